From an optimization exercise on the open Yosys and OpenROAD flow, aimed at small area and a short achievable clock period; shortcuts taken in it are not production practice.
RTL that was checked went through simulation tests only; none was proved equivalent to the original.
Runs are listed by start time; runs that overlapped did not see each other's results, and the first one shown may already differ from the original design.
Not every run is shown, and edits may drop behaviour that the tests do not exercise.
Only the layout flow was run in run 1; the RTL was not checked for function there.
Power and IR drop assume default switching activity.

[flow/constraint.sdc]
create_clock -name core_clock -period 12.0 [get_ports {clk}]
set_input_delay 2.4000 -clock core_clock [delete_from_list [all_inputs] [get_ports {clk}]]
set_output_delay 2.4000 -clock core_clock [all_outputs]
set_load 0.01 [all_outputs]
[flow/config.mk]
export PLATFORM = sky130hd
export DESIGN_NAME = processor
export DESIGN_NICKNAME = processor
export VERILOG_FILES = /design/flow/design.v
export SDC_FILE = /design/flow/constraint.sdc
export NUM_CORES = 4
export LEC_CHECK = 0
export CAP_MARGIN = 30
export CORE_MARGIN = 2
export CORE_UTILIZATION = 30
export PLACE_DENSITY = 0.34
export SETUP_SLACK_MARGIN = 0.3
export SLEW_MARGIN = 45
[flow/run.sh]
#!/bin/bash
# synth_recipe.tcl (not shown) runs the flow's synth.tcl, then flattens the netlist and writes it again
# the make line also repeats each setting of config.mk as NAME=value (left out here)
make -C /OpenROAD-flow-scripts/flow DESIGN_CONFIG=/design/flow/config.mk WORK_HOME=/design/flow/orfs CLKGATE_MAP_FILE= SYNTH_SCRIPT=/design/flow/synth_recipe.tcl finish
[flow/design.v]
`timescale 1ns / 1ps
module processor(
    input clk, reset,
    input [31:0] Instr,
    output [7:0] PC,
    output [31:0] Result
    );
    wire [6:0] Funct7, Opcode;
    wire [2:0] Funct3;
    wire [3:0] Operation;
    wire ALUSrc, MemtoReg, RegWrite, MemRead, MemWrite;
    wire [1:0] ALUOp;
    Controller controller(.Opcode(Opcode), .ALUSrc(ALUSrc), .MemtoReg(MemtoReg), .RegWrite(RegWrite), .MemRead(MemRead), .MemWrite(MemWrite), .ALUOp(ALUOp));
    ALUController alu_controller(.ALUOp(ALUOp), .Funct7(Funct7), .Funct3(Funct3), .Operation(Operation));
    data_path datapath(.clk(clk), .reset(reset), .reg_write(RegWrite), .mem2reg(MemtoReg), .alu_src(ALUSrc), .mem_write(MemWrite), .mem_read(MemRead), .alu_cc(Operation), .opcode(Opcode), .funct7(Funct7), .funct3(Funct3), .instr(Instr), .pc(PC), .alu_result(Result));
endmodule   
`timescale 1 ns / 1 ps
module data_path #(
    parameter PC_W = 8,                 
    parameter INS_W = 32,               
    parameter RF_ADDRESS = 5,           
    parameter DATA_W = 32,              
    parameter DM_ADDRESS = 9,           
    parameter ALU_CC_W = 4              
)(                                      
    input                  clk,         
    input                  reset,       
    input                  reg_write,   
    input                  mem2reg,     
    input                  alu_src,     
    input                  mem_write,   
    input                  mem_read,    
    input  [ALU_CC_W-1:0]  alu_cc,      
    output          [6:0]  opcode,      
    output          [6:0]  funct7,      
    output          [2:0]  funct3,      
    input    [INS_W-1:0]  instr,       
    output          [7:0]  pc,          
    output   [DATA_W-1:0]  alu_result   
);
    wire [7:0] PC;
    wire carry_out, zero, overflow;
    wire [31:0] instruct, Reg1, Reg2, SrcB, ExtImm, WriteBack_Data, ALU_Result, DataMem_Read;
    ALU_32 ALU_instant(.A_in(Reg1), .B_in(SrcB), .ALU_ctrl(alu_cc), .ALU_out(ALU_Result), .carry_out(carry_out), .zero(zero), .overflow(overflow));
    FlipFlop FF_instant(.clk(clk), .reset(reset), .d(PC + 4), .q(PC));
    ImmGen IG_instant(.InstCode(instruct[31:0]), .ImmOut(ExtImm));
    mux21 MUX0_instant(.S(alu_src), .D1(Reg2), .D2(ExtImm), .Y(SrcB));
    mux21 MUX1_instant(.S(mem2reg), .D1(ALU_Result), .D2(DataMem_Read), .Y(WriteBack_Data));
    DataMem DM_instant(.clk(clk), .MemRead(mem_read), .MemWrite(mem_write), .addr(ALU_Result[8:0]), .write_data(Reg2), .read_data(DataMem_Read));
    RegFile RF_instant(.clk(clk), .reset(reset), .rg_wrt_en(reg_write), .rg_wrt_addr(instruct[11:7]), .rg_rd_addr1(instruct[19:15]), .rg_rd_addr2(instruct[24:20]), .rg_wrt_data(WriteBack_Data), .rg_rd_data1(Reg1), .rg_rd_data2(Reg2));
    assign instruct = instr;
    assign pc = PC;
    assign opcode = instruct[6:0];
    assign funct7 = instruct[31:25];
    assign funct3 = instruct[14:12];
    assign alu_result = ALU_Result;
endmodule   
`timescale 1ns / 1ps
module Controller(
    Opcode,
    ALUSrc,
    MemtoReg,
    RegWrite,
    MemRead,
    MemWrite,
    ALUOp
    );
    input [6:0] Opcode;
    output reg ALUSrc, MemtoReg, RegWrite, MemRead, MemWrite;
    output reg [1:0] ALUOp;
    always @(*)
    begin
        MemtoReg = 1'b0;
        MemWrite = 1'b0;
        MemRead = 1'b0;
        ALUSrc = 1'b0;
        RegWrite = 1'b0;
        ALUOp = 2'b00;
        case(Opcode)
            7'b0100011: begin
                MemtoReg = 1'b0;
                MemWrite = 1'b1;
                MemRead = 1'b0;
                ALUSrc = 1'b1;
                RegWrite = 1'b0;
                ALUOp = 2'b01;
            end
            7'b0000011: begin
                MemtoReg = 1'b1;
                MemWrite = 1'b0;
                MemRead = 1'b1;
                ALUSrc = 1'b1;
                RegWrite = 1'b1;
                ALUOp = 2'b01;
            end
            7'b0010011: begin
                MemtoReg = 1'b0;
                MemWrite = 1'b0;
                MemRead = 1'b0;
                ALUSrc = 1'b1;
                RegWrite = 1'b1;
                ALUOp = 2'b00;
            end
            7'b0110011: begin
                MemtoReg = 1'b0;
                MemWrite = 1'b0;
                MemRead = 1'b0;
                ALUSrc = 1'b0;
                RegWrite = 1'b1;
                ALUOp = 2'b10;
            end
        endcase
    end
endmodule   
`timescale 1ns / 1ps
module ALUController (
    ALUOp, Funct7, Funct3, Operation
    );
    input [1:0] ALUOp;
    input [6:0] Funct7;
    input [2:0] Funct3;
    output [3:0] Operation;
    assign Operation[0]=
        ((Funct3[1] == 1)&&
         (Funct3 != 3'b111)&&
         (ALUOp[0] == 0))
         ? 1'b1 : 1'b0;
    assign Operation[1] = (Funct3[2] == 1) ? 1'b0 : 1'b1;
    assign Operation[2]=
        ((Funct3 == 3'b100)||
         (Funct7[5] == 1 && Funct3 == 3'b000 && ALUOp == 2'b10)||
         (Funct3 == 3'b010 && ALUOp[0] != 1))
         ? 1'b1 : 1'b0;
    assign Operation[3] = (Funct3 == 3'b100) ? 1'b1 : 1'b0;
endmodule  
`timescale 1ns / 1ps
module ALU_32(A_in, B_in, ALU_ctrl, ALU_out, carry_out, zero, overflow);
    input [31:0] A_in, B_in;
    input [3:0] ALU_ctrl;
    output [31:0] ALU_out;
    output overflow, zero, carry_out;
    reg [31:0] ALU_reg;
    reg [32:0] tmp;
    assign ALU_out = ALU_reg;
    assign carry_out = tmp[32];
    always @(*)
    begin
        tmp = 33'b0;
        case(ALU_ctrl)
            4'b0000: ALU_reg = A_in & B_in;
            4'b0001: ALU_reg = A_in | B_in;
            4'b0010: {tmp, ALU_reg} = $signed(A_in) + $signed(B_in);
            4'b0110: {tmp, ALU_reg} = $signed(A_in) - $signed(B_in);
            4'b0111: ALU_reg = $signed(A_in) < $signed(B_in);
            4'b1100: ALU_reg = ~(A_in | B_in);
            4'b1111: ALU_reg = A_in == B_in;
            default: {tmp, ALU_reg} = $signed(A_in) + $signed(B_in);  
        endcase
    end
    assign overflow = (A_in[31] == B_in[31]) & (A_in[31] != ALU_out[31]);
    assign zero = (ALU_out == 32'b0);
endmodule  
`timescale 1ns / 1ps
module RegFile(
    clk, reset, rg_wrt_en,
    rg_wrt_addr,
    rg_rd_addr1,
    rg_rd_addr2,
    rg_wrt_data,
    rg_rd_data1,
    rg_rd_data2
    );
    input clk, reset, rg_wrt_en;
    input [4:0] rg_wrt_addr, rg_rd_addr1, rg_rd_addr2;
    input [31:0] rg_wrt_data;
    output reg [31:0] rg_rd_data1, rg_rd_data2;
    reg [31:0] register_file [31:0];
    integer i;
    always @(posedge clk or posedge reset) begin
        if (reset) begin
            for(i = 0; i < 32; i = i + 1) begin
                register_file[i] <= 32'h00000000;
            end
        end else begin
            if (rg_wrt_en && rg_wrt_addr != 5'b0) begin  
                register_file[rg_wrt_addr] <= rg_wrt_data;
            end
        end
    end
    always @(*) begin
        rg_rd_data1 = register_file[rg_rd_addr1];
        rg_rd_data2 = register_file[rg_rd_addr2];
    end
endmodule  
`timescale 1 ns / 1 ps
module DataMem(clk, MemRead, MemWrite, addr, write_data, read_data);
    input clk, MemRead, MemWrite;
    input [8:0] addr;
    input [31:0] write_data;
    output reg [31:0] read_data;
    reg [31:0] data_mem [127:0];   
    wire [6:0] mem_addr = addr[8:2];   
    assign read_data = (MemRead) ? data_mem[mem_addr] : 32'b0;
    always @(posedge clk) begin
        if (MemWrite) begin
            data_mem[mem_addr] <= write_data;   
        end
    end
endmodule   
`timescale 1ns / 1ps
module FlipFlop(clk, reset, d, q);
    input clk, reset;  
    input [7:0] d;  
    output reg [7:0] q;
    always @(posedge clk)
        begin
            if (reset == 1'b1)
                q <= 8'b00000000;
            else
                q <= d;
        end
endmodule  
`timescale 1ns / 1ps
module mux21(
    input S,
    input [31:0] D1,
    input [31:0] D2,
    output [31:0] Y);
    assign Y = S ? D2 : D1;
endmodule
`timescale 1ns / 1ps
module ImmGen(InstCode, ImmOut);
    input [31:0] InstCode;
    output reg [31:0] ImmOut;
    always @(InstCode) begin
        case (InstCode [6:0])
            7'b0000011:
                ImmOut = {InstCode [31]? {20{1'b1}}:20'b0, InstCode [31:20]};
            7'b0010011:
                ImmOut = {InstCode [31]? {20{1'b1}}:20'b0, InstCode [31:20]};
            7'b0100011:
                ImmOut = {InstCode [31]? {20{1'b1}}:20'b0, InstCode [31:25], InstCode [11:7]};
            7'b0010111:
                ImmOut = {InstCode [31:12], 12'b0};
            default:
                ImmOut = {32'b0};
        endcase
    end
endmodule
==> key figures, run 1 <==
Clock tree
  • Longest Clk Path Bufs: 4
  • Root Buffer: clkbuf_16
  • Worst-Skew Late Latency: 1.15 ns
  • CTS clk-pin slew, worst paths: 0.05 ns
  • Clock sinks: 5126
  • CTS Hold Bufs: 0
  • Htree depth: 6
  • TritonCTS Buffers: 621
  • CTS tree: yes

Die
  • Core Rows: 313
  • DIE AREA: ~0.73 mm2
  • Die X: 856 um
  • Die H: ~860 um
  • I/O pin total: 74
  • Core area: 0.725 mm2
  • Starting density of the core: between 30% and 40%

Hold path
  • Hold path depth: 0
  • Hold Crit Class: reg2reg
  • Hold Path Sink: datapath.RF_instant.register_file[0][13]
  • Hold path start: datapath.RF_instant.register_file[0][13]

Yosys
  • Top FF cell, synth: edfxtp_1
  • Syn Std Cell Area: 0.218 mm2
  • Seq/Total Area, Yosys: 68.3%
  • Share of the synthesized area in the top cell type: a little under three fifths
  • Syn Area/Cell: around 12 um2
  • Post-synth EDFFs: 4096
  • Top area cells in the synthesized netlist: edfxtp_1 56%, dfrtp_1 12%, nand2_1 7.5%, nand3_1 3.5%, mux2i_1 2.3%
  • Syn Inst Count: 18051
  • Register bit total from synthesis: 5126
  • Cell taking the most area after synthesis: edfxtp_1
  • Yosys cell types: 111
  • Synth Warn #: 9
  • Ys async rst share: 20.0%

Cells and area
  • Largest Register: datapath.DM_instant.data_mem
  • Commonest non-fill, non-tap cells in the layout: 4325 x nand2_1, 4096 x edfxtp_1, 1497 x nand3_1
  • Layout cell share with drive strength beyond 1: 15.2%
  • Largest registers: datapath.DM_instant.data_mem: 4096 flops, datapath.RF_instant.register_file: 1024 flops, datapath.FF_instant.q: 6 flops
  • Nets: ~19000
  • Max FFs per register: 4096
  • FF+latch area: 0.149 mm2
  • Layout area overhead: 20.2%
  • Filler cell count: 71090
  • Area occupied by multi-input gates: 0.0660 mm2
  • Commonest non-fill, non-tap cell in the layout: nand2_1

Setup path
  • Worst r2r dst: datapath.RF_instant.register_file[31][24]
  • CP Class: in2out
  • CP Launch Type: input port
  • Worst-path maximum fanout: 22
  • Required time of the critical path: 9.60 ns
  • Data arrival, critical path: 9.03 ns
  • Crit. End Element: primary output
  • Reg2Reg Launch Point: datapath.RF_instant.register_file[24][0]
  • Worst-case reg-to-reg path depth: 27
  • Worst reg2reg setup slack: 3.71 ns

STA
  • RSZ-0062 raised after global routing: no
  • Hold Vio Cnt, Final: 0
  • Max Fclk: 0.0875 GHz
  • Setup Skew: roughly 0.096 ns
  • Final setup fails: 0
  • Final Cycle Share: 95.2%
  • WHS: roughly 0.40 ns
  • Setup TNS: 0 ns
  • Relative slew slack: 41.1%
  • Max-slew violations: 0
  • Final worst path period need: 11.43 ns
  • Worst-margin pin slew: 0.880 ns

Global routing
  • M3 GR Usage: under 10%
  • Gr busiest metal: met2
  • Met1 usage: between 40 and 50%
  • Initial antenna violation count: 128
  • Vias in the first global route: 153975
  • Routing usage on met2: 48.3%
  • Gr usage total: 31.1%
  • GRT overflow: 0
  • Largest net degree at the start of global routing: 118
  • First-pass GRT wire length: 1550000 um

Pwr
  • P_leak: 95.0 nW
  • Power Density: about 160 mW/mm2
  • Maximum VDD drop: 0.158 mV
  • Power Total: 0.0419 W

Detailed routing
  • Pre-antenna DRT Iters: 6
  • Vias/cell: 5.65
  • 1st-iter DRT viols: 21672
  • DRC Markers: 0
  • Final wirelength: 1180000 um
  • Post-DRT Antenna Nets: 0
  • DR vias: 163344
  • WL/cell: 40.8 um

Place
  • Hpwl dp: 772000 um
  • # port buffers: 71
  • Placer Congestion: 0.918

Flow run
  • Max_cap viols: 0

Outcome
  • Status: complete, no violations
==> kinds of logic after synthesis <==
logic type	after synthesis	synth area share, %
AND/OR/NAND/NOR	7000	13.8
flip-flops	5126	68.3
AO/OA/AOI/OAI	3652	11.3
buffers and inverters	1545	3.14
multiplexers	625	2.95
adder cells (fa/ha/maj)	90	0.524
XOR/XNOR	12	0.0482
other	1	0.00172
==> power breakdown <==
part / total [W] / internal (W) / switching, W
registers: 0.0192 / 0.0191 / 0.0000637
clock network: 0.0182 / 0.0103 / 0.00794
logic: 0.00448 / 0.00113 / 0.00334
==> through the flow <==
stage	cell area (um2)	util, %	instances	setup WS [ns]
4_1_cts	261000	36.0	28800	0.235
3_5_place_dp	242000	33.4	27685	-0.473
6_report	262000	36.1	28913	0.571
5_1_grt	262000	36.1	28859	0.389
3_3_place_gp	241000	33.2	27638	-0.887
2_1_floorplan	218000	-	18052	-4.51
==> metal layers <==
layer  up-vias  wire, um
met1     86447    530000
li1      68571         -
met3      1490     77300
met4        10     45900
met2      6826    526000
met5         -        60
==> worst max-delay path, stage by stage <==
cell,delay (ns)
dlymetal6s2s_1,0.25
buf_4,0.28
nor2_1,0.28
inv_1,0.16
nor3_2,0.43
buf_4,0.52
buf_4,0.42
a22oi_1,0.13
nand2_1,0.08
nor4_1,0.05
nand2_1,0.07
o21a_1,0.47
ha_1,0.41
o21ai_0,0.14
nand2b_1,0.12
and3_1,0.20
a211oi_2,0.40
buf_4,0.23
o31ai_1,0.10
a311oi_1,0.47
mux2i_1,0.33
nand3_2,0.28
buf_4,0.27
clkdlybuf4s50_1,0.49
==> how the worst max path moves through the flow <==
stage / endpoint / slack, ns / start / depth (start not counted)
after global routing: Result[30] / 0.39 / Instr[19] / 29
after CTS: Result[20] / 0.24 / Instr[21] / 30
after global placement: datapath.RF_instant.register_file[21][2] / -0.89 / Instr[20] / 31
after floorplan: datapath.RF_instant.register_file[0][0] / -4.51 / reset / 1
after detailed placement: Result[20] / -0.47 / Instr[22] / 28
final: Result[20] / 0.57 / Instr[19] / 24
==> layout make-up <==
type | count | share of cell area (%)
tap | 9607 | 4.59
clock buffer | 848 | 6.47
timing repair buffer | 1456 | 5.86
antenna | 105 | 0.100
multi-input combinational | 11381 | 25.2
inverter | 126 | 0.200
clock inverter | 264 | 0.788
sequential | 5126 | 56.8
==> synth_stat cells, types with 81 or more instances <==
cell and count:
a21oi_1 571, a22oi_1 569, a32oi_1 139, a22o_1 157, buf_2 457, clkbuf_1 670
mux2i_1 500, nand4_1 138, dfrtp_1 1024, mux2_2 124, buf_1 172, nand2_1 4361
a221oi_1 199, buf_4 98, a31oi_1 172, ha_1 88, o21ai_1 81, edfxtp_1 4096
nor2_1 440, a211oi_1 136, o21ai_0 956, nand3_1 1509, inv_1 117, and3_1 184
==> repair_timing <==
action	4_1_cts	5_1_grt
pin swaps	2	1
setup endpoints to repair	18	17
buffers inserted	3	3
gates resized for setup	21	23
==> inputs of run 2 (changes only) <==
==> flow/design.v (replaced) <==
`timescale 1ns / 1ps
module processor(
    input clk, reset,
    input [31:0] Instr,
    output [7:0] PC,
    output [31:0] Result
    );
    wire [6:0] opcode = Instr[6:0];
    wire [4:0] rd     = Instr[11:7];
    wire [2:0] funct3 = Instr[14:12];
    wire [4:0] rs1    = Instr[19:15];
    wire [4:0] rs2    = Instr[24:20];
    wire is_op, is_imm, is_load, is_store, reg_write;
    wire [31:0] A, R2, B, ALU_Result, MemData;
    Controller controller(.Opcode(opcode), .IsOp(is_op), .IsImm(is_imm),
                          .IsLoad(is_load), .IsStore(is_store), .RegWrite(reg_write));
    ImmGen imm_gen(.InstCode(Instr), .R2(R2), .B(B));
    RegFile rf(.clk(clk), .reset(reset), .we(reg_write), .wa(rd),
               .wd(is_load ? MemData : ALU_Result),
               .ra1(rs1), .ra2(rs2), .rd1(A), .rd2(R2));
    ALU_32 alu(.A(A), .B(B), .Funct3(funct3), .B30(Instr[30]), .Instr5(Instr[5]),
               .Instr4(Instr[4]), .Y(ALU_Result));
    DataMem dm(.clk(clk), .we(is_store), .addr(ALU_Result[8:2]), .wd(R2), .rd(MemData));
    FlipFlop pc_reg(.clk(clk), .reset(reset), .q(PC));
    assign Result = ALU_Result;
endmodule
`timescale 1ns / 1ps
module Controller(
    input [6:0] Opcode,
    output IsOp, IsImm, IsLoad, IsStore, RegWrite
    );
    assign IsOp    = (Opcode == 7'b0110011);
    assign IsImm   = (Opcode == 7'b0010011);
    assign IsLoad  = (Opcode == 7'b0000011);
    assign IsStore = (Opcode == 7'b0100011);
    assign RegWrite = IsOp | IsImm | IsLoad;
endmodule
`timescale 1ns / 1ps
module ALU_32(
    input [31:0] A, B,
    input [2:0] Funct3,
    input B30, Instr5, Instr4,
    output reg [31:0] Y
    );
    wire ls  = ~Instr4;
    wire slt = (Funct3 == 3'b010) & ~ls;
    wire sub = ((Funct3 == 3'b000) & B30 & Instr5 & Instr4) | slt;
    wire [31:0] sum = A + (sub ? ~B : B) + {31'b0, sub};
    wire lt = (A[31] ^ B[31]) ? A[31] : sum[31];
    always @(*) begin
        case (Funct3)
            3'b010:  Y = ls ? sum : {31'b0, lt};
            3'b100:  Y = ~(A | B);
            3'b101:  Y = A & B;
            3'b110:  Y = ls ? (A & B) : (A | B);
            3'b111:  Y = A & B;
            default: Y = sum;
        endcase
    end
endmodule
`timescale 1ns / 1ps
module RegFile(
    input clk, reset, we,
    input [4:0] wa, ra1, ra2,
    input [31:0] wd,
    output reg [31:0] rd1, rd2
    );
    wire [32*32-1:0] q;
    wire [31:0] v;
    assign q[31:0] = 32'b0;
    assign v[0] = 1'b0;
    genvar i;
    generate
        for (i = 1; i < 32; i = i + 1) begin : r
            reg [31:0] data;
            reg valid;
            wire wen = we & (wa == i);
            always @(posedge clk)
                if (wen) data <= wd;
            always @(posedge clk or posedge reset)
                if (reset) valid <= 1'b0;
                else if (wen) valid <= 1'b1;
            assign q[i*32 +: 32] = data;
            assign v[i] = valid;
        end
    endgenerate
    integer k;
    always @(*) begin
        rd1 = 32'b0;
        rd2 = 32'b0;
        for (k = 1; k < 32; k = k + 1) begin
            rd1 = rd1 | ({32{v[k] & (ra1 == k)}} & q[k*32 +: 32]);
            rd2 = rd2 | ({32{v[k] & (ra2 == k)}} & q[k*32 +: 32]);
        end
    end
endmodule
`timescale 1 ns / 1 ps
module DataMem(
    input clk, we,
    input [6:0] addr,
    input [31:0] wd,
    output reg [31:0] rd
    );
    wire [128*32-1:0] q;
    genvar w;
    generate
        for (w = 0; w < 128; w = w + 1) begin : m
            reg [31:0] data;
            always @(posedge clk)
                if (we && addr == w) data <= wd;
            assign q[w*32 +: 32] = data;
        end
    endgenerate
    integer k;
    always @(*) begin
        rd = 32'b0;
        for (k = 0; k < 128; k = k + 1)
            rd = rd | ({32{addr == k}} & q[k*32 +: 32]);
    end
endmodule
`timescale 1ns / 1ps
module FlipFlop(
    input clk, reset,
    output [7:0] q
    );
    reg [5:0] pc;
    always @(posedge clk)
        if (reset) pc <= 6'b0;
        else pc <= pc + 6'd1;
    assign q = {pc, 2'b00};
endmodule
`timescale 1ns / 1ps
module ImmGen(
    input [31:0] InstCode,
    input [31:0] R2,
    output [31:0] B
    );
    wire use_reg = InstCode[5] & InstCode[4];
    wire s_type  = InstCode[5] & ~InstCode[4];
    wire [31:0] imm = {{21{InstCode[31]}}, InstCode[30:25],
                       s_type ? InstCode[11:7] : InstCode[24:20]};
    assign B = use_reg ? R2 : imm;
endmodule
==> run 2 against run 1 <==
Critical path type unchanged. Final cell count is 19% lower. Critical path depth is 4 higher. Flip-flop and latch count is 1 lower. Still clean on timing, DRC and antenna. Power is 3.6% lower. Register-to-register slack worse by 1.4 ns. Cell area is 3.3% lower. Synthesized cell count is 35% lower. First-iteration DRC count is 59% higher. Die area is 9.5% lower. Fmax is 2.5% lower.
==> key figures, run 2 <==
Outcome
  • Status: complete, no violations

Pwr
  • P_leak: 87.2 nW
  • NetSw: 0.0100 W
  • Clock power frac: 44.4%
  • Sequential power share: 48.8%
  • Sw Ratio: 24.9%
  • Power Internal: 0.0303 W
  • Power share of the combinational group: 6.8%
  • Maximum VDD drop: 0.142 mV
  • Power Density: 159 mW/mm2

Detailed routing
  • DRC Markers: 0
  • DR vias: approximately 160k
  • Final wirelength: 1450000 um
  • Vias/cell: 6.67
  • Pre-antenna DRT Iters: 10
  • 1st-iter DRT viols: between 30000 and 40000
  • Post-DRT Antenna Nets: 0
  • WL/cell: 62.2 um

Cells and area
  • Layout cell share with drive strength beyond 1: 26.6%
  • Final Core Density: 38.7%
  • Post-route insts no fill: ~23000
  • Max FFs per register: 4096
  • Largest registers: dm.m.data: 4096 flops, rf.r.data: 992 flops, rf.r.valid: 31 flops
  • Largest Register: dm.m.data
  • Layout area overhead: 28.5%
  • Filler cell count: 60524
  • Commonest non-fill, non-tap cells in the layout: 5088 x edfxtp_1, 1778 x buf_4, 1630 x a22oi_1
  • Commonest non-fill, non-tap cell in the layout: edfxtp_1
  • Fin area: ~0.25 mm2
  • FF+latch area: 0.154 mm2
  • Area occupied by multi-input gates: 0.0432 mm2
  • Nets: 14165

STA
  • Worst-margin pin slew: 1.00 ns
  • Max Fclk: around 0.085 GHz
  • Hold Vio Cnt, Final: 0
  • Relative slew slack: 33.2%
  • Final setup fails: 0
  • Max-slew violations: 0
  • RSZ-0062 raised after global routing: yes
  • Final Cycle Share: 97.7%
  • Setup TNS: 0 ns
  • Setup Skew: ~0.094 ns
  • Final worst path period need: 11.72 ns

Flow run
  • Max_cap viols: 0

Global routing
  • Met1 usage: 56.4%
  • Largest net degree at the start of global routing: between 100 and 150
  • Routing usage on met2: a little over three fifths
  • M3 GR Usage: 11.3%
  • Vias in the first global route: 140744
  • First-pass GRT wire length: 1780000 um
  • GRT overflow: 0
  • Initial antenna violation count: 268
  • Gr usage total: 42.3%
  • Gr busiest metal: met2

Setup path
  • CP bufs+invs: 10
  • Data arrival, critical path: 9.32 ns
  • Worst-path maximum fanout: 11
  • CP Class: in2out
  • Most used cell, CP: buf_4
  • Crit. End Element: primary output
  • CP Launch Type: input port
  • Worst path slowest cell: a2111oi_1
  • Peak per-stage delay on the critical path: 0.71 ns
  • Critical path's top delay family: buffers and inverters
  • Required time of the critical path: roughly 9.6 ns

Yosys
  • Share of the synthesized area in the top cell type: slightly below 80%
  • Yosys cell types: 106
  • Synth Warn #: 4
  • Top area cells in the synthesized netlist: edfxtp_1 78%, a22oi_1 6.2%, nand4_1 1.5%, and3_1 1.2%, a22o_1 1.2%
  • Syn Inst Count: 11822
  • Syn Area/Cell: 16.7 um2
  • Syn Std Cell Area: 0.197 mm2
  • Count leader, synth: edfxtp_1
  • Ys async rst share: 0.605%
  • Post-synth EDFFs: between 5000 and 6000
  • Cell taking the most area after synthesis: edfxtp_1
  • Post-synth top cells: 5088 x edfxtp_1, 1633 x a22oi_1, 615 x nand2_1, 602 x clkbuf_1, 485 x nand4_1
  • Top FF cell, synth: edfxtp_1
  • Seq/Total Area, Yosys: 78.0%
  • Register bit total from synthesis: between 5000 and 6000

Clock tree
  • CTS Hold Bufs: 0
  • Root Buffer: clkbuf_16
  • Worst-Skew Late Latency: 1.16 ns
  • Htree depth: 6
  • CTS clk-pin slew, worst paths: around 0.060 ns
  • TritonCTS Buffers: around 600
  • Clock sinks: slightly above 5000
  • CTS tree: yes
  • Longest Clk Path Bufs: 4

Die
  • DIE AREA: 0.663 mm2
  • Core Rows: 297
  • I/O pin total: 74
  • Die H: ~810 um
  • Die X: 815 um
  • Starting density of the core: 30.1%
  • Core area: between 0.6 and 0.7 mm2

Hold path
  • Hold Crit Class: reg2reg

Place
  • Placer Congestion: 0.975
  • # port buffers: 71
  • Cell Area, Placed: about 0.23 mm2
  • Cells after DPL: ~22000
  • Hpwl dp: 1000000 um
[run 2: changes by cell type in the layout (fill, tap and decap cells not counted), sizes merged, moves of 349 or more]
cell | before | now
nand2 | 4363 | 615
buf | 1390 | 2446
a21oi | 571 | 92
edfxtp | 4096 | 5088
dfrtp | 1024 | 31
mux2i | 500 | 14
a22oi | 569 | 1633
nand3 | 1511 | 292
o21ai | 1066 | 60
nand4 | 138 | 487
[run 2: logic make-up (layout without fill, tap and decap cells)]
group | after synthesis | count (layout) | share of synthesized area (%)
other cells | 1 | 137 | 0.00190
buf+inv | 883 | 3625 | 1.82
flops | 5125 | 5125 | 78.0
compound gates | 2986 | 2986 | 12.1
xor+xnor | 55 | 55 | 0.244
fa+ha+maj | 38 | 38 | 0.240
mux | 22 | 22 | 0.119
simple gates | 2712 | 2712 | 7.51
[run 2: metal layers]
| layer | part of all wire, % | vias to the layer above |
|---|---|---|
| met2 | 43 | 13657 |
| met1 | 39 | 84661 |
| met4 | 6.7 | 68 |
| met3 | 11 | 2870 |
| met5 | 0.029 | - |
| li1 | - | 54738 |
[run 2: power by group through the flow]
stage                     clock network [W]  registers (W)  logic (W)
after floorplan                           0         0.0201   0.000710
after global routing                 0.0186         0.0197    0.00270
final                                0.0179         0.0197    0.00275
after CTS                            0.0179         0.0197    0.00264
after detailed placement                  0         0.0201    0.00263
after global placement                    0         0.0201    0.00260
[run 2: final cells by class]
type,count,area share (%)
Clock buffer,771,6.28
Sequential cell,5125,60.7
Inverter,46,0.0741
Timing Repair Buffer,2508,10.4
Multi-Input combinational cell,5815,17.1
Antenna cell,135,0.133
Tap cell,8671,4.28
Clock inverter,300,1.03
[run 2: path summary, 6_finish.rpt]
path / slack, ns / start / depth (start not counted) / to
setup reg to reg: 2.36 / rf.r[20].valid / 35 / rf.r[22].data[6]
hold / removal: 0.48 / pc_reg.pc[0] / 1 / pc_reg.pc[0]
setup / recovery: 0.28 / Instr[20] / 28 / Result[0]
hold reg to reg: 0.48 / pc_reg.pc[0] / 1 / pc_reg.pc[0]
max in group asynchronous: 9.44 / reset / 3 / rf.r[11].valid
min in group asynchronous: 1.94 / reset / 3 / rf.r[4].valid
[run 2: what timing repair did]
item / CTS / global route
pin swaps: 14 / 22
setup endpoints to repair: 10 / 12
resized for setup: 40 / 15
buffers inserted: 7 / 7
[run 2: worst reg2reg max path: cells and delay by family (launching register included)]
kind,cells,cell delay [ns]
DFF,1,0.90
and+or+nand+nor,10,2.50
xor gates and xnor gates,1,0.16
adders and majority gates,1,0.27
AOI/OAI and AO/OA,10,2.41
buffers and inverters,13,2.95
[run 2: through the flow]
step | hold slack [ns] | total power, W | worst slack (ns)
6_report | 0.476 | 0.0403 | 0.278
2_1_floorplan | 0.469 | 0.0208 | -0.457
3_5_place_dp | 0.460 | 0.0227 | -0.455
4_1_cts | 0.478 | 0.0403 | 0.320
5_1_grt | 0.518 | 0.0410 | 0.266
3_3_place_gp | 0.446 | 0.0227 | -1.19
==> inputs of run 3 (changes only) <==
==> flow/design.v (replaced) <==
`timescale 1ns / 1ps
module processor(
    input clk, reset,
    input [31:0] Instr,
    output [7:0] PC,
    output [31:0] Result
    );
    wire [6:0] opcode = Instr[6:0];
    wire [4:0] rd     = Instr[11:7];
    wire [2:0] funct3 = Instr[14:12];
    wire [4:0] rs1    = Instr[19:15];
    wire [4:0] rs2    = Instr[24:20];
    wire is_op, is_imm, is_load, is_store, reg_write;
    wire [31:0] A, B, R2, Y, WB, MemData, Imm;
    Controller controller(.Opcode(opcode), .IsOp(is_op), .IsImm(is_imm),
                          .IsLoad(is_load), .IsStore(is_store), .RegWrite(reg_write));
    wire s_type = Instr[5] & ~Instr[4];
    assign Imm = {{21{Instr[31]}}, Instr[30:25], s_type ? Instr[11:7] : Instr[24:20]};
    wire use_reg = Instr[5] & Instr[4];
    RegFile rf(.clk(clk), .reset(reset), .we(reg_write), .wa(rd), .wd(WB),
               .ra1(rs1), .ra2(rs2), .use_reg(use_reg), .imm(Imm),
               .rd1(A), .rdb(B), .rd2(R2));
    ALU_32 alu(.A(A), .B(B), .Funct3(funct3), .B30(Instr[30]), .Instr5(Instr[5]),
               .Instr4(Instr[4]), .MemData(MemData), .Y(Y), .WB(WB));
    DataMem dm(.clk(clk), .we(is_store), .addr(Y[8:2]), .wd(R2), .rd(MemData));
    FlipFlop pc_reg(.clk(clk), .reset(reset), .q(PC));
    assign Result = Y;
endmodule
`timescale 1ns / 1ps
module Controller(
    input [6:0] Opcode,
    output IsOp, IsImm, IsLoad, IsStore, RegWrite
    );
    assign IsOp    = (Opcode == 7'b0110011);
    assign IsImm   = (Opcode == 7'b0010011);
    assign IsLoad  = (Opcode == 7'b0000011);
    assign IsStore = (Opcode == 7'b0100011);
    assign RegWrite = IsOp | IsImm | IsLoad;
endmodule
`timescale 1ns / 1ps
module ALU_32(
    input [31:0] A, B,
    input [2:0] Funct3,
    input B30, Instr5, Instr4,
    input [31:0] MemData,
    output [31:0] Y, WB
    );
    wire ls    = ~Instr4;
    wire s_slt = (Funct3 == 3'b010) & ~ls;
    wire s_sub = (Funct3 == 3'b000) & B30 & Instr5 & Instr4;
    wire s_add = ~Funct3[2] & ~s_slt & ~s_sub;
    wire s_and = (Funct3 == 3'b101) | (Funct3 == 3'b111) | ((Funct3 == 3'b110) & ls);
    wire s_or  = (Funct3 == 3'b110) & ~ls;
    wire s_nor = (Funct3 == 3'b100);
    wire [31:0] x, gna, tna, gns, tns, ca, cs;
    genvar i;
    generate
        for (i = 0; i < 32; i = i + 1) begin : pg
            g_xor2   ux(.a(A[i]), .b(B[i]), .y(x[i]));
            g_pg_add ua(.a(A[i]), .b(B[i]), .gn(gna[i]), .tn(tna[i]));
            g_pg_sub us(.a(A[i]), .b(B[i]), .gn(gns[i]), .tn(tns[i]));
        end
    endgenerate
    KSCarry add_c(.gn0(gna), .tn0(tna), .c(ca));
    KSCarry sub_c(.gn0({gns[31:1], tns[0]}), .tn0(tns), .c(cs));
    wire [31:0] a_and = A & B;
    wire [31:0] a_or  = A | B;
    wire [31:0] lv = ({32{s_and}} & a_and) | ({32{s_or}} & a_or) | ({32{s_nor}} & ~a_or);
    wire e0 = lv[0] | ((s_add | s_sub) & x[0]);
    g_res0 r0(.e(e0), .s_slt(s_slt), .x31(x[31]), .a31(A[31]), .cs31(cs[31]), .y(Y[0]));
    generate
        for (i = 1; i < 32; i = i + 1) begin : res
            g_res u(.x(x[i]), .ca(ca[i-1]), .cs(cs[i-1]), .s_add(s_add), .s_sub(s_sub),
                    .l(lv[i]), .y(Y[i]));
        end
    endgenerate
    wire ld = ~Instr5 & ~Instr4;
    assign WB = ld ? MemData : Y;
endmodule
`timescale 1ns / 1ps
module RegDec(
    input [4:0] ra,
    input [31:1] v,
    input en,
    output [31:1] sel
    );
    genvar k;
    generate
        for (k = 1; k < 32; k = k + 1) begin : d
            assign sel[k] = en & v[k] & (ra == k);
        end
    endgenerate
endmodule
module ReadPort(
    input [31:0] s,
    input [32*32-1:0] q,
    output [31:0] y
    );
    genvar j, k;
    generate
        for (j = 0; j < 32; j = j + 1) begin : b
            wire [31:0] d;
            for (k = 0; k < 32; k = k + 1) begin : w
                assign d[k] = q[k*32 + j];
            end
            g_aomux32 m(.s(s), .d(d), .y(y[j]));
        end
    endgenerate
endmodule
module RegFile(
    input clk, reset, we,
    input [4:0] wa, ra1, ra2,
    input [31:0] wd,
    input use_reg,
    input [31:0] imm,
    output [31:0] rd1, rdb, rd2
    );
    wire [32*32-1:0] q;
    wire [31:1] v;
    genvar i;
    generate
        for (i = 1; i < 32; i = i + 1) begin : r
            reg [31:0] data;
            reg valid;
            wire wen = we & (wa == i);
            always @(posedge clk)
                if (wen) data <= wd;
            always @(posedge clk or posedge reset)
                if (reset) valid <= 1'b0;
                else if (wen) valid <= 1'b1;
            assign q[i*32 +: 32] = data;
            assign v[i] = valid;
        end
    endgenerate
    wire [31:1] s1, sb, s2;
    RegDec d1(.ra(ra1), .v(v), .en(1'b1),    .sel(s1));
    RegDec db(.ra(ra2), .v(v), .en(use_reg), .sel(sb));
    RegDec d2(.ra(ra2), .v(v), .en(1'b1),    .sel(s2));
    ReadPort p1(.s({s1, 1'b0}),     .q({q[32*32-1:32], 32'b0}), .y(rd1));
    ReadPort pb(.s({sb, ~use_reg}), .q({q[32*32-1:32], imm}),   .y(rdb));
    ReadPort p2(.s({s2, 1'b0}),     .q({q[32*32-1:32], 32'b0}), .y(rd2));
endmodule
`timescale 1 ns / 1 ps
module g_aomux32a(input [31:0] s, input [31:0] d, output y);
    wire [15:0] a;
    wire [3:0] n;
    genvar i;
    generate
        for (i = 0; i < 16; i = i + 1) begin : l1
            assign a[i] = ~((s[2*i] & d[2*i]) | (s[2*i+1] & d[2*i+1]));
        end
        for (i = 0; i < 4; i = i + 1) begin : l2
            assign n[i] = ~(a[4*i] & a[4*i+1] & a[4*i+2] & a[4*i+3]);
        end
    endgenerate
    assign y = |n;
endmodule
module DataMem(
    input clk, we,
    input [6:0] addr,
    input [31:0] wd,
    output [31:0] rd
    );
    wire [128*32-1:0] q;
    wire [127:0] sel;
    genvar w, j, c;
    generate
        for (w = 0; w < 128; w = w + 1) begin : m
            reg [31:0] data;
            assign sel[w] = (addr == w);
            always @(posedge clk)
                if (we && sel[w]) data <= wd;
            assign q[w*32 +: 32] = data;
        end
        for (j = 0; j < 32; j = j + 1) begin : b
            wire [3:0] part;
            for (c = 0; c < 4; c = c + 1) begin : c4
                wire [31:0] d;
                for (w = 0; w < 32; w = w + 1) begin : x
                    assign d[w] = q[(c*32 + w)*32 + j];
                end
                g_aomux32a u(.s(sel[c*32 +: 32]), .d(d), .y(part[c]));
            end
            assign rd[j] = |part;
        end
    endgenerate
endmodule
`timescale 1ns / 1ps
module FlipFlop(
    input clk, reset,
    output [7:0] q
    );
    reg [5:0] pc;
    always @(posedge clk)
        if (reset) pc <= 6'b0;
        else pc <= pc + 6'd1;
    assign q = {pc, 2'b00};
endmodule
`timescale 1ns / 1ps
module g_aoi22(input a1, a2, b1, b2, output y);
    assign y = ~((a1 & a2) | (b1 & b2));
endmodule
module g_nand4(input a, b, c, d, output y);
    assign y = ~(a & b & c & d);
endmodule
module g_nor2(input a, b, output y);
    assign y = ~(a | b);
endmodule
module g_nand2(input a, b, output y);
    assign y = ~(a & b);
endmodule
module g_inv(input a, output y);
    assign y = ~a;
endmodule
module g_pre_n(input gn_hi, tn_hi, gn_lo, tn_lo, output g, t);
    assign g = ~(gn_hi & (tn_hi | gn_lo));
    assign t = ~(tn_hi | tn_lo);
endmodule
module g_pre_p(input g_hi, t_hi, g_lo, t_lo, output gn, tn);
    assign gn = ~(g_hi | (t_hi & g_lo));
    assign tn = ~(t_hi & t_lo);
endmodule
module g_aomux32(input [31:0] s, input [31:0] d, output y);
    wire [15:0] a;
    wire [3:0] n;
    wire [1:0] o;
    genvar i;
    generate
        for (i = 0; i < 16; i = i + 1) begin : l1
            assign a[i] = ~((s[2*i] & d[2*i]) | (s[2*i+1] & d[2*i+1]));
        end
        for (i = 0; i < 4; i = i + 1) begin : l2
            assign n[i] = ~(a[4*i] & a[4*i+1] & a[4*i+2] & a[4*i+3]);
        end
    endgenerate
    g_nor2  u0(.a(n[0]), .b(n[1]), .y(o[0]));
    g_nor2  u1(.a(n[2]), .b(n[3]), .y(o[1]));
    g_nand2 u2(.a(o[0]), .b(o[1]), .y(y));
endmodule
module g_pg_add(input a, b, output gn, tn);
    assign gn = ~(a & b);
    assign tn = ~(a | b);
endmodule
module g_pg_sub(input a, b, output gn, tn);
    assign gn = ~(a & ~b);
    assign tn = ~(a | ~b);
endmodule
module g_xor2(input a, b, output y);
    assign y = a ^ b;
endmodule
module KSCarry(input [31:0] gn0, tn0, output [31:0] c);
    wire [32*5-1:0] g, t;
    assign g[31:0] = gn0;
    assign t[31:0] = tn0;
    genvar l, i;
    generate
        for (l = 0; l < 5; l = l + 1) begin : lev
            for (i = 0; i < 32; i = i + 1) begin : b
                if (i >= (1 << l) && l == 4) begin : last
                    assign c[i] = ~(g[l*32+i] & (t[l*32+i] | g[l*32+i-(1<<l)]));
                end else if (i >= (1 << l)) begin : cl
                    if (l % 2 == 0) begin : n
                        g_pre_n u(.gn_hi(g[l*32+i]), .tn_hi(t[l*32+i]),
                                  .gn_lo(g[l*32+i-(1<<l)]), .tn_lo(t[l*32+i-(1<<l)]),
                                  .g(g[(l+1)*32+i]), .t(t[(l+1)*32+i]));
                    end else begin : p
                        g_pre_p u(.g_hi(g[l*32+i]), .t_hi(t[l*32+i]),
                                  .g_lo(g[l*32+i-(1<<l)]), .t_lo(t[l*32+i-(1<<l)]),
                                  .gn(g[(l+1)*32+i]), .tn(t[(l+1)*32+i]));
                    end
                end else if (l == 4) begin : wl
                    assign c[i] = ~g[l*32+i];
                end else begin : w
                    g_inv u(.a(g[l*32+i]), .y(g[(l+1)*32+i]));
                    assign t[(l+1)*32+i] = 1'b0;
                end
            end
        end
    endgenerate
endmodule
module g_res(input x, ca, cs, s_add, s_sub, l, output y);
    assign y = l | (s_add & (x ^ ca)) | (s_sub & ~(x ^ cs));
endmodule
module g_res0(input e, s_slt, x31, a31, cs31, output y);
    assign y = e | (s_slt & (x31 ? a31 : ~cs31));
endmodule
--- a/flow/config.mk
+++ b/flow/config.mk
@@ -8,6 +8,10 @@
 export CAP_MARGIN = 30
 export CORE_MARGIN = 2
-export CORE_UTILIZATION = 30
-export PLACE_DENSITY = 0.34
-export SETUP_SLACK_MARGIN = 0.3
+export CORE_UTILIZATION = 55
+export CTS_CLUSTER_DIAMETER = 100
+export CTS_CLUSTER_SIZE = 20
+export PLACE_DENSITY = 0.62
+export SETUP_SLACK_MARGIN = 4.0
 export SLEW_MARGIN = 45
+export SYNTH_HIERARCHICAL = 1
+export TNS_END_PERCENT = 5
==> run 3 against run 2 <==
Now fails the layout checks on antenna violations. Fmax grew 29%. Largest power group unchanged. Clock power shrank 42%. Critical path depth fell by 3. Critical endpoint is now Result[23]. Clock skew fell by 0.014 ns. Largest cell class unchanged. Register-to-register slack better by 1.8 ns. Combinational power increased by 93%.
==> key figures, run 3 <==
Pwr
  • P_leak: around 70 nW
  • NetSw: 0.00960 W
  • Power Total: around 0.036 W
  • Maximum VDD drop: ~0.13 mV
  • Power share of the combinational group: 14.9%
  • Sw Ratio: 26.8%
  • Power Internal: 0.0262 W
  • Sequential power share: 56.0%
  • Power Density: 150 mW/mm2
  • Clock power frac: 29.1%

STA
  • Worst-margin pin slew: a little under 0.9 ns
  • Max Fclk: 0.110 GHz
  • Setup Skew: 0.0795 ns
  • RSZ-0062 raised after global routing: yes
  • Final setup fails: 0
  • Max-slew violations: 0
  • Hold Vio Cnt, Final: 0
  • Final worst path period need: 9.12 ns
  • Final Cycle Share: approximately 76%
  • Worst path setup slack after routing: 2.88 ns
  • Relative slew slack: roughly 40%

Setup path
  • Peak per-stage delay on the critical path: between 0.5 and 0.6 ns
  • Worst path slowest cell: nor2_4
  • Crit. End Element: primary output
  • Most used cell, CP: buf_6
  • Required time of the critical path: 9.60 ns
  • CP Class: in2out
  • Data arrival, critical path: 6.72 ns
  • CP Launch Type: input port
  • Worst-path maximum fanout: 7

Detailed routing
  • Pre-antenna DRT Iters: 11
  • DR vias: 138541
  • Final wirelength: 792000 um
  • WL/cell: around 43 um
  • Vias/cell: 7.46
  • DRC Markers: 0
  • Post-DRT Antenna Nets: 1
  • 1st-iter DRT viols: 26146

Outcome
  • Status: complete, but fails checks
  • Fail Reasons: antenna violations

Clock tree
  • TritonCTS Buffers: 297
  • CTS clk-pin slew, worst paths: 0.08 ns
  • CTS tree: yes
  • Worst-Skew Late Latency: 0.99 ns
  • Root Buffer: clkbuf_16
  • Clock sinks: 5125
  • Longest Clk Path Bufs: 4
  • Htree depth: 5
  • CTS Hold Bufs: 0

Global routing
  • Largest net degree at the start of global routing: 96
  • First-pass GRT wire length: 1060000 um
  • Gr usage total: 42.1%
  • Vias in the first global route: 127764
  • Initial antenna violation count: approximately 100
  • GRT overflow: 0

Die
  • Die H: approximately 600 um
  • Core area: 0.362 mm2
  • DIE AREA: between 0.3 and 0.4 mm2
  • I/O pin total: 74
  • Die X: 606 um
  • Core Rows: approximately 220
  • Starting density of the core: 55.2%

Yosys
  • Syn Area/Cell: 17.1 um2
  • Synth Warn #: 9
  • Syn Std Cell Area: 0.200 mm2
  • Syn Inst Count: 11681

Hold path
  • Hold Crit Class: reg2reg

Cells and area
  • Commonest non-fill, non-tap cell in the layout: edfxtp_1
  • Commonest non-fill, non-tap cells in the layout: 5088 x edfxtp_1, 3347 x a22oi_1, 904 x buf_4
  • Nets: 13671
  • Largest Register: dm.m.data
  • FF+latch area: 0.154 mm2
  • Largest registers: dm.m.data: 4096 flops, rf.r.data: 992 flops, rf.r.valid: 31 flops
  • Area occupied by multi-input gates: 0.0532 mm2
  • Max FFs per register: 4096
  • Filler cell count: 24537
  • Layout area overhead: 19.8%
  • Layout cell share with drive strength beyond 1: 25.2%

Place
  • Placer Congestion: 1.04
  • Hpwl dp: roughly 500000 um
  • Place WS: -0.106 ns
  • # port buffers: 71

Flow run
  • Max_cap viols: 0
run 3: path summary, 6_finish.rpt:
path | start | to | slack, ns | depth (start not counted)
min reg2reg | pc_reg.pc[0] | pc_reg.pc[0] | 0.48 | 1
max in group asynchronous | reset | rf.r[9].valid | 9.40 | 3
min | pc_reg.pc[0] | pc_reg.pc[0] | 0.48 | 1
max reg2reg | rf.r[4].valid | rf.r[29].data[4] | 4.11 | 31
max | Instr[5] | Result[23] | 2.88 | 25
min in group asynchronous | reset | rf.r[7].valid | 2.19 | 3
run 3: layer usage:
layer | GRT usage, % | vias up | wire length [um]
met2 | 60.4 | 11400 | 339000
met5 | 0 | - | 222
met1 | 57.5 | 70802 | 282000
met3 | 12.5 | 1808 | 113000
met4 | 24.2 | 32 | 57100
li1 | - | 54499 | -
run 3: cell type report:
cell class / count / area share (%)
sequential: 5125 / 64.3
multi-input combinational: 6496 / 22.2
timing repair buffer: 1559 / 7.19
clock buffer: 317 / 3.19
tap: 4794 / 2.51
inverter: 157 / 0.261
clock inverter: 31 / 0.232
antenna: 99 / 0.104
run 3: repair_timing:
| item | CTS | global route |
|---|---|---|
| resized for setup | 1425 | 243 |
| endpoints found under the setup margin | 4972 | 1024 |
| setup buffers | 454 | 116 |
| cloned | 48 | 14 |
| pin swaps | 448 | 197 |
run 3: critical path, delay by kind of cell:
| family | cells | cell delay, ns |
|---|---|---|
| compound gates | 4 | 0.73 |
| simple gates | 11 | 2.38 |
| buf+inv | 10 | 1.15 |
run 3: stage by stage:
step	setup TNS (ns)	instance area, um2	instances	util [%]	hold slack, ns
2_1_floorplan	-162.77	201000	11828	-	0.463
3_3_place_gp	0	215000	17314	59.3	0.454
3_5_place_dp	-4.51	218000	17481	60.3	0.467
4_1_cts	0	236000	18331	65.3	0.486
5_1_grt	0	239000	18510	66.1	0.518
6_report	0	239000	18578	66.1	0.482
run 3: power by group through the flow:
stage / registers (W) / logic [W] / clock network [W]
floorplan: 0.0205 / 0.00132 / 0
global placement: 0.0205 / 0.00368 / 0
detailed placement: 0.0205 / 0.00379 / 0
CTS: 0.0200 / 0.00474 / 0.0104
global route: 0.0200 / 0.00523 / 0.0110
finish: 0.0200 / 0.00532 / 0.0104
==> inputs of run 4 (changes only) <==
--- a/flow/design.v
+++ b/flow/design.v
@@ -142,18 +142,4 @@
 endmodule
 `timescale 1 ns / 1 ps
-module g_aomux32a(input [31:0] s, input [31:0] d, output y);
-    wire [15:0] a;
-    wire [3:0] n;
-    genvar i;
-    generate
-        for (i = 0; i < 16; i = i + 1) begin : l1
-            assign a[i] = ~((s[2*i] & d[2*i]) | (s[2*i+1] & d[2*i+1]));
-        end
-        for (i = 0; i < 4; i = i + 1) begin : l2
-            assign n[i] = ~(a[4*i] & a[4*i+1] & a[4*i+2] & a[4*i+3]);
-        end
-    endgenerate
-    assign y = |n;
-endmodule
 module DataMem(
     input clk, we,
@@ -180,7 +166,10 @@
                     assign d[w] = q[(c*32 + w)*32 + j];
                 end
-                g_aomux32a u(.s(sel[c*32 +: 32]), .d(d), .y(part[c]));
+                g_aomux32 u(.s(sel[c*32 +: 32]), .d(d), .y(part[c]));
             end
-            assign rd[j] = |part;
+            wire [1:0] o;
+            g_nor2  u0(.a(part[0]), .b(part[1]), .y(o[0]));
+            g_nor2  u1(.a(part[2]), .b(part[3]), .y(o[1]));
+            g_nand2 u2(.a(o[0]), .b(o[1]), .y(rd[j]));
         end
     endgenerate
==> flow/config.mk (replaced) <==
export PLATFORM = sky130hd
export DESIGN_NAME = processor
export DESIGN_NICKNAME = processor
export VERILOG_FILES = /design/flow/design.v
export SDC_FILE = /design/flow/constraint.sdc
export NUM_CORES = 4
export LEC_CHECK = 0
export CAP_MARGIN = 20
export CORE_MARGIN = 2
export CORE_UTILIZATION = 65
export CTS_CLUSTER_DIAMETER = 100
export CTS_CLUSTER_SIZE = 20
export PLACE_DENSITY = 0.72
export SETUP_SLACK_MARGIN = 3.4
export SLEW_MARGIN = 25
export SYNTH_HIERARCHICAL = 1
export TNS_END_PERCENT = 5
==> run 4 against run 3 <==
Utilization up 9.7 points. Combinational power decreased by 19%. Synthesized cell count up 2.7%. Global-route usage rose by 3.4 points. The layout still fails its checks (antenna violations). Largest power group unchanged.
==> key figures, run 4 <==
Outcome
  • Status: complete, but fails checks
  • Fail Reasons: antenna violations

Setup path
  • Worst-path maximum fanout: 6
  • Data arrival, critical path: approximately 6.9 ns
  • CP Launch Type: input port
  • Crit. End Element: primary output
  • Required time of the critical path: approximately 9.6 ns
  • CP Class: in2out
  • Worst reg2reg setup slack: 4.24 ns

Die
  • Core area: 0.306 mm2
  • I/O pin total: 74
  • Die X: 558 um
  • Starting density of the core: 65.3%
  • Die H: 558 um
  • Core Rows: between 200 and 250
  • DIE AREA: about 0.31 mm2

Place
  • Place WS: 0.153 ns
  • Placer Congestion: 1.01
  • Hpwl dp: roughly 440000 um
  • # port buffers: just over 70

Cells and area
  • Commonest non-fill, non-tap cell in the layout: edfxtp_1
  • Final Core Density: 75.8%
  • Layout cell share with drive strength beyond 1: 20.2%
  • Largest registers: dm.m.data: 4096 flops, rf.r.data: 992 flops, rf.r.valid: 31 flops
  • Commonest non-fill, non-tap cells in the layout: 5088 x edfxtp_1, 3551 x a22oi_1, 899 x nand4_1
  • Max FFs per register: 4096
  • Layout area overhead: 16.1%
  • Nets: 13620
  • Largest Register: dm.m.data

STA
  • Max Fclk: 0.108 GHz
  • Setup Skew: 0.0828 ns
  • Relative slew slack: 18.5%
  • RSZ-0062 raised after global routing: yes
  • Hold Vio Cnt, Final: 0
  • Max-slew violations: 0
  • Worst path setup slack after routing: 2.75 ns
  • Worst-margin pin slew: 1.22 ns
  • Final setup fails: 0
  • Setup TNS: 0 ns
  • Final Cycle Share: around 77%
  • Final worst path period need: about 9 ns

Clock tree
  • CTS Hold Bufs: 0
  • CTS tree: yes
  • Htree depth: 5
  • Clock sinks: 5125
  • Worst-Skew Late Latency: 0.99 ns
  • CTS clk-pin slew, worst paths: 0.07 ns
  • Root Buffer: clkbuf_16
  • Longest Clk Path Bufs: 4
  • TritonCTS Buffers: 296

Detailed routing
  • DR vias: 138381
  • Post-DRT Antenna Nets: 1
  • WL/cell: just over 40 um
  • Vias/cell: a little under 8
  • 1st-iter DRT viols: 27557
  • Pre-antenna DRT Iters: 9
  • Final wirelength: 719000 um
  • DRC Markers: 0

Hold path
  • Hold Crit Class: reg2reg

Pwr
  • Power Density: 149 mW/mm2
  • Maximum VDD drop: 0.152 mV
  • P_leak: 67.5 nW

Global routing
  • Gr busiest metal: met2
  • Gr usage total: 45.5%
  • GRT overflow: 0
  • Initial antenna violation count: 39
  • Vias in the first global route: 129312
  • Routing usage on met2: 64.8%
  • Met1 usage: 60.4%
  • First-pass GRT wire length: 984000 um
  • M3 GR Usage: 16.6%
  • Largest net degree at the start of global routing: 104

Yosys
  • Syn Inst Count: 12001
  • Syn Std Cell Area: around 0.20 mm2
  • Syn Area/Cell: ~17 um2
  • Synth Warn #: 9

Flow run
  • Max_cap viols: 0
## run 4: cell count changes in the layout (fill, tap and decap cells not counted), sizes merged, moves of 11 or more
cell	previous run	this run
buf	1506	1165
clkbuf	329	318
diode	99	30
mux2	72	37
nand2	219	379
nor2	632	968
or4	161	1
## run 4: stage by stage
stage	cell area, um2	instances	hold slack [ns]	total power (W)
after global routing	231000	17735	0.516	0.0350
final	232000	17764	0.493	0.0345
after detailed placement	216000	17039	0.479	0.0241
after global placement	215000	16994	0.457	0.0240
after CTS	230000	17670	0.494	0.0341
after floorplan	201000	12148	0.463	0.0219
## run 4: area by class of cell
cell class,instances,area (um2)
sequential,5125,154000
fill,17582,74000
multi-input combinational,6793,51200
timing repair buffer,1211,12800
clock buffer,316,7520
tap,4100,5130
inverter,157,596
clock inverter,31,515
antenna,30,75.1
timing repair inverter,1,7.51
## run 4: report_power, final
group	switching [W]	leakage (nW)	internal (W)
clock network	0.00561	3.91	0.00453
registers	0.00000921	41.6	0.0200
logic	0.00326	21.9	0.00105
## run 4: layer usage
layer / vias up / share of wire, %
li1: 54260 / -
met1: 68594 / 33
met2: 12988 / 42
met3: 2513 / 17
met4: 26 / 7.9
met5: - / 0.094
## run 4: final timing paths
path                       depth (start not counted)                 to     startpoint
max                                               23         Result[27]       Instr[5]
min                                                1       pc_reg.pc[0]   pc_reg.pc[0]
max reg2reg                                       33  rf.r[26].data[21]  rf.r[5].valid
min reg2reg                                        1       pc_reg.pc[0]   pc_reg.pc[0]
max in group asynchronous                          3     rf.r[30].valid          reset
min in group asynchronous                          3     rf.r[13].valid          reset
## run 4: what timing repair did
item	in CTS	in global routing
cloned	34	9
pin swaps	333	48
endpoints found under the hold margin	0	0
endpoints found under the setup margin	3065	1024
resized for setup	1145	57
setup buffers	250	42
## run 4: critical path, cell delays in order
cell and delay (ns):
buf_8 0.11, and2_4 0.20, and4bb_4 0.22, buf_4 0.15, and3_2 0.27, a22oi_1 0.22, nand4_1 0.51, nor2_4 0.48
nand2_4 0.11, nor2b_4 0.17, buf_4 0.14, nor2_4 0.22, buf_6 0.16, nand2_8 0.07, nor2_2 0.16, a21oi_2 0.09
buf_4 0.14, o21ai_4 0.20, inv_2 0.06, a221oi_2 0.28, o21bai_2 0.17, buf_6 0.16, buf_6 0.11
==> inputs of run 5 (changes only) <==
--- a/flow/config.mk
+++ b/flow/config.mk
@@ -8,8 +8,8 @@
 export CAP_MARGIN = 20
 export CORE_MARGIN = 2
-export CORE_UTILIZATION = 65
+export CORE_UTILIZATION = 60
 export CTS_CLUSTER_DIAMETER = 100
 export CTS_CLUSTER_SIZE = 20
-export PLACE_DENSITY = 0.72
+export PLACE_DENSITY = 0.68
 export SETUP_SLACK_MARGIN = 3.4
 export SLEW_MARGIN = 25
==> run 5 against run 4 <==
Critical endpoint is now rf.r[27].data[26]. Global-route usage shrank 2.2 points. Combinational power barely moved. First-iteration DRC count down 5.1%. Largest power group unchanged. Sequential power about the same. The run now finishes clean. Worst hold slack better by 0.023 ns.
==> key figures, run 5 <==
Clock tree
  • CTS tree: yes
  • TritonCTS Buffers: 295
  • Htree depth: 5
  • Longest Clk Path Bufs: 4
  • CTS Hold Bufs: 0
  • CTS clk-pin slew, worst paths: 0.08 ns
  • Worst-Skew Late Latency: 0.98 ns
  • Root Buffer: clkbuf_16
  • Clock sinks: just over 5000

Die
  • DIE AREA: 0.337 mm2
  • I/O pin total: 74
  • Starting density of the core: 60.3%
  • Core area: 0.331 mm2
  • Core Rows: 211
  • Die X: 581 um
  • Die H: 581 um

Setup path
  • Worst path slowest cell: nor2_1
  • Worst-path maximum fanout: 33
  • CP Launch Type: input port
  • Crit. End Element: flip-flop
  • CP Class: in2reg
  • Most used cell, CP: buf_4
  • Peak per-stage delay on the critical path: 0.62 ns
  • Required time of the critical path: 12.66 ns
  • Data arrival, critical path: about 9.6 ns

STA
  • Final Cycle Share: 74.7%
  • Final setup fails: 0
  • RSZ-0062 raised after global routing: yes
  • Max-slew violations: 0
  • Worst-margin pin slew: around 1.2 ns
  • WHS: 0.516 ns
  • Final worst path period need: 8.97 ns
  • Setup TNS: 0 ns
  • Max Fclk: 0.112 GHz
  • Setup Skew: 0.0532 ns
  • Relative slew slack: roughly 17%
  • Worst path setup slack after routing: about 3.0 ns
  • Hold Vio Cnt, Final: 0

Cells and area
  • Commonest non-fill, non-tap cell in the layout: edfxtp_1
  • Fin area: around 0.23 mm2
  • Largest registers: dm.m.data: 4096 flops, rf.r.data: 992 flops, rf.r.valid: 31 flops
  • FF+latch area: 0.154 mm2
  • Layout cell share with drive strength beyond 1: a little over 20%
  • Commonest non-fill, non-tap cells in the layout: 5088 x edfxtp_1, 3566 x a22oi_1, 997 x buf_4
  • Filler cell count: around 21000
  • Largest Register: dm.m.data
  • Nets: 13707
  • Max FFs per register: 4096
  • Layout area overhead: 15.8%
  • Area occupied by multi-input gates: between 0.05 and 0.06 mm2

Place
  • Place WS: 0.157 ns
  • Hpwl dp: 474000 um
  • Placer Congestion: ~1.0
  • Cell Area, Placed: 0.217 mm2
  • # port buffers: 71

Yosys
  • Syn Area/Cell: 16.6 um2
  • Syn Inst Count: 12001
  • Synth Warn #: 9
  • Syn Std Cell Area: 0.199 mm2

Detailed routing
  • Final wirelength: 743000 um
  • DR vias: 138228
  • Vias/cell: 7.63
  • 1st-iter DRT viols: 26157
  • Pre-antenna DRT Iters: 10
  • WL/cell: 41.0 um
  • DRC Markers: 0
  • Post-DRT Antenna Nets: 0

Global routing
  • First-pass GRT wire length: between 1000000 and 1500000 um
  • Vias in the first global route: 131451
  • Gr usage total: 43.3%
  • Initial antenna violation count: 46
  • Largest net degree at the start of global routing: 90
  • GRT overflow: 0

Hold path
  • Hold Crit Class: reg2reg

Outcome
  • Status: complete, no violations

Pwr
  • Maximum VDD drop: 0.156 mV
  • P_leak: a little under 70 nW
  • Power Total: 0.0345 W
  • Power Density: 150 mW/mm2

Flow run
  • Max_cap viols: 0
==> run 5: changes by cell type in the layout (fill, tap and decap cells not counted), sizes merged <==
cell           delta
buf             +104
clkbuf           +13
bufbuf            -9
clkinv            -8
diode             -8
inv               +4
nor2              -4
and3              -3
clkinvlp          -3
clkdlybuf4s15     -1
dlygate4sd2       -1
==> run 5: final cells by class <==
class	count	area share (%)
clock inverters	25	0.140
clock buffers	326	3.31
inverters	157	0.257
multi-input cells	6786	22.0
diodes	22	0.0238
flip-flops and latches	5125	66.5
repair buffers	1307	5.36
well taps	4366	2.36
==> run 5: report_power, final <==
| group | internal (W) | switching (W) | total, W |
|---|---|---|---|
| combinational | 0.00110 | 0.00319 | 0.00429 |
| sequential | 0.0200 | 0.0000121 | 0.0200 |
| clock | 0.00456 | 0.00565 | 0.0102 |
| total | 0.0257 | 0.00885 | 0.0345 |
==> run 5: what timing repair did <==
action	4_1_cts	5_1_grt
setup buffers	203	52
pin swaps	243	67
cloned	14	4
setup endpoints to repair	2455	1024
gates resized for setup	1025	81
==> run 5: final timing paths <==
| kind | from | to | slack [ns] | cells after the start |
|---|---|---|---|---|
| setup / recovery | Instr[21] | rf.r[27].data[26] | 3.03 | 33 |
| min in group asynchronous | reset | rf.r[27].valid | 2.30 | 3 |
| hold / removal | pc_reg.pc[5] | pc_reg.pc[5] | 0.52 | 2 |
| setup reg to reg | rf.r[4].valid | rf.r[27].data[26] | 4.50 | 27 |
| hold reg to reg | pc_reg.pc[5] | pc_reg.pc[5] | 0.52 | 2 |
| max in group asynchronous | reset | rf.r[8].valid | 9.24 | 3 |
==> run 5: metal layers <==
layer / up-vias / track usage (%) / share of wire (%)
met5: - / 0 / 0.017
met4: 20 / 26.9 / 7.7
met3: 2357 / 13.6 / 15
met2: 12145 / 63.4 / 44
met1: 69307 / 56.9 / 34
li1: 54399 / - / -
==> run 5: worst max-delay path, delay by kind of cell <==
kind	cells	cell delay, ns
buffers and inverters	12	1.98
AOI/OAI and AO/OA	5	1.05
and+or+nand+nor	15	3.72
muxes	1	0.35
==> run 5: per-stage QoR <==
step                util [%]  instances
floorplan                  -      12148
global placement        65.5      17445
detailed placement      65.7      17467
CTS                     69.6      18035
global route            69.9      18095
finish                  69.9      18114
==> inputs of run 6 (changes only) <==
--- a/flow/config.mk
+++ b/flow/config.mk
@@ -6,12 +6,12 @@
 export NUM_CORES = 4
 export LEC_CHECK = 0
-export CAP_MARGIN = 20
+export CAP_MARGIN = 30
 export CORE_MARGIN = 2
-export CORE_UTILIZATION = 60
+export CORE_UTILIZATION = 45
 export CTS_CLUSTER_DIAMETER = 100
 export CTS_CLUSTER_SIZE = 20
-export PLACE_DENSITY = 0.68
+export PLACE_DENSITY = 0.55
 export SETUP_SLACK_MARGIN = 3.4
-export SLEW_MARGIN = 25
+export SLEW_MARGIN = 45
 export SYNTH_HIERARCHICAL = 1
 export TNS_END_PERCENT = 5
==> run 6 against run 5 <==
Clock skew increased by 0.011 ns. Global-route usage decreased by 9.4 points. Flip-flop and latch count is the same. First-iteration DRC count decreased by 8.7%. Final cell count up 8.6%. Combinational power grew 3%. Wire length up 5.6%. Highest routed layer unchanged. Critical endpoint is now Result[24]. Synthesized cell count unchanged. Synthesized area unchanged. Register-to-register slack better by 0.20 ns. Worst hold slack got worse by 0.034 ns.
==> key figures, run 6 <==
Detailed routing
  • 1st-iter DRT viols: 23894
  • Final wirelength: approximately 780000 um
  • Vias/cell: 6.91
  • DRC Markers: 0
  • DR vias: 135984
  • Pre-antenna DRT Iters: 9
  • Post-DRT Antenna Nets: 0
  • WL/cell: between 30 and 40 um

Setup path
  • Worst reg2reg setup slack: around 4.7 ns
  • Data arrival, critical path: 6.53 ns
  • Worst-case reg-to-reg path depth: 28
  • CP Launch Type: input port
  • Worst-path maximum fanout: 6
  • Crit. End Element: primary output
  • Required time of the critical path: about 9.6 ns
  • CP Class: in2out

Global routing
  • Gr busiest metal: met2
  • Gr usage total: 33.9%
  • Vias in the first global route: 129528
  • M3 GR Usage: between 10% and 20%
  • Met1 usage: 45.8%
  • First-pass GRT wire length: around 1100000 um
  • Routing usage on met2: 50.5%
  • GRT overflow: 0
  • Largest net degree at the start of global routing: 105
  • Initial antenna violation count: 45

Die
  • Core Rows: 244
  • Starting density of the core: 45.2%
  • Core area: 0.441 mm2
  • DIE AREA: 0.449 mm2
  • Die X: 670 um
  • Die H: 670 um
  • I/O pin total: 74

STA
  • Max Fclk: ~0.11 GHz
  • Hold Vio Cnt, Final: 0
  • Setup Skew: 0.0646 ns
  • Relative slew slack: a little under two fifths
  • Max-slew violations: 0
  • Final Cycle Share: 74.4%
  • RSZ-0062 raised after global routing: yes
  • Final worst path period need: around 8.9 ns
  • Worst-margin pin slew: roughly 0.94 ns
  • Final setup fails: 0
  • Setup TNS: 0 ns

Pwr
  • Power Density: 148 mW/mm2
  • Power Total: 0.0348 W
  • P_leak: 68.2 nW
  • Maximum VDD drop: 0.117 mV

Clock tree
  • Root Buffer: clkbuf_16
  • CTS tree: yes
  • CTS clk-pin slew, worst paths: 0.08 ns
  • TritonCTS Buffers: between 200 and 300
  • Htree depth: 5
  • Worst-Skew Late Latency: 1.01 ns
  • Longest Clk Path Bufs: 4
  • Clock sinks: 5125
  • CTS Hold Bufs: 0

Flow run
  • Max_cap viols: 0

Cells and area
  • FF+latch area: 0.154 mm2
  • Final Core Density: 53.3%
  • Largest registers: dm.m.data: 4096 flops, rf.r.data: 992 flops, rf.r.valid: 31 flops
  • Layout area overhead: 17.9%
  • Commonest non-fill, non-tap cells in the layout: 5088 x edfxtp_1, 3571 x a22oi_1, 899 x nand4_1
  • Largest Register: dm.m.data
  • Area occupied by multi-input gates: 0.0511 mm2
  • Max FFs per register: 4096
  • Nets: 13750
  • Layout cell share with drive strength beyond 1: 21.1%
  • Filler cell count: 35545
  • Commonest non-fill, non-tap cell in the layout: edfxtp_1

Place
  • Hpwl dp: 506000 um
  • Placer Congestion: between 0.9 and 1
  • # port buffers: 71

Hold path
  • Hold path depth: 1
  • Hold Crit Class: reg2reg

Outcome
  • Status: complete, no violations

Yosys
  • Synth Warn #: 9
  • Syn Area/Cell: about 17 um2
  • Syn Inst Count: 12001
  • Syn Std Cell Area: ~0.20 mm2
-- run 6: worst max-delay path, stage by stage --
cell      delay (ns)
buf_6           0.10
and2_4          0.18
buf_6           0.14
and4bb_2        0.27
and3_4          0.25
buf_12          0.17
buf_12          0.15
a22oi_2         0.18
nand4_1         0.34
nor2_4          0.39
nand2_8         0.16
nor2b_4         0.20
nor2_4          0.14
nand2_4         0.09
nor2_4          0.21
nand2_2         0.11
o21ai_4         0.31
inv_2           0.09
a221oi_4        0.30
o21bai_2        0.13
buf_2           0.16
-- run 6: stage by stage --
| stage | hold slack, ns | area (um2) | setup slack, ns | std cells |
|---|---|---|---|---|
| finish | 0.482 | 235000 | 3.07 | 19679 |
| global placement | 0.456 | 219000 | 0.325 | 18974 |
| detailed placement | 0.463 | 221000 | 0.368 | 19086 |
| floorplan | 0.463 | 201000 | 0.114 | 12148 |
| CTS | 0.482 | 234000 | 3.29 | 19570 |
| global route | 0.498 | 235000 | 3.14 | 19670 |
-- run 6: worst paths after layout --
kind | to | start
max | Result[24] | Instr[4]
min | pc_reg.pc[0] | pc_reg.pc[0]
max reg2reg | rf.r[2].data[23] | rf.r[8].valid
min reg2reg | pc_reg.pc[0] | pc_reg.pc[0]
max in group asynchronous | rf.r[29].valid | reset
min in group asynchronous | rf.r[2].valid | reset
-- run 6: final cells by class --
| type | count | share of cell area [%] |
|---|---|---|
| Antenna cell | 15 | 0.0160 |
| Clock buffer | 317 | 3.27 |
| Clock inverter | 28 | 0.161 |
| Inverter | 157 | 0.251 |
| Multi-Input combinational cell | 6780 | 21.7 |
| Sequential cell | 5125 | 65.3 |
| Tap cell | 5904 | 3.14 |
| Timing Repair Buffer | 1353 | 6.10 |
-- run 6: repair_timing --
action                                  in CTS  in global routing
buffers inserted                           133                 69
gates resized for setup                    958                119
cloned                                       6                  7
endpoints found under the setup margin    1469               1024
pin swaps                                  226                 93
hold endpoints to repair                     0                  0
-- run 6: layer usage --
metal | share of wire [%] | wire length [um] | vias up
li1 | - | - | 54492
met1 | 38 | 295000 | 69787
met2 | 44 | 344000 | 9933
met3 | 13 | 102000 | 1764
met4 | 5.6 | 43700 | 8
met5 | 0.0073 | 57 | -
-- run 6: power by group --
group	leakage (nW)	switching (W)	internal, W
logic	22.7	0.00321	0.00122
registers	41.6	0.0000110	0.0200
clock network	3.95	0.00573	0.00465
total	68.2	0.00895	0.0259
==> inputs of run 7 (changes only) <==
==> flow/config.mk (replaced) <==
export PLATFORM = sky130hd
export DESIGN_NAME = processor
export DESIGN_NICKNAME = processor
export VERILOG_FILES = /design/flow/design.v
export SDC_FILE = /design/flow/constraint.sdc
export NUM_CORES = 4
export LEC_CHECK = 0
export CAP_MARGIN = 20
export CORE_MARGIN = 2
export CORE_UTILIZATION = 60
export CTS_CLUSTER_DIAMETER = 120
export CTS_CLUSTER_SIZE = 24
export PLACE_DENSITY = 0.68
export SETUP_SLACK_MARGIN = 3.1
export SLEW_MARGIN = 25
export SYNTH_HIERARCHICAL = 1
export TNS_END_PERCENT = 5
==> run 7 against run 6 <==
Worst setup slack got worse by 0.12 ns. Critical path type is now in2reg. Global-route usage is 9.0 points higher. Still clean. Clock-buffer cell count down 50. Largest cell class unchanged. Cell area decreased by 3.1%. Utilization rose by 16 points. Sequential power barely moved.
==> key figures, run 7 <==
Pwr
  • P_leak: 66.0 nW
  • Power Total: 0.0333 W
  • Power Internal: 0.0247 W
  • Sw Ratio: 25.7%
  • NetSw: 0.00857 W
  • Power Density: 146 mW/mm2
  • Clock power frac: 27.1%
  • Power share of the combinational group: roughly 13%
  • Maximum VDD drop: 0.146 mV
  • Sequential power share: 60.2%

Die
  • Die X: 581 um
  • Die H: 581 um
  • Starting density of the core: 60.3%
  • Core Rows: 211
  • I/O pin total: 74
  • Core area: ~0.33 mm2
  • DIE AREA: 0.337 mm2

Cells and area
  • Post-route insts no fill: about 18000
  • Final Core Density: 68.9%
  • Nets: 13548
  • Largest registers: dm.m.data: 4096 flops, rf.r.data: 992 flops, rf.r.valid: 31 flops
  • Max FFs per register: between 4000 and 5000
  • Layout cell share with drive strength beyond 1: 19.1%
  • Fin area: 0.228 mm2
  • Largest Register: dm.m.data
  • Layout area overhead: 14.2%
  • Filler cell count: 21681
  • Commonest non-fill, non-tap cells in the layout: 5088 x edfxtp_1, 3577 x a22oi_1, 945 x buf_4
  • Commonest non-fill, non-tap cell in the layout: edfxtp_1

Clock tree
  • Root Buffer: clkbuf_16
  • Htree depth: 4
  • CTS tree: yes
  • Worst-Skew Late Latency: 1.06 ns
  • TritonCTS Buffers: 237
  • Longest Clk Path Bufs: 4
  • CTS Hold Bufs: 0
  • Clock sinks: 5125
  • CTS clk-pin slew, worst paths: 0.09 ns

Global routing
  • First-pass GRT wire length: ~1000000 um
  • GRT overflow: 0
  • Gr usage total: 42.9%
  • Largest net degree at the start of global routing: 90
  • Initial antenna violation count: 40
  • Vias in the first global route: 130493

Detailed routing
  • Pre-antenna DRT Iters: 9
  • Post-DRT Antenna Nets: 0
  • 1st-iter DRT viols: 25548
  • Final wirelength: between 700000 and 800000 um
  • DR vias: 137099
  • DRC Markers: 0
  • Vias/cell: 7.64
  • WL/cell: 41.0 um

STA
  • RSZ-0062 raised after global routing: yes
  • Setup Skew: around 0.12 ns
  • Hold Vio Cnt, Final: 0
  • Setup TNS: 0 ns
  • Relative slew slack: ~22%
  • Max Fclk: 0.110 GHz
  • Final Cycle Share: 75.4%
  • Worst-margin pin slew: 1.17 ns
  • Final worst path period need: slightly above 9 ns
  • Max-slew violations: 0
  • Final setup fails: 0

Setup path
  • Worst-case reg-to-reg path depth: 28
  • CP Launch Type: input port
  • Worst reg2reg setup slack: 4.47 ns
  • Worst path slowest cell: nor2_1
  • Reg2Reg Launch Point: rf.r[4].valid
  • CP Capture Point: rf.r[19].data[10]
  • Worst r2r dst: rf.r[5].data[0]
  • Crit. End Element: flip-flop
  • Required time of the critical path: about 13 ns
  • CP Class: in2reg
  • Most used cell, CP: buf_4
  • Peak per-stage delay on the critical path: ~0.48 ns
  • Worst-path maximum fanout: 31
  • Worst setup path startpoint: Instr[18]
  • Data arrival, critical path: approximately 10 ns

Flow run
  • Max_cap viols: 0

Place
  • Hpwl dp: 474000 um
  • Placer Congestion: 1.03
  • Cells after DPL: 17467
  • # port buffers: 71
  • Cell Area, Placed: 0.217 mm2

Hold path
  • Hold Crit Class: reg2reg

Yosys
  • Syn Area/Cell: around 17 um2
  • Syn Inst Count: 12001
  • Synth Warn #: 9
  • Syn Std Cell Area: 0.199 mm2

Outcome
  • Status: complete, no violations
-- run 7: worst min-delay path by stage --
stage                        start             end  slack [ns]  cells after the start
floorplan           rf.r[10].valid  rf.r[10].valid        0.46                      1
global placement      pc_reg.pc[0]    pc_reg.pc[0]        0.45                      1
detailed placement    pc_reg.pc[5]    pc_reg.pc[5]        0.49                      2
CTS                   pc_reg.pc[5]    pc_reg.pc[5]        0.51                      2
global route          pc_reg.pc[5]    pc_reg.pc[5]        0.54                      2
finish                pc_reg.pc[5]    pc_reg.pc[5]        0.52                      2
-- run 7: repair_timing --
action	CTS	global route
setup buffers	143	19
hold endpoints to repair	0	0
pin swaps	181	39
gates resized for setup	814	92
cloned	9	0
setup endpoints to repair	1175	1024
-- run 7: power by group through the flow --
stage               Combinational, W  Sequential (W)  Clock [W]
floorplan                    0.00138          0.0205          0
global placement             0.00372          0.0205          0
detailed placement           0.00377          0.0205          0
CTS                          0.00398          0.0200    0.00900
global route                 0.00423          0.0200    0.00958
finish                       0.00420          0.0200    0.00904
-- run 7: layer usage --
metal,global-route usage (%),vias to the layer above,wire length [um]
li1,-,54055,-
met1,56.5,68862,251000
met2,63.4,11852,322000
met3,13.1,2316,106000
met4,26.0,14,56600
met5,0.0142,-,90
-- run 7: through the flow --
step / hold slack [ns] / setup WS (ns)
finish: 0.519 / 2.95
global placement: 0.454 / 0.208
CTS: 0.512 / 3.01
global route: 0.540 / 2.96
floorplan: 0.463 / 0.114
detailed placement: 0.494 / 0.157
-- run 7: layout make-up --
class / count / area (um2) / area share (%)
multi-input cells: 6779 / 50400 / 22.1
repair buffers: 1213 / 11300 / 4.98
clock inverters: 13 / 244 / 0.107
diodes: 20 / 50.0 / 0.0220
inverters: 157 / 591 / 0.259
flip-flops and latches: 5125 / 154000 / 67.4
well taps: 4366 / 5460 / 2.40
clock buffers: 267 / 6100 / 2.68
-- run 7: worst max-delay path: cells and delay by family --
kind	cells	cell delay (ns)
simple gates	14	3.49
compound gates	6	1.26
mux	1	0.33
buf+inv	11	2.09

[static timing again, ports no longer ideal]
The results above use ideal ports. As a check the final layouts listed here were re-extracted and re-timed, cells and wires unchanged. Step 1 sets driving cells, clkbuf_16 on the clock port and buf_2 on the other inputs (assumed; they add their load-dependent delay and slew). Step 2 adds t to the input delays and takes it off the output delays; t is the mean of the earliest and latest rising clock arrival at the registers after step 1. Input paths then give back, and output paths get back, about the clock's delay inside the block. a / b / c = ideal ports / drivers / drivers and shift; a / b = the first two.
run | t, ns | setup slack, ns | clock arrival spread, ns | worst register clock-pin slew, ns
run 1 | 1.244 | 0.571 / 0.549 / 0.549 | 0.096 / 0.095 | 0.07 / 0.07
run 2 | 1.254 | 0.278 / 0.242 / -0.022 | 0.094 / 0.094 | 0.07 / 0.07
run 3 | 1.071 | 2.879 / 2.743 / 1.784 | 0.080 / 0.079 | 0.09 / 0.09
run 4 | 1.058 | 2.753 / 2.712 / 1.832 | 0.083 / 0.083 | 0.09 / 0.09
run 5 | 1.079 | 3.033 / 2.991 / 1.946 | 0.053 / 0.053 | 0.09 / 0.09
run 6 | 1.090 | 3.073 / 3.027 / 2.188 | 0.065 / 0.065 | 0.10 / 0.10
run 7 | 1.118 | 2.949 / 2.820 / 1.855 | 0.127 / 0.127 | 0.11 / 0.11
Met with ideal ports but missed after step 2: setup timing in run 2. The setup slack of run 3, which loses most, moves by -0.136 ns with the drivers and by -1.095 ns with both steps.
